Background: an optimization exercise with open tools, aiming at small area, a short achievable clock period and few clock cycles. Do not read the settings as production practice. The RTL was checked by simulation tests, not by an equivalence proof against the original design. The runs stand in the order in which they began. Some may have run side by side, so a run need not build on the results above it, and the first need not be the original design. The series may have gaps, and a smaller design here may also do less where the tests do not look. Power and IR drop assume default switching activity.

===== design/flow/design.v =====
module adder (out,in1,in2);
  output [31:0] out;
  input [31:0] in1,in2;
  assign  out=in1+in2;
endmodule
module alu (out,A,B,opr);
  output reg [31:0] out;
  input [31:0] A,B;
  input [3:0] opr;
  always @ ( * ) begin
    case (opr)
      4'd0: out=A+B;  
      4'd1: out=A-B;  
      4'd2: out=A&B;  
      4'd3: out=A|B;  
      4'd4: out=A^B;  
      4'd5: out={31'b0,(A<B)};  
      4'd8: out=A<<B[4:0];  
      4'd9: out=A>>B[4:0];  
      4'd10: out=$signed(A)>>>B[4:0];  
      4'd11: out={31'b0,($signed(A)<$signed(B))};  
      default: out=A+B;
    endcase
  end
endmodule
module regr_file (readout1,readout2,rs1,rs2,rd,in,clk,enW);
  output reg [31:0] readout1,readout2;
  input [4:0] rs1,rs2;
  input [4:0] rd;
  input clk,enW;
  input [31:0] in;
  reg [31:0] rx09,rx18,rx19,rx20,rx21,rx22,rx23,rx24,rx25,rx26,rx27;
  always @ ( posedge clk ) begin
    if (enW) begin
      case (rd)
        5'd09: rx09<=in;
        5'd18: rx18<=in;
        5'd19: rx19<=in;
        5'd20: rx20<=in;
        5'd21: rx21<=in;
        5'd22: rx22<=in;
        5'd23: rx23<=in;
        5'd24: rx24<=in;
        5'd25: rx25<=in;
        5'd26: rx26<=in;
        5'd27: rx27<=in;
        default: ;
      endcase
    end
  end
  always @ ( * ) begin
    case (rs1)
      5'd09: readout1=rx09;
      5'd18: readout1=rx18;
      5'd19: readout1=rx19;
      5'd20: readout1=rx20;
      5'd21: readout1=rx21;
      5'd22: readout1=rx22;
      5'd23: readout1=rx23;
      5'd24: readout1=rx24;
      5'd25: readout1=rx25;
      5'd26: readout1=rx26;
      5'd27: readout1=rx27;
      default: readout1=32'd0;
    endcase
    case (rs2)
      5'd09: readout2=rx09;
      5'd18: readout2=rx18;
      5'd19: readout2=rx19;
      5'd20: readout2=rx20;
      5'd21: readout2=rx21;
      5'd22: readout2=rx22;
      5'd23: readout2=rx23;
      5'd24: readout2=rx24;
      5'd25: readout2=rx25;
      5'd26: readout2=rx26;
      5'd27: readout2=rx27;
      default: readout2=32'd0;
    endcase
  end
endmodule
module immediate_gen_unit (out,format,immsrc);
  output reg [31:0] out;
  input [31:0] format;
  input [2:0] immsrc;
  always @ ( * ) begin
    case (immsrc)
      3'd0: out={format[31:12],12'b0};  
      3'd1: out={{12{format[31]}},format[19:12],format[20],format[30:21],1'b0};  
      3'd5: out={{20{format[31]}},format[31:25],format[11:7]};   
      3'd6: out={{20{format[31]}},format[7],format[30:25],format[11:8],1'b0};  
      default: out={{20{format[31]}},format[31:20]};  
    endcase
  end
endmodule
module controller (state_init,ir_en,exec,wb,opr,immsrc,ALUsrcA,ALUsrcB,enW,wbsel,read_mem,write_mem,jump,jalr,branch,opcode,funct3,funct7b5,start,clk,rst);
  input clk,rst,start;
  input [6:0] opcode;
  input [2:0] funct3;
  input funct7b5;
  output state_init,ir_en,exec,wb;
  output reg [3:0] opr;
  output reg [2:0] immsrc;
  output reg [1:0] ALUsrcA;  
  output reg ALUsrcB;        
  output reg enW;
  output reg [1:0] wbsel;    
  output reg read_mem,write_mem,jump,jalr,branch;
  reg [2:0] state;
  parameter rtype=7'b0110011, ijalrtype=7'b1100111, itype=7'b0010011, imemtype=7'b0000011, stype=7'b0100011, ultype=7'b0110111, uatype=7'b0010111, jtype=7'b1101111, btype=7'b1100011;
  parameter S0=3'd0, S1=3'd1, S2=3'd2, S3=3'd3, S4=3'd4;
  always @ ( posedge clk ) begin
    if (rst) state<=S0;
    else begin
      case (state)
        S0: if (start) state<=S1;
        S1: state<=S2;
        S2: state<=S3;
        S3: state<=S4;
        S4: state<=S1;
        default: state<=S0;
      endcase
    end
  end
  assign state_init=(state==S0);
  assign ir_en=(state==S2);
  assign exec=(state==S3);
  assign wb=(state==S4);
  always @ ( * ) begin
    opr=4'd0; immsrc=3'd2; ALUsrcA=2'd0; ALUsrcB=1'b1; enW=1'b0; wbsel=2'd0;
    read_mem=1'b0; write_mem=1'b0; jump=1'b0; jalr=1'b0; branch=1'b0;
    case (opcode)
      rtype: begin
        ALUsrcB=1'b0; enW=1'b1;
        case (funct3)
          3'd0: opr=funct7b5?4'd1:4'd0;
          3'd1: opr=4'd8;
          3'd2: opr=4'd11;
          3'd3: opr=4'd5;
          3'd4: opr=4'd4;
          3'd5: opr=funct7b5?4'd10:4'd9;
          3'd6: opr=4'd3;
          3'd7: opr=4'd2;
        endcase
      end
      itype: begin
        enW=1'b1;
        case (funct3)
          3'd0: opr=4'd0;
          3'd1: opr=4'd8;
          3'd2: opr=4'd11;
          3'd3: opr=4'd5;
          3'd4: opr=4'd4;
          3'd5: opr=funct7b5?4'd10:4'd9;
          3'd6: opr=4'd3;
          3'd7: opr=4'd2;
        endcase
      end
      imemtype: begin enW=1'b1; read_mem=1'b1; wbsel=2'd1; end
      stype: begin immsrc=3'd5; write_mem=1'b1; end
      btype: begin immsrc=3'd6; ALUsrcB=1'b0; branch=1'b1; end
      jtype: begin immsrc=3'd1; enW=1'b1; wbsel=2'd2; jump=1'b1; end
      ijalrtype: begin enW=1'b1; wbsel=2'd2; jalr=1'b1; end
      ultype: begin immsrc=3'd0; ALUsrcA=2'd2; enW=1'b1; end
      uatype: begin immsrc=3'd0; ALUsrcA=2'd1; enW=1'b1; end
      default: ;
    endcase
  end
endmodule
module datapath (imem_addr,imem_rdata,dmem_addr,dmem_wdata,dmem_wstrb,dmem_rdata,initialize,start,clk,rst);
  output [31:0] imem_addr;
  input [31:0] imem_rdata;
  output [31:0] dmem_addr;
  output reg [31:0] dmem_wdata;
  output reg [3:0] dmem_wstrb;
  input [31:0] dmem_rdata;
  input [31:0] initialize;
  input start,clk,rst;
  wire state_init,ir_en,exec,wb;
  wire [3:0] opr;
  wire [2:0] immsrc;
  wire [1:0] ALUsrcA,wbsel;
  wire ALUsrcB,enW,read_mem,write_mem,jump,jalr,branch;
  reg [31:0] pc,format,aluout;
  reg take;
  wire [31:0] readout1,readout2,immdout,ALUresult,plus4,pcjumpout;
  reg [31:0] aluin1,toregfile,loadval;
  wire [2:0] funct3=format[14:12];
  controller CTRL (state_init,ir_en,exec,wb,opr,immsrc,ALUsrcA,ALUsrcB,enW,wbsel,read_mem,write_mem,jump,jalr,branch,format[6:0],funct3,format[30],start,clk,rst);
  assign imem_addr=pc;
  adder pcincrement (plus4,pc,32'd4);
  adder pcjump (pcjumpout,pc,immdout);
  immediate_gen_unit IGU (immdout,format,immsrc);
  regr_file RGF (readout1,readout2,format[19:15],format[24:20],format[11:7],toregfile,clk,enW&wb);
  always @ ( * ) begin
    case (ALUsrcA)
      2'd1: aluin1=pc;
      2'd2: aluin1=32'd0;
      default: aluin1=readout1;
    endcase
  end
  alu ALU (ALUresult,aluin1,ALUsrcB?immdout:readout2,opr);
  assign dmem_addr=ALUresult;
  always @ ( * ) begin
    dmem_wstrb=4'b0000;
    case (funct3[1:0])
      2'd0: begin dmem_wdata={4{readout2[7:0]}}; dmem_wstrb=4'b0001<<ALUresult[1:0]; end
      2'd1: begin dmem_wdata={2{readout2[15:0]}}; dmem_wstrb=ALUresult[1]?4'b1100:4'b0011; end
      default: begin dmem_wdata=readout2; dmem_wstrb=4'b1111; end
    endcase
    if (!(write_mem&exec)) dmem_wstrb=4'b0000;
  end
  always @ ( * ) begin
    case ({funct3[1:0],aluout[1:0]})
      4'b0000: loadval={{24{dmem_rdata[7]&~funct3[2]}},dmem_rdata[7:0]};
      4'b0001: loadval={{24{dmem_rdata[15]&~funct3[2]}},dmem_rdata[15:8]};
      4'b0010: loadval={{24{dmem_rdata[23]&~funct3[2]}},dmem_rdata[23:16]};
      4'b0011: loadval={{24{dmem_rdata[31]&~funct3[2]}},dmem_rdata[31:24]};
      4'b0100,4'b0101: loadval={{16{dmem_rdata[15]&~funct3[2]}},dmem_rdata[15:0]};
      4'b0110,4'b0111: loadval={{16{dmem_rdata[31]&~funct3[2]}},dmem_rdata[31:16]};
      default: loadval=dmem_rdata;
    endcase
    case (wbsel)
      2'd1: toregfile=loadval;
      2'd2: toregfile=plus4;
      default: toregfile=aluout;
    endcase
  end
  always @ ( posedge clk ) begin
    if (rst) format<=32'd0;
    else if (ir_en) format<=imem_rdata;
    if (exec) begin
      aluout<=ALUresult;
      case (funct3)
        3'd0: take<=(readout1==readout2);
        3'd1: take<=(readout1!=readout2);
        3'd4: take<=($signed(readout1)<$signed(readout2));
        3'd5: take<=!($signed(readout1)<$signed(readout2));
        3'd6: take<=(readout1<readout2);
        3'd7: take<=!(readout1<readout2);
        default: take<=1'b0;
      endcase
    end
  end
  always @ ( posedge clk ) begin
    if (rst|state_init) pc<=initialize;
    else if (wb) begin
      if (jalr) pc<={aluout[31:1],1'b0};
      else if (jump|(branch&take)) pc<=pcjumpout;
      else pc<=plus4;
    end
  end
endmodule
module riscv_core (clk,rst,start,initialize,imem_addr,imem_rdata,dmem_addr,dmem_wdata,dmem_wstrb,dmem_rdata);
  input clk,rst,start;
  input [31:0] initialize;
  output [31:0] imem_addr;
  input [31:0] imem_rdata;
  output [31:0] dmem_addr;
  output [31:0] dmem_wdata;
  output [3:0] dmem_wstrb;
  input [31:0] dmem_rdata;
  datapath DP (imem_addr,imem_rdata,dmem_addr,dmem_wdata,dmem_wstrb,dmem_rdata,initialize,start,clk,rst);
endmodule

===== design/flow/run.sh =====
#!/bin/bash
# synth_recipe.tcl (not shown) runs the flow's synth.tcl, then flattens the netlist and writes it again
# the make line also repeats each setting of config.mk as NAME=value (left out here)
make -C /OpenROAD-flow-scripts/flow DESIGN_CONFIG=/design/flow/config.mk WORK_HOME=/design/flow/orfs CLKGATE_MAP_FILE= SYNTH_SCRIPT=/design/flow/synth_recipe.tcl finish

===== design/flow/config.mk =====
export PLATFORM = sky130hd
export DESIGN_NAME = riscv_core
export DESIGN_NICKNAME = riscv_core
export VERILOG_FILES = /design/flow/design.v
export SDC_FILE = /design/flow/constraint.sdc
export NUM_CORES = 4
export LEC_CHECK = 0
export CAP_MARGIN = 40
export CORE_MARGIN = 2
export CORE_UTILIZATION = 40
export SLEW_MARGIN = 20

===== design/flow/constraint.sdc =====
create_clock -name core_clock -period 20.0 [get_ports {clk}]
set_input_delay 4.0000 -clock core_clock [delete_from_list [all_inputs] [get_ports {clk}]]
set_output_delay 4.0000 -clock core_clock [all_outputs]
set_load 0.01 [all_outputs]

==> qor.csv, run 1 <==
metric;value;unit
most common cell after layout, fill and taps aside;edfxtp_1;
worst slack at placement;8780;ps
Final ANT Viol Nets;0;
Reg2Reg Depth;19;
WS Path Type;register to output pin;
Critical Path Fanout Max;14;
Initial Util;40.2;%
met3 usage;12.0;%
peak supply drop;0.0657;mV
flops & latches, synth;452;
WHS Path Cells;2;
Req. time, crit path;16000;ps
Syn-to-layout area delta;16.4;%
synthesized instance count;3756;
Syn Std Cell Area;34700;um2
nets;4182;
CTS Root Cell;clkbuf_16;
share of the synthesized area in the top cell type;36.1;%
# setup viols final;0;
Core ar.;86300;um2
r2r setup slk;12920;ps
die width;299;um
busiest grt layer;met2;
critical path launch point type;register;
worst hold margin;514;ps
deepest clock path buffer count;3;
Rows;108;
filler instances;8201;
drt total wl;178;mm
later-pin clock latency in the skew report;680;ps
fin worst setup slack;7890;ps
Clock Sinks;452;
Reg clk slew, reported paths;60;ps
RSZ-0062 raised after global routing;no;
GRT Total Usage;38.5;%
total area of sequential cells;13200;um2
grt met1 use;51.9;%
worst slew margin relative to its limit;31.1;%
Post-CTS Hold Fix Bufs;0;
die height;299;um
sequential-to-total area share from yosys stat;38.1;%
Post-CTS Resized;0;
synth warn;5;
drt pass-1 iters;8;
Iteration-0 DRC Markers;6581;
gr ovfl total;0;
ys async rst share;0;%
met2 Use GR;54.7;%
Hold Path End;DP.format[26];
HPWL after DPL;129;mm
r2r startpoint;DP.format[17];
Fin. Hold Viols;0;
critical path endpoint category;output pin;
Hold Path Origin;DP.format[26];
vias in the first global route;32200;
CTS Buf Count;53;
I/O pin cnt;199;
Die Area;89200;um2
Via-to-Cell Ratio;6.92;
Area contributors post-synth;edfxtp_1 (36%), ha_1 (5.9%), mux2i_1 (4.3%);
most frequent cells in the layout;edfxtp_1 (417), nand2_1 (297), a21oi_1 (285);
GPL Wtd Cong;1.08;
skew final;80.1;ps
Wirelength per Cell;34.9;um
Arr. time, crit path;8110;ps
Yosys top cell by area;edfxtp_1;
PD cells;67.3;nW/um2
fmax;82.6;MHz
Main synth FF type;edfxtp_1;
initial antenna violation count;7;
first-pass GRT wire length;248;mm
Final Max Slew Viols;0;
CTS tree;yes;
pin count of the biggest net entering global routing;65;
number of max-cap violations;0;
worst-margin pin slew;1030;ps
P_leak;15.9;nW
Min Clock Period, post-route;12110;ps
Period Utilization, post-route;60.6;%
setup repair bufs after CTS;0;
Worst R2R End;DP.aluout[0];
H-tree levels;2;
Hold/Removal Path Class;register to register;
drt drc;0;
total negative slack;0;ps
status;finished clean;
Post-synth EDFFs;417;
layout cell share with drive strength beyond 1;10.9;%
Mean Syn Cell Area;9.25;um2
area of the multi-input gates;19900;um2
PortBufs;198;
Vias;35400;
synth unique cells;112;
## through the flow
step	utilization [%]	power, W	area (um2)	cells
after detailed placement	44.6	0.00167	38500	5011
after CTS	46.8	0.00270	40400	5109
after global routing	46.8	0.00278	40400	5113
final	46.8	0.00272	40400	5117
after global placement	44.4	0.00167	38300	4988
after floorplan	-	0.00142	34700	3756
## power breakdown
part           internal, W  total, W  leakage, nW  switching (W)
Clock             0.000603   0.00104        0.891       0.000440
Combinational     0.000213  0.000570         10.9       0.000357
Sequential         0.00105   0.00111         4.09      0.0000575
## worst max-delay path, stage by stage, from the launching register on
cell and delay [ps]:
dfxtp_1 590, nand3b_1 720, nor2_2 820, buf_4 460, a2111oi_1 190, a31oi_1 400
buf_4 260, ha_1 270, nor2b_1 220, o31a_1 170, nor2_1 90, o311ai_1 260
buf_4 220, nand3_1 140, a2111oi_0 760, o21ai_0 340, o41ai_1 510, o21bai_1 160
nand2_1 120, a31o_1 150, clkdlybuf4s50_1 530
## worst max-delay path by stage
stage | startpoint | to | cells after the start
2_1_floorplan | DP.format[6] | dmem_wstrb[0] | 25
3_3_place_gp | DP.format[4] | dmem_wstrb[2] | 24
3_5_place_dp | DP.format[4] | dmem_wstrb[2] | 24
4_1_cts | DP.format[4] | dmem_wstrb[2] | 24
5_1_grt | DP.format[4] | dmem_wstrb[0] | 24
6_report | DP.format[17] | dmem_wstrb[2] | 20
## layer usage
layer  share of wire, %  vias to the layer above  wire [um]
met2                 40                     2935      72200
met5              0.023                        -         41
li1                   -                    14900          -
met1                 39                    17100      69000
met3                 14                      524      25400
met4                6.6                        6      11800
## area by class of cell
class / count / area share [%]
clock buffer: 69 / 3.72
clock inverter: 29 / 0.913
timing repair buffer: 378 / 8.34
inverter: 173 / 1.61
sequential: 452 / 32.7
tap: 1155 / 3.57
antenna: 4 / 0.0248
multi-input combinational: 2857 / 49.1
## logic make-up (layout without fill, tap and decap cells)
group / after synthesis / in the layout / share of synthesized area (%)
AOI/OAI and AO/OA: 1245 / 1245 / 25.7
and+or+nand+nor: 1199 / 1199 / 17.7
DFF: 452 / 452 / 38.1
buffers and inverters: 447 / 649 / 5.47
muxes: 184 / 184 / 5.44
adders and majority gates: 168 / 168 / 6.12
xor gates and xnor gates: 61 / 61 / 1.54
other: 0 / 4 / 0
## cell usage after synthesis (18+ instances only)
cell / number
a211oi_1: 36
a22o_1: 47
nor2b_1: 24
o221ai_1: 25
o31ai_1: 18
a21o_1: 50
a2111oi_0: 20
a2111oi_1: 22
edfxtp_1: 417
a222oi_1: 22
nand3b_1: 28
nor3_1: 60
nand2_1: 297
nand3_1: 130
o22ai_1: 28
a31oi_1: 44
o211ai_1: 37
xor2_1: 21
clkbuf_1: 178
o21a_1: 34
nand2b_1: 55
a41oi_1: 20
nand4_1: 31
nor2_1: 231
o21ai_0: 169
mux2i_1: 148
and2_1: 21
buf_2: 51
inv_1: 166
a221oi_1: 111
a221o_1: 29
buf_1: 19
and3_1: 217
ha_1: 165
a21oi_1: 288
xnor2_1: 40
o21ai_1: 18
mux2_2: 33
dfxtp_1: 35
a22oi_1: 78
Testbench counts, summed over its fixed seeds: cycles 48,244.
==> run 2: changes to the inputs <==
==> design/flow/design.v (replaced) <==
module adder #(parameter W=32) (out,in1,in2);
  output [W-1:0] out;
  input [W-1:0] in1,in2;
  assign  out=in1+in2;
endmodule
module alu (out,sum,lt,eq,A,B,f3,sub,uns,arith);
  output reg [31:0] out;
  output [31:0] sum;
  output lt,eq;
  input [31:0] A,B;
  input [2:0] f3;
  input sub,uns,arith;
  wire [31:0] bx=sub?~B:B;
  wire c;
  assign {c,sum}={1'b0,A}+{1'b0,bx}+{32'd0,sub};
  assign lt=uns?~c:((A[31]^B[31])?A[31]:sum[31]);
  assign eq=(A==B);
  wire left=~f3[2];
  reg [31:0] ar,sh;
  integer i;
  always @ ( * ) begin
    for (i=0;i<32;i=i+1) ar[i]=left?A[31-i]:A[i];
  end
  wire [63:0] srx={{32{arith&A[31]}},ar}>>B[4:0];
  always @ ( * ) begin
    for (i=0;i<32;i=i+1) sh[i]=left?srx[31-i]:srx[i];
  end
  always @ ( * ) begin
    case (f3)
      3'd1,3'd5: out=sh;
      3'd2,3'd3: out={31'd0,lt};
      3'd4: out=A^B;
      3'd6: out=A|B;
      3'd7: out=A&B;
      default: out=sum;
    endcase
  end
endmodule
module regr_file (readout1,readout2,rs1,rs2,rd,in,clk,enW);
  output reg [31:0] readout1,readout2;
  input [4:0] rs1,rs2;
  input [4:0] rd;
  input clk,enW;
  input [31:0] in;
  reg [31:0] rx09,rx18,rx19,rx20,rx21,rx22,rx23,rx24,rx25,rx26,rx27;
  always @ ( posedge clk ) begin
    if (enW) begin
      case (rd)
        5'd09: rx09<=in;
        5'd18: rx18<=in;
        5'd19: rx19<=in;
        5'd20: rx20<=in;
        5'd21: rx21<=in;
        5'd22: rx22<=in;
        5'd23: rx23<=in;
        5'd24: rx24<=in;
        5'd25: rx25<=in;
        5'd26: rx26<=in;
        5'd27: rx27<=in;
        default: ;
      endcase
    end
  end
  always @ ( * ) begin
    case (rs1)
      5'd09: readout1=rx09;
      5'd18: readout1=rx18;
      5'd19: readout1=rx19;
      5'd20: readout1=rx20;
      5'd21: readout1=rx21;
      5'd22: readout1=rx22;
      5'd23: readout1=rx23;
      5'd24: readout1=rx24;
      5'd25: readout1=rx25;
      5'd26: readout1=rx26;
      5'd27: readout1=rx27;
      default: readout1=32'd0;
    endcase
    case (rs2)
      5'd09: readout2=rx09;
      5'd18: readout2=rx18;
      5'd19: readout2=rx19;
      5'd20: readout2=rx20;
      5'd21: readout2=rx21;
      5'd22: readout2=rx22;
      5'd23: readout2=rx23;
      5'd24: readout2=rx24;
      5'd25: readout2=rx25;
      5'd26: readout2=rx26;
      5'd27: readout2=rx27;
      default: readout2=32'd0;
    endcase
  end
endmodule
module immediate_gen_unit (out,format,is_store);
  output [31:0] out;
  input [31:0] format;
  input is_store;
  assign out={{20{format[31]}},format[31:25],is_store?format[11:7]:format[24:20]};
endmodule
module controller (op,f3,f7b5,sub,use_imm,uns,arith,is_load,is_store,is_branch,is_jal,is_jalr,is_lui,is_auipc,we);
  input [6:0] op;
  input [2:0] f3;
  input f7b5;
  output sub,use_imm,uns,arith,is_load,is_store,is_branch,is_jal,is_jalr,is_lui,is_auipc,we;
  wire ctl=op[6];                  
  assign is_branch=ctl&~op[2];
  assign is_jal=ctl&op[3];
  assign is_jalr=ctl&op[2]&~op[3];
  wire mem=~ctl&~op[4];            
  assign is_load=mem&~op[5];
  assign is_store=mem&op[5];
  wire upper=~ctl&op[4]&op[2];     
  assign is_lui=upper&op[5];
  assign is_auipc=upper&~op[5];
  wire is_alu=~ctl&op[4]&~op[2];   
  wire rtype=op[5];
  assign use_imm=~(is_alu&rtype)&~is_branch;
  assign sub=is_branch|(is_alu&((f3==3'd0)&rtype&f7b5|(f3[2:1]==2'b01)));
  assign uns=is_branch?f3[1]:f3[0];
  assign arith=f7b5;
  assign we=is_alu|upper|is_jal|is_jalr;
endmodule
module datapath (imem_addr,imem_rdata,dmem_addr,dmem_wdata,dmem_wstrb,dmem_rdata,initialize,start,clk,rst);
  output [31:0] imem_addr;
  input [31:0] imem_rdata;
  output [31:0] dmem_addr;
  output reg [31:0] dmem_wdata;
  output reg [3:0] dmem_wstrb;
  input [31:0] dmem_rdata;
  input [31:0] initialize;
  input start,clk,rst;
  reg [11:2] fpc;           
  reg d_valid;              
  reg [31:0] ir;            
  reg x_valid;
  wire [11:2] xpc=fpc-10'd2;  
  assign imem_addr={20'd0,fpc,2'b00};
  wire [6:0] op=ir[6:0];
  wire [2:0] f3=ir[14:12];
  wire [4:0] rd=ir[11:7];
  wire sub,use_imm,uns,arith,is_load,is_store,is_branch,is_jal,is_jalr,is_lui,is_auipc,we;
  controller CTRL (op,f3,ir[30],sub,use_imm,uns,arith,is_load,is_store,is_branch,is_jal,is_jalr,is_lui,is_auipc,we);
  wire [31:0] rs1v,rs2v,immdout;
  reg ld_p1,ld_p2;
  reg [4:0] ld_rd;
  reg [2:0] ld_f3;
  reg [1:0] ld_a;
  reg [31:0] loadval;
  wire [31:0] exres,wdata_rf;
  wire rf_we=ld_p2|(x_valid&we);
  wire [4:0] rf_wa=ld_p2?ld_rd:rd;
  immediate_gen_unit IGU (immdout,ir,is_store);
  regr_file RGF (rs1v,rs2v,ir[19:15],ir[24:20],rf_wa,wdata_rf,clk,rf_we);
  wire [31:0] aluout,sum;
  wire lt,eq;
  alu ALU (aluout,sum,lt,eq,rs1v,use_imm?immdout:rs2v,f3,sub,uns,arith);
  wire [12:2] link=xpc+10'd1;
  reg [31:0] res;
  always @ ( * ) begin
    if (is_lui) res={ir[31:12],12'd0};
    else if (is_auipc) res={ir[31:12],xpc,2'b00};
    else if (is_jal|is_jalr) res={19'd0,link,2'b00};
    else res=aluout;
  end
  assign exres=res;
  assign wdata_rf=ld_p2?loadval:exres;
  wire taken=f3[2]?(lt^f3[0]):(eq^f3[0]);
  wire [11:2] btarget;
  adder #(10) pcjump (btarget,xpc,is_jal?{ir[20],ir[30:22]}:{ir[7],ir[30:25],ir[11:9]});
  wire redirect=x_valid&(is_jal|is_jalr|is_load|(is_branch&taken));
  reg [11:2] target;
  always @ ( * ) begin
    if (is_jalr) target=sum[11:2];
    else if (is_load) target=link[11:2];
    else target=btarget;
  end
  always @ ( posedge clk ) begin
    if (rst) begin
      fpc<=initialize[11:2];
      d_valid<=1'b0;
      x_valid<=1'b0;
    end else begin
      if (redirect) fpc<=target;
      else if (start) fpc<=fpc+10'd1;
      d_valid<=start&~redirect;
      x_valid<=d_valid&~redirect;
    end
    ir<=imem_rdata;
  end
  reg [11:0] maddr;
  assign dmem_addr={20'd0,maddr};
  always @ ( posedge clk ) begin
    maddr<=sum[11:0];
    case (f3[1:0])
      2'd0: dmem_wdata<={4{rs2v[7:0]}};
      2'd1: dmem_wdata<={2{rs2v[15:0]}};
      default: dmem_wdata<=rs2v;
    endcase
    if (rst|~(x_valid&is_store)) dmem_wstrb<=4'b0000;
    else case (f3[1:0])
      2'd0: dmem_wstrb<=4'b0001<<sum[1:0];
      2'd1: dmem_wstrb<=sum[1]?4'b1100:4'b0011;
      default: dmem_wstrb<=4'b1111;
    endcase
    if (rst) begin
      ld_p1<=1'b0;
      ld_p2<=1'b0;
    end else begin
      ld_p1<=x_valid&is_load;
      ld_p2<=ld_p1;
    end
    if (x_valid) begin
      ld_rd<=rd;
      ld_f3<=f3;
      ld_a<=sum[1:0];
    end
  end
  always @ ( * ) begin
    case ({ld_f3[1:0],ld_a})
      4'b0000: loadval={{24{dmem_rdata[7]&~ld_f3[2]}},dmem_rdata[7:0]};
      4'b0001: loadval={{24{dmem_rdata[15]&~ld_f3[2]}},dmem_rdata[15:8]};
      4'b0010: loadval={{24{dmem_rdata[23]&~ld_f3[2]}},dmem_rdata[23:16]};
      4'b0011: loadval={{24{dmem_rdata[31]&~ld_f3[2]}},dmem_rdata[31:24]};
      4'b0100,4'b0101: loadval={{16{dmem_rdata[15]&~ld_f3[2]}},dmem_rdata[15:0]};
      4'b0110,4'b0111: loadval={{16{dmem_rdata[31]&~ld_f3[2]}},dmem_rdata[31:16]};
      default: loadval=dmem_rdata;
    endcase
  end
endmodule
module riscv_core (clk,rst,start,initialize,imem_addr,imem_rdata,dmem_addr,dmem_wdata,dmem_wstrb,dmem_rdata);
  input clk,rst,start;
  input [31:0] initialize;
  output [31:0] imem_addr;
  input [31:0] imem_rdata;
  output [31:0] dmem_addr;
  output [31:0] dmem_wdata;
  output [3:0] dmem_wstrb;
  input [31:0] dmem_rdata;
  datapath DP (imem_addr,imem_rdata,dmem_addr,dmem_wdata,dmem_wstrb,dmem_rdata,initialize,start,clk,rst);
endmodule
==> qor.csv, run 2 <==
metric;value;unit;change
PortBufs;132;;-33%
Min Clock Period, post-route;8810;ps;-3300 ps
crit path cell chain;buf_4 -> or3b_1 -> nor3b_4 -> buf_4 -> a22o_1 -> o41ai_2 -> nand2_2 -> inv_2 -> xnor2_1 -> inv_1 -> fa_1 -> nor2b_1 -> o21ai_0 -> a21oi_1 -> o21ai_0 -> a31oi_1 -> a221oi_1 -> o31a_1 -> nand3_1 -> o21ai_1 -> xor2_1 -> a31oi_1 -> buf_4 -> nand2b_1;;
fmax;114;MHz;+38%
vias in the first global route;24200;;-25%
skew final;38.1;ps;-42.0 ps
r2r setup slk;11190;ps;-1730 ps
setup repair bufs after CTS;0;;unchanged
Syn Std Cell Area;28200;um2;-19%
initial antenna violation count;4;;-3
Initial Util;40.3;%;+0.070 points
Hold/Removal Path Class;register to register;;
Int Pwr;0.00184;W;-1.4%
switching part of the total;32.3;%;+0.84 points
gr ovfl total;0;;unchanged
CTS Root Cell;clkbuf_16;;
synth unique cells;104;;-7.1%
synthesized instance count;2737;;-27%
Vias;25200;;-29%
worst slack at placement;11470;ps;+2690 ps
flops & latches, synth;454;;+0.44%
Reg2Reg Depth;24;;+5
Wirelength per Cell;32.9;um;-5.7%
H-tree levels;2;;unchanged
NetSw;0.000877;W;+2.5%
Clock Sinks;454;;+0.44%
Flop pwr share;40.3;%;-0.4 points
critical path endpoint category;register;;
deepest clock path buffer count;3;;unchanged
Fin. Hold Viols;0;;unchanged
HPWL after DPL;86.4;mm;-33%
Logic pwr share;25.3;%;+4.3 points
peak supply drop;0.0867;mV;+32%
Arr. time, crit path;9060;ps;+950 ps
Die Area;72600;um2;-19%
share of the synthesized area in the top cell type;39.7;%;+3.6 points
Iteration-0 DRC Markers;3721;;-43%
I/O pin cnt;199;;unchanged
die height;269;um;-9.8%
pin count of the biggest net entering global routing;64;;-1.5%
# setup viols final;0;;unchanged
Yosys top cell by area;edfxtp_1;;
Post-CTS Hold Fix Bufs;0;;unchanged
Req. time, crit path;20250;ps;+4250 ps
GPL Wtd Cong;1.02;;-5.7%
Period Utilization, post-route;44.0;%;-17 points
Hold Path End;DP.ld_p2;;
Tot Pwr;0.00272;W;-0.16%
later-pin clock latency in the skew report;640;ps;-40 ps
ys async rst share;0;%;unchanged
Final ANT Viol Nets;0;;unchanged
most used cell, CP;buf_4;;
r2r startpoint;DP.ir[21];;
Post-CTS Resized;0;;unchanged
drt total wl;125;mm;-30%
critical path's largest stage delay;750;ps;-70 ps
CTS Buf Count;50;;-5.7%
drt pass-1 iters;7;;-1
RSZ-0062 raised after global routing;no;;
Post-synth EDFFs;372;;-11%
CP max-delay cell;o21ai_0;;
GRT Total Usage;33.4;%;-5.2 points
Mean Syn Cell Area;10.3;um2;+11%
nets;3043;;-27%
Placed Area;30600;um2;-21%
first-pass GRT wire length;176;mm;-29%
synth cell count leaders;edfxtp_1 (372), nand2_1 (202), a22oi_1 (195);;
synth warn;3;;-2
sequential-to-total area share from yosys stat;45.5;%;+7.4 points
P_leak;11.8;nW;-26%
layout cell share with drive strength beyond 1;10.1;%;-0.74 points
Area contributors post-synth;edfxtp_1 (40%), dfxtp_1 (5.8%), a22oi_1 (5.2%);;
number of max-cap violations;0;;unchanged
fin worst setup slack;11190;ps;+3300 ps
Critical Path Fanout Max;39;;+25
Core ar.;69900;um2;-19%
Via-to-Cell Ratio;6.59;;-4.7%
Reg clk slew, reported paths;60;ps;about the same
clock network fraction of design power;34.5;%;-3.8 points
most frequent cells in the layout;edfxtp_1 (372), nand2_1 (202), a22oi_1 (195);;
critical path launch point type;register;;
most common cell after layout, fill and taps aside;edfxtp_1;;
Syn-to-layout area delta;14.6;%;
Rows;97;;-10%
total negative slack;0;ps;unchanged
status;finished clean;;
post-route cell area;32300;um2;-20%
die width;269;um;-9.8%
drt drc;0;;unchanged
most common cell in the netlist;edfxtp_1;;
WS Path Type;register to register;;
worst-margin pin slew;1060;ps;+22.5 ps
Main synth FF type;edfxtp_1;;
WHS Path Cells;1;;-1
Hold Path Origin;DP.ld_p1;;
Worst R2R End;DP.fpc[5];;
Final Max Slew Viols;0;;unchanged
CTS tree;yes;;
worst slew margin relative to its limit;29.6;%;-1.5 points
PD cells;84.2;nW/um2;+25%
-- run 2: cell count changes after synthesis, moves of 66 or more --
cell	delta
a21oi_1	-126
nand3_1	-68
a22oi_1	+117
nor2_1	-77
nand2_1	-95
clkbuf_1	-66
and3_1	-120
-- run 2: final cells by class --
class | count | area, um2
tap | 940 | 1180
antenna | 2 | 5.00
timing repair buffer | 238 | 2100
multi-input combinational | 1964 | 14000
clock inverter | 28 | 363
fill | 6554 | 37600
sequential | 454 | 12800
inverter | 125 | 469
clock buffer | 64 | 1300
-- run 2: how the worst max path moves through the flow --
stage	startpoint	end	slack (ps)
after floorplan	dmem_rdata[15]	DP.RGF.rx09[17]	13700
after global placement	DP.ir[21]	DP.fpc[10]	11440
after detailed placement	DP.ir[21]	DP.fpc[7]	11470
after CTS	DP.ir[21]	DP.fpc[5]	11440
after global routing	DP.ir[21]	DP.fpc[9]	10960
final	DP.ir[21]	DP.fpc[5]	11190
-- run 2: worst max-delay path, delay by kind of cell, from the launching register on --
family	cells	cell delay, ps
AO/OA/AOI/OAI	10	3610
XOR/XNOR	2	340
adder cells (fa/ha/maj)	1	210
buffers and inverters	5	1980
flip-flops	1	310
AND/OR/NAND/NOR	6	1960
-- run 2: kinds of logic (layout without fill, tap and decap cells) --
| family | count (synthesis) | in the layout | synth area share, % |
|---|---|---|---|
| adder cells (fa/ha/maj) | 111 | 111 | 4.98 |
| AO/OA/AOI/OAI | 867 | 867 | 21.4 |
| XOR/XNOR | 89 | 89 | 2.79 |
| buffers and inverters | 360 | 455 | 5.82 |
| other | 1 | 44 | 0.0133 |
| flip-flops | 454 | 454 | 45.5 |
| AND/OR/NAND/NOR | 719 | 719 | 13.1 |
| multiplexers | 136 | 136 | 6.47 |
-- run 2: layer usage --
layer / GRT usage, % / vias to the layer above / wire length, um
met5: 0 / - / 18
met4: 19.3 / 4 / 8180
met3: 9.24 / 394 / 14700
met2: 50.4 / 1775 / 54600
met1: 42.9 / 12300 / 48000
li1: - / 10700 / -
-- run 2: power groups by stage --
stage	Combinational, W	Clock (W)	Sequential (W)
finish	0.000686	0.000936	0.00109
global route	0.000715	0.000992	0.00110
CTS	0.000663	0.000949	0.00109
detailed placement	0.000660	0	0.00111
global placement	0.000653	0	0.00111
floorplan	0.000383	0	0.00111
-- run 2: metrics by stage --
stage | std cells | hold slack (ps) | utilization, %
detailed placement | 3719 | 419 | 43.8
finish | 3815 | 434 | 46.2
global placement | 3704 | 419 | 43.6
floorplan | 2778 | 406 | -
CTS | 3811 | 440 | 46.1
global route | 3813 | 461 | 46.2
Testbench counts for the RTL of run 2, summed over its fixed seeds: cycles 17,537.
==> run 3: changes to the inputs <==
--- a/design/flow/design.v
+++ b/design/flow/design.v
@@ -134,7 +134,8 @@
   reg d_valid;              
   reg [31:0] ir;            
   reg x_valid;
-  wire [11:2] xpc=fpc-10'd2;  
+  reg ld_p1,ld_p2;          
+  wire [11:2] xpc=fpc-{8'd0,~ld_p1,ld_p1};
   assign imem_addr={20'd0,fpc,2'b00};
   wire [6:0] op=ir[6:0];
   wire [2:0] f3=ir[14:12];
@@ -142,13 +143,17 @@
   wire sub,use_imm,uns,arith,is_load,is_store,is_branch,is_jal,is_jalr,is_lui,is_auipc,we;
   controller CTRL (op,f3,ir[30],sub,use_imm,uns,arith,is_load,is_store,is_branch,is_jal,is_jalr,is_lui,is_auipc,we);
   wire [31:0] rs1v,rs2v,immdout;
-  reg ld_p1,ld_p2;
-  reg [4:0] ld_rd;
+  reg [4:0] ld1_rd,ld_rd;
+  reg [2:0] ld1_f3;
+  reg [1:0] ld1_a;
   reg [2:0] ld_f3;
   reg [1:0] ld_a;
   reg [31:0] loadval;
   wire [31:0] exres,wdata_rf;
-  wire rf_we=ld_p2|(x_valid&we);
+  wire replay=x_valid&ld_p1&((ir[19:15]==ld1_rd)|(ir[24:20]==ld1_rd)|(ir[11:7]==ld1_rd));
+  wire ex_ok=x_valid&~replay;
+  wire ex_load=ex_ok&is_load;
+  wire rf_we=ld_p2|(ex_ok&we);
   wire [4:0] rf_wa=ld_p2?ld_rd:rd;
   immediate_gen_unit IGU (immdout,ir,is_store);
   regr_file RGF (rs1v,rs2v,ir[19:15],ir[24:20],rf_wa,wdata_rf,clk,rf_we);
@@ -168,11 +173,11 @@
   wire taken=f3[2]?(lt^f3[0]):(eq^f3[0]);
   wire [11:2] btarget;
   adder #(10) pcjump (btarget,xpc,is_jal?{ir[20],ir[30:22]}:{ir[7],ir[30:25],ir[11:9]});
-  wire redirect=x_valid&(is_jal|is_jalr|is_load|(is_branch&taken));
+  wire redirect=replay|(ex_ok&(is_jal|is_jalr|(is_branch&taken)));
   reg [11:2] target;
   always @ ( * ) begin
-    if (is_jalr) target=sum[11:2];
-    else if (is_load) target=link[11:2];
+    if (replay) target=xpc;
+    else if (is_jalr) target=sum[11:2];
     else target=btarget;
   end
   always @ ( posedge clk ) begin
@@ -182,9 +187,9 @@
       x_valid<=1'b0;
     end else begin
       if (redirect) fpc<=target;
-      else if (start) fpc<=fpc+10'd1;
+      else if (start&~ex_load) fpc<=fpc+10'd1;
       d_valid<=start&~redirect;
-      x_valid<=d_valid&~redirect;
+      x_valid<=d_valid&~redirect&~ld_p1;
     end
     ir<=imem_rdata;
   end
@@ -197,7 +202,7 @@
       2'd1: dmem_wdata<={2{rs2v[15:0]}};
       default: dmem_wdata<=rs2v;
     endcase
-    if (rst|~(x_valid&is_store)) dmem_wstrb<=4'b0000;
+    if (rst|~(ex_ok&is_store)) dmem_wstrb<=4'b0000;
     else case (f3[1:0])
       2'd0: dmem_wstrb<=4'b0001<<sum[1:0];
       2'd1: dmem_wstrb<=sum[1]?4'b1100:4'b0011;
@@ -207,14 +212,15 @@
       ld_p1<=1'b0;
       ld_p2<=1'b0;
     end else begin
-      ld_p1<=x_valid&is_load;
+      ld_p1<=ex_load;
       ld_p2<=ld_p1;
     end
-    if (x_valid) begin
-      ld_rd<=rd;
-      ld_f3<=f3;
-      ld_a<=sum[1:0];
-    end
+    ld1_rd<=rd;
+    ld1_f3<=f3;
+    ld1_a<=sum[1:0];
+    ld_rd<=ld1_rd;
+    ld_f3<=ld1_f3;
+    ld_a<=ld1_a;
   end
   always @ ( * ) begin
     case ({ld_f3[1:0],ld_a})
==> qor.csv, run 3 <==
metric;value;unit;change
initial antenna violation count;4;;unchanged
number of max-cap violations;0;;unchanged
Placed Area;31800;um2;+3.8%
setup repair bufs after CTS;0;;unchanged
Main synth FF type;edfxtp_1;;
switching part of the total;33.0;%;+0.79 points
fmax;124;MHz;+9.2%
CTS Root Cell;clkbuf_16;;
Core ar.;71900;um2;+2.8%
Hold/Removal Path Class;register to register;;
Tot Pwr;0.00280;W;+3.0%
worst slew margin relative to its limit;35.2;%;+5.5 points
Final Max Slew Viols;0;;unchanged
P_leak;12.9;nW;+9.8%
GPL Wtd Cong;1.03;;+1.3%
Compound-Gate Fraction of Synth Area;22.2;%;+0.80 points
Int Pwr;0.00187;W;+1.8%
Initial Util;40.5;%;+0.25 points
Rows;98;;+1.0%
first-pass GRT wire length;191;mm;+8.6%
clock network fraction of design power;33.5;%;-1.0 points
nets;3294;;+8.2%
Iteration-0 DRC Markers;3859;;+3.7%
share of the synthesized area in the top cell type;37.3;%;-2.3 points
drt pass-1 iters;9;;+2
Fin. Hold Viols;0;;unchanged
Reg clk slew, reported paths;60;ps;about the same
Synth Area in Simple Gates;16.2;%;+3.2 points
Syn Std Cell Area;29100;um2;+3.4%
drt drc;0;;unchanged
CTS Buf Count;49;;-2.0%
Req. time, crit path;20300;ps;+50 ps
mux cell area share after synthesis;3.79;%;-2.7 points
die height;274;um;+1.7%
Vias;27700;;+10%
GRT Total Usage;35.5;%;+2.1 points
layout cell share with drive strength beyond 1;10.9;%;+0.72 points
pin count of the biggest net entering global routing;58;;-9.4%
Mean Syn Cell Area;9.79;um2;-4.9%
deepest clock path buffer count;3;;unchanged
largest family of logic cells by synthesized area;compound AO/OA/AOI/OAI gates;;
PD cells;83.4;nW/um2;-0.97%
flops & latches, synth;462;;+1.8%
critical path endpoint category;register;;
Via-to-Cell Ratio;6.79;;+3.0%
synth unique cells;109;;+4.8%
Min Clock Period, post-route;8060;ps;-745 ps
post-route cell area;33600;um2;+4.0%
RSZ-0062 raised after global routing;no;;
worst-margin pin slew;967;ps;-89.1 ps
H-tree levels;2;;unchanged
synth cell count leaders;edfxtp_1 (362), nand2_1 (215), nor2_1 (188);;
XOR/XNOR Fraction of Synth Area;2.95;%;+0.15 points
Wirelength per Cell;33.5;um;+1.8%
Period Utilization, post-route;40.3;%;-3.7 points
PortBufs;132;;unchanged
Logic pwr share;26.7;%;+1.4 points
Arr. time, crit path;8370;ps;-690 ps
Final ANT Viol Nets;0;;unchanged
Post-synth EDFFs;362;;-2.7%
drt total wl;137;mm;+8.9%
Post-CTS Resized;0;;unchanged
I/O pin cnt;199;;unchanged
most common cell in the netlist;edfxtp_1;;
worst hold margin;328;ps;-106 ps
total negative slack;0;ps;unchanged
Syn-to-layout area delta;15.2;%;
skew final;42.6;ps;+4.52 ps
sequential-to-total area share from yosys stat;44.2;%;-1.3 points
later-pin clock latency in the skew report;620;ps;-20 ps
Adder-Cell Fraction of Synth Area;4.84;%;-0.14 points
synthesized instance count;2976;;+8.7%
NetSw;0.000925;W;+5.5%
most common cell after layout, fill and taps aside;edfxtp_1;;
gr ovfl total;0;;unchanged
peak supply drop;0.0762;mV;-12%
# setup viols final;0;;unchanged
status;finished clean;;
Die Area;75000;um2;+3.4%
critical path launch point type;register;;
WS Path Type;register to register;;
die width;274;um;+1.7%
Post-CTS Hold Fix Bufs;0;;unchanged
HPWL after DPL;94.0;mm;+8.8%
most frequent cells in the layout;edfxtp_1 (362), nand2_1 (215), a21oi_1 (178);;
Yosys top cell by area;edfxtp_1;;
Critical Path Fanout Max;30;;-23%
Clock Sinks;462;;+1.8%
CTS tree;yes;;
Area contributors post-synth;edfxtp_1 (37%), dfxtp_1 (6.9%), ha_1 (4.6%);;
vias in the first global route;26100;;+7.6%
ys async rst share;0;%;unchanged
Flop pwr share;39.8;%;-0.5 points
synth warn;3;;unchanged
run 3: cell count changes in the layout (fill, tap and decap cells not counted), moves of 18 or more:
cell,previous run,this run
and3_1,97,150
xor2_1,23,42
a31oi_1,17,53
a21oi_1,158,178
a22oi_1,195,143
nor2_1,139,167
nor3_1,28,50
nand3_1,62,106
dfxtp_1,77,95
a222oi_1,5,30
a221oi_1,51,28
run 3: layout make-up:
type	instances	area, um2
Fill cell	6754	38300
Clock buffer	64	1440
Tap cell	950	1190
Clock inverter	27	233
Antenna cell	5	12.5
Multi-Input combinational cell	2173	14900
Inverter	127	477
Sequential cell	462	12900
Timing Repair Buffer	271	2440
run 3: power groups by stage:
stage / clock network, W / registers (W) / logic, W
2_1_floorplan: 0 / 0.00113 / 0.000412
3_3_place_gp: 0 / 0.00114 / 0.000703
3_5_place_dp: 0 / 0.00114 / 0.000712
4_1_cts: 0.000947 / 0.00112 / 0.000715
5_1_grt: 0.000981 / 0.00112 / 0.000779
6_report: 0.000937 / 0.00111 / 0.000746
run 3: worst paths after layout:
check | start | end | slack, ps | cells after the start
setup / recovery | DP.ir[23] | DP.fpc[10] | 11940 | 23
hold / removal | DP.ld1_f3[0] | DP.ld_f3[0] | 330 | 0
setup reg to reg | DP.ir[23] | DP.fpc[10] | 11940 | 23
hold reg to reg | DP.ld1_f3[0] | DP.ld_f3[0] | 330 | 0
run 3: metal layers:
metal	track usage, %	share of wire [%]
met1	46.0	38
met2	53.5	43
met3	9.55	12
met4	19.6	6.8
met5	0.770	0.081
run 3: critical path: stages (launching register included):
cell and delay (ps):
dfxtp_1 740, or3b_1 540, nor3b_4 220, buf_4 520, a222oi_1 200, nand3_1 130
buf_4 200, a21o_1 140, buf_4 290, inv_1 140, buf_4 220, xnor2_1 400
ha_1 360, and3_1 200, o21ai_0 160, a21oi_1 210, o31a_1 350, or3_1 450
a41oi_1 500, mux2i_1 370, nand4_2 260, and2_4 310, or2_2 300, a211o_1 460
run 3: kinds of logic (layout without fill, tap and decap cells):
group	after synthesis	in the layout
adders and majority gates	111	111
and+or+nand+nor	912	912
AOI/OAI and AO/OA	915	915
DFF	462	462
other	1	47
buffers and inverters	382	489
muxes	95	95
xor gates and xnor gates	98	98
run 3: through the flow:
stage | cells | utilization, % | setup WS [ps]
finish | 4079 | 46.7 | 11940
global placement | 3952 | 43.9 | 11550
global route | 4075 | 46.7 | 11760
CTS | 4065 | 46.5 | 11800
floorplan | 3017 | - | 13870
detailed placement | 3974 | 44.2 | 11820
Testbench counts for the RTL of run 3, summed over its fixed seeds: cycles 16,523.
==> run 4: changes to the inputs <==
--- a/design/flow/design.v
+++ b/design/flow/design.v
@@ -10,10 +10,8 @@
   input [31:0] A,B;
   input [2:0] f3;
   input sub,uns,arith;
-  wire [31:0] bx=sub?~B:B;
-  wire c;
-  assign {c,sum}={1'b0,A}+{1'b0,bx}+{32'd0,sub};
-  assign lt=uns?~c:((A[31]^B[31])?A[31]:sum[31]);
+  assign sum=sub?A-B:A+B;
+  assign lt=uns?(A<B):($signed(A)<$signed(B));
   assign eq=(A==B);
   wire left=~f3[2];
   reg [31:0] ar,sh;
@@ -36,61 +34,49 @@
     endcase
   end
 endmodule
-module regr_file (readout1,readout2,rs1,rs2,rd,in,clk,enW);
+module regr_file (readout1,readout2,sel1,sel2,rd,in,clk,enW);
   output reg [31:0] readout1,readout2;
-  input [4:0] rs1,rs2;
+  input [10:0] sel1,sel2;
   input [4:0] rd;
   input clk,enW;
   input [31:0] in;
-  reg [31:0] rx09,rx18,rx19,rx20,rx21,rx22,rx23,rx24,rx25,rx26,rx27;
+  reg [31:0] rx [0:10];
+  integer k;
   always @ ( posedge clk ) begin
     if (enW) begin
       case (rd)
-        5'd09: rx09<=in;
-        5'd18: rx18<=in;
-        5'd19: rx19<=in;
-        5'd20: rx20<=in;
-        5'd21: rx21<=in;
-        5'd22: rx22<=in;
-        5'd23: rx23<=in;
-        5'd24: rx24<=in;
-        5'd25: rx25<=in;
-        5'd26: rx26<=in;
-        5'd27: rx27<=in;
+        5'd09: rx[0]<=in;
+        5'd18: rx[1]<=in;
+        5'd19: rx[2]<=in;
+        5'd20: rx[3]<=in;
+        5'd21: rx[4]<=in;
+        5'd22: rx[5]<=in;
+        5'd23: rx[6]<=in;
+        5'd24: rx[7]<=in;
+        5'd25: rx[8]<=in;
+        5'd26: rx[9]<=in;
+        5'd27: rx[10]<=in;
         default: ;
       endcase
     end
   end
   always @ ( * ) begin
-    case (rs1)
-      5'd09: readout1=rx09;
-      5'd18: readout1=rx18;
-      5'd19: readout1=rx19;
-      5'd20: readout1=rx20;
-      5'd21: readout1=rx21;
-      5'd22: readout1=rx22;
-      5'd23: readout1=rx23;
-      5'd24: readout1=rx24;
-      5'd25: readout1=rx25;
-      5'd26: readout1=rx26;
-      5'd27: readout1=rx27;
-      default: readout1=32'd0;
-    endcase
-    case (rs2)
-      5'd09: readout2=rx09;
-      5'd18: readout2=rx18;
-      5'd19: readout2=rx19;
-      5'd20: readout2=rx20;
-      5'd21: readout2=rx21;
-      5'd22: readout2=rx22;
-      5'd23: readout2=rx23;
-      5'd24: readout2=rx24;
-      5'd25: readout2=rx25;
-      5'd26: readout2=rx26;
-      5'd27: readout2=rx27;
-      default: readout2=32'd0;
-    endcase
-  end
+    readout1=32'd0;
+    readout2=32'd0;
+    for (k=0;k<11;k=k+1) begin
+      readout1=readout1|({32{sel1[k]}}&rx[k]);
+      readout2=readout2|({32{sel2[k]}}&rx[k]);
+    end
+  end
+endmodule
+module regr_sel (sel,r);
+  output [10:0] sel;
+  input [4:0] r;
+  assign sel[0]=(r==5'd9);
+  genvar i;
+  generate for (i=1;i<11;i=i+1) begin : g
+    assign sel[i]=(r==5'd17+i);
+  end endgenerate
 endmodule
 module immediate_gen_unit (out,format,is_store);
   output [31:0] out;
@@ -116,7 +102,7 @@
   wire is_alu=~ctl&op[4]&~op[2];   
   wire rtype=op[5];
   assign use_imm=~(is_alu&rtype)&~is_branch;
-  assign sub=is_branch|(is_alu&((f3==3'd0)&rtype&f7b5|(f3[2:1]==2'b01)));
+  assign sub=is_alu&rtype&f7b5;
   assign uns=is_branch?f3[1]:f3[0];
   assign arith=f7b5;
   assign we=is_alu|upper|is_jal|is_jalr;
@@ -156,7 +142,11 @@
   wire rf_we=ld_p2|(ex_ok&we);
   wire [4:0] rf_wa=ld_p2?ld_rd:rd;
   immediate_gen_unit IGU (immdout,ir,is_store);
-  regr_file RGF (rs1v,rs2v,ir[19:15],ir[24:20],rf_wa,wdata_rf,clk,rf_we);
+  wire [10:0] nsel1,nsel2;
+  reg [10:0] sel1,sel2;
+  regr_sel RS1 (nsel1,imem_rdata[19:15]);
+  regr_sel RS2 (nsel2,imem_rdata[24:20]);
+  regr_file RGF (rs1v,rs2v,sel1,sel2,rf_wa,wdata_rf,clk,rf_we);
   wire [31:0] aluout,sum;
   wire lt,eq;
   alu ALU (aluout,sum,lt,eq,rs1v,use_imm?immdout:rs2v,f3,sub,uns,arith);
@@ -187,11 +177,13 @@
       x_valid<=1'b0;
     end else begin
       if (redirect) fpc<=target;
-      else if (start&~ex_load) fpc<=fpc+10'd1;
+      else fpc<=fpc+{9'd0,start&~ex_load};
       d_valid<=start&~redirect;
       x_valid<=d_valid&~redirect&~ld_p1;
     end
     ir<=imem_rdata;
+    sel1<=nsel1;
+    sel2<=nsel2;
   end
   reg [11:0] maddr;
   assign dmem_addr={20'd0,maddr};
==> design/flow/flow/run.sh (new file) <==
#!/bin/bash
# The standard layout, with the resizer's setup repair asked to leave
# 13 ns of slack at the design's 20 ns clock (it stops when it can do no
# better), so that the achieved period is shorter. The SDC is unchanged.
set -euo pipefail
bash standard.sh SETUP_SLACK_MARGIN=13 finish > standard_flow.log 2>&1
==> design/flow/standard.sh (new file) <==
#!/bin/bash
# synth_recipe.tcl (not shown) runs the flow's synth.tcl, then flattens the netlist and writes it again
# the make line also repeats each setting of config.mk as NAME=value (left out here)
make -C /OpenROAD-flow-scripts/flow DESIGN_CONFIG=/design/flow/config.mk WORK_HOME=/design/flow/orfs CLKGATE_MAP_FILE= SYNTH_SCRIPT=/design/flow/synth_recipe.tcl "${@:-finish}"
removed: design/flow/run.sh
==> qor.csv, run 4 <==
metric;value;unit;change
Final ANT Viol Nets;0;;unchanged
Hold Path Origin;DP.ld1_f3[0];;
PortBufs;132;;unchanged
Fin. Hold Viols;0;;unchanged
Syn-to-layout area delta;14.6;%;
Final Non-Filler Cells;4028;;-1.3%
crit path launch;DP.ir[5];;
Ant. Diodes;0;;-5
Die Area;74200;um2;-1.0%
RSZ-0062 raised after global routing;no;;
nets;3249;;-1.4%
Flop pwr share;40.6;%;+0.8 points
share of the synthesized area in the top cell type;36.7;%;-0.66 points
synth unique cells;97;;-11%
XOR/XNOR Fraction of Synth Area;2.19;%;-0.76 points
synth cell count leaders;edfxtp_1 (352), nor2_1 (231), a21oi_1 (228);;
most common cell after layout, fill and taps aside;edfxtp_1;;
NetSw;0.000898;W;-2.8%
peak supply drop;0.0845;mV;+11%
Rows;98;;unchanged
# setup viols final;0;;unchanged
gr ovfl total;0;;unchanged
skew final;46.4;ps;+3.83 ps
die width;272;um;-0.51%
H-tree levels;2;;unchanged
worst-margin pin slew;940;ps;-26.6 ps
sequential-to-total area share from yosys stat;45.8;%;+1.6 points
flops & latches, synth;484;;+4.8%
Hold/Removal Path Class;register to register;;
r2r setup slk;13320;ps;+1380 ps
Initial Util;40.3;%;-0.21 points
Reg2Reg Depth;17;;-26%
GRT Total Usage;34.0;%;-1.5 points
drt drc;0;;unchanged
layout cell share with drive strength beyond 1;8.87;%;-2.0 points
Area contributors post-synth;edfxtp_1 (37%), dfxtp_1 (9.2%), ha_1 (4.8%);;
Period Utilization, post-route;33.4;%;-6.9 points
drt total wl;130;mm;-4.6%
Final Max Slew Viols;0;;unchanged
most frequent cells in the layout;edfxtp_1 (352), a21oi_1 (227), nor2_1 (226);;
drt pass-1 iters;8;;-1
Synth Area in Simple Gates;12.1;%;-4.1 points
Arr. time, crit path;7050;ps;-1320 ps
Mean Syn Cell Area;9.77;um2;-0.18%
synth warn;4;;+1
synthesized instance count;2951;;-0.84%
Critical Path Fanout Max;43;;+43%
Worst R2R End;DP.RGF.rx[1][16];;
WS Path Type;register to register;;
Main synth FF type;edfxtp_1;;
HPWL after DPL;90.0;mm;-4.3%
first-pass GRT wire length;182;mm;-4.8%
vias in the first global route;25400;;-2.5%
critical path endpoint category;register;;
switching part of the total;31.8;%;-1.3 points
die height;272;um;-0.51%
critical path capture point;DP.RGF.rx[1][16];;
fmax;150;MHz;+21%
Adder-Cell Fraction of Synth Area;5.05;%;+0.21 points
Post-synth EDFFs;352;;-2.8%
largest family of logic cells by synthesized area;compound AO/OA/AOI/OAI gates;;
Req. time, crit path;20370;ps;+70 ps
Syn Std Cell Area;28800;um2;-1.0%
number of max-cap violations;0;;unchanged
later-pin clock latency in the skew report;640;ps;+20 ps
most common cell in the netlist;edfxtp_1;;
CTS tree;yes;;
Logic pwr share;24.8;%;-1.9 points
Min Clock Period, post-route;6680;ps;-1380 ps
pin count of the biggest net entering global routing;58;;unchanged
Largest Register;DP.RGF.rx;;
GPL Wtd Cong;1.01;;-1.4%
PD cells;85.6;nW/um2;+2.6%
status;finished clean;;
total negative slack;0;ps;unchanged
Wirelength per Cell;32.3;um;-3.4%
critical path launch point type;register;;
max FFs per register;352;;
Compound-Gate Fraction of Synth Area;25.3;%;+3.1 points
clock network fraction of design power;34.6;%;+1.1 points
Yosys top cell by area;edfxtp_1;;
Iteration-0 DRC Markers;3830;;-0.75%
Placed Cells;3930;;-1.1%
mux cell area share after synthesis;3.38;%;-0.41 points
CTS Buf Count;51;;+4.1%
Core ar.;71500;um2;-0.51%
initial antenna violation count;1;;-3
setup repair bufs after CTS;0;;unchanged
Clock Sinks;484;;+4.8%
P_leak;12.3;nW;-4.9%
worst hold margin;327;ps;-1.03 ps
deepest clock path buffer count;3;;unchanged
I/O pin cnt;199;;unchanged
Via-to-Cell Ratio;6.67;;-1.7%
r2r startpoint;DP.ir[5];;
Reg clk slew, reported paths;60;ps;about the same
CTS Root Cell;clkbuf_16;;
Int Pwr;0.00193;W;+2.9%
worst slew margin relative to its limit;36.9;%;+1.7 points
biggest regs;DP.RGF.rx x352, DP.dmem_wdata x32, DP.ir x30;;
ys async rst share;0;%;unchanged
Vias;26900;;-3.0%
run 4: changes by cell type after synthesis, sizes merged, moves of 34 or more:
cell    delta
buf       -47
nor2      +40
nand3     -61
inv       +44
a22o      +40
and3     -116
a21oi     +47
clkbuf    +34
a221oi    +47
run 4: final cells by class:
cell class,instances,area (um2)
Timing Repair Buffer,233,2090
Sequential cell,484,13200
Clock inverter,17,253
Tap cell,950,1190
Clock buffer,78,1490
Inverter,173,658
Fill cell,6700,38500
Multi-Input combinational cell,2093,14100
run 4: critical path: stages (launching register included):
cell and delay, ps:
dfxtp_1 660, or3b_1 530, a221o_1 390, o41ai_4 60, buf_4 520, inv_2 320, ha_1 410, o311a_1 410
o41ai_1 540, a2111oi_0 330, nor3_1 310, a21oi_1 150, o41ai_2 440, o21ai_0 180, xnor2_1 170, o211ai_1 510
a21oi_1 170, buf_4 250
run 4: power groups by stage:
stage / Sequential (W) / Combinational (W) / Clock (W)
4_1_cts: 0.00115 / 0.000677 / 0.000989
6_report: 0.00115 / 0.000702 / 0.000977
2_1_floorplan: 0.00117 / 0.000394 / 0
5_1_grt: 0.00115 / 0.000738 / 0.00103
3_3_place_gp: 0.00117 / 0.000664 / 0
3_5_place_dp: 0.00117 / 0.000674 / 0
run 4: metrics by stage:
| stage | cell area [um2] | total power, W | util (%) | worst slack, ps |
|---|---|---|---|---|
| floorplan | 29000 | 0.00156 | - | 13990 |
| global route | 33000 | 0.00291 | 46.2 | 13050 |
| detailed placement | 31200 | 0.00184 | 43.7 | 13030 |
| finish | 33000 | 0.00283 | 46.2 | 13320 |
| CTS | 33000 | 0.00281 | 46.1 | 13230 |
| global placement | 31100 | 0.00183 | 43.6 | 12750 |
run 4: timing repair:
action                     4_1_cts  5_1_grt
hold buffers                     0        0
resized for setup                0        3
setup endpoints to repair        0       44
run 4: how the worst min path moves through the flow:
| stage | endpoint | slack [ps] | cells after the start |
|---|---|---|---|
| after floorplan | DP.ld_f3[0] | 310 | 0 |
| after global placement | DP.ld_f3[1] | 310 | 0 |
| after detailed placement | DP.ld_f3[1] | 310 | 0 |
| after CTS | DP.ld_f3[2] | 330 | 0 |
| after global routing | DP.ld_f3[2] | 340 | 0 |
| final | DP.ld_f3[0] | 330 | 0 |
run 4: per-layer routing:
metal | up-vias | track usage (%) | share of wire (%)
li1 | 11400 | - | -
met1 | 13100 | 43.4 | 38
met2 | 1932 | 51.9 | 44
met3 | 431 | 8.80 | 12
met4 | 0 | 19.9 | 6.7
met5 | - | 0 | 0
run 4: kinds of logic after synthesis:
group | after synthesis
adder cells (fa/ha/maj) | 114
other | 1
flip-flops | 484
AO/OA/AOI/OAI | 1030
multiplexers | 92
AND/OR/NAND/NOR | 743
buffers and inverters | 415
XOR/XNOR | 72
Testbench counts for the RTL of run 4, summed over its fixed seeds: cycles 16,523.
==> run 5: changes to the inputs <==
--- a/design/flow/design.v
+++ b/design/flow/design.v
@@ -3,17 +3,16 @@
   input [W-1:0] in1,in2;
   assign  out=in1+in2;
 endmodule
-module alu (out,sum,lt,eq,A,B,f3,sub,uns,arith);
-  output reg [31:0] out;
+module alu (out,sum,lt,eq,A,B,rsel,sub,uns,arith,left);
+  output [31:0] out;
   output [31:0] sum;
   output lt,eq;
   input [31:0] A,B;
-  input [2:0] f3;
-  input sub,uns,arith;
+  input [5:0] rsel;
+  input sub,uns,arith,left;
   assign sum=sub?A-B:A+B;
   assign lt=uns?(A<B):($signed(A)<$signed(B));
   assign eq=(A==B);
-  wire left=~f3[2];
   reg [31:0] ar,sh;
   integer i;
   always @ ( * ) begin
@@ -23,16 +22,8 @@
   always @ ( * ) begin
     for (i=0;i<32;i=i+1) sh[i]=left?srx[31-i]:srx[i];
   end
-  always @ ( * ) begin
-    case (f3)
-      3'd1,3'd5: out=sh;
-      3'd2,3'd3: out={31'd0,lt};
-      3'd4: out=A^B;
-      3'd6: out=A|B;
-      3'd7: out=A&B;
-      default: out=sum;
-    endcase
-  end
+  assign out=({32{rsel[0]}}&sum)|({32{rsel[1]}}&sh)|{31'd0,rsel[2]&lt}|
+    ({32{rsel[3]}}&(A^B))|({32{rsel[4]}}&(A|B))|({32{rsel[5]}}&(A&B));
 endmodule
 module regr_file (readout1,readout2,sel1,sel2,rd,in,clk,enW);
   output reg [31:0] readout1,readout2;
@@ -84,11 +75,12 @@
   input is_store;
   assign out={{20{format[31]}},format[31:25],is_store?format[11:7]:format[24:20]};
 endmodule
-module controller (op,f3,f7b5,sub,use_imm,uns,arith,is_load,is_store,is_branch,is_jal,is_jalr,is_lui,is_auipc,we);
+module controller (op,f3,f7b5,sub,use_imm,uns,is_load,is_store,is_branch,is_jal,is_jalr,we,rsel);
   input [6:0] op;
   input [2:0] f3;
   input f7b5;
-  output sub,use_imm,uns,arith,is_load,is_store,is_branch,is_jal,is_jalr,is_lui,is_auipc,we;
+  output sub,use_imm,uns,is_load,is_store,is_branch,is_jal,is_jalr,we;
+  output [8:0] rsel;
   wire ctl=op[6];                  
   assign is_branch=ctl&~op[2];
   assign is_jal=ctl&op[3];
@@ -97,15 +89,21 @@
   assign is_load=mem&~op[5];
   assign is_store=mem&op[5];
   wire upper=~ctl&op[4]&op[2];     
-  assign is_lui=upper&op[5];
-  assign is_auipc=upper&~op[5];
   wire is_alu=~ctl&op[4]&~op[2];   
   wire rtype=op[5];
   assign use_imm=~(is_alu&rtype)&~is_branch;
   assign sub=is_alu&rtype&f7b5;
   assign uns=is_branch?f3[1]:f3[0];
-  assign arith=f7b5;
   assign we=is_alu|upper|is_jal|is_jalr;
+  assign rsel[0]=is_alu&(f3==3'd0);
+  assign rsel[1]=is_alu&(f3[1:0]==2'b01);
+  assign rsel[2]=is_alu&(f3[2:1]==2'b01);
+  assign rsel[3]=is_alu&(f3==3'd4);
+  assign rsel[4]=is_alu&(f3==3'd6);
+  assign rsel[5]=is_alu&(f3==3'd7);
+  assign rsel[6]=upper&op[5];
+  assign rsel[7]=upper&~op[5];
+  assign rsel[8]=is_jal|is_jalr;
 endmodule
 module datapath (imem_addr,imem_rdata,dmem_addr,dmem_wdata,dmem_wstrb,dmem_rdata,initialize,start,clk,rst);
   output [31:0] imem_addr;
@@ -126,8 +124,11 @@
   wire [6:0] op=ir[6:0];
   wire [2:0] f3=ir[14:12];
   wire [4:0] rd=ir[11:7];
-  wire sub,use_imm,uns,arith,is_load,is_store,is_branch,is_jal,is_jalr,is_lui,is_auipc,we;
-  controller CTRL (op,f3,ir[30],sub,use_imm,uns,arith,is_load,is_store,is_branch,is_jal,is_jalr,is_lui,is_auipc,we);
+  wire n_sub,n_use_imm,n_uns,n_is_load,n_is_store,n_is_branch,n_is_jal,n_is_jalr,n_we;
+  wire [8:0] n_rsel;
+  controller CTRL (imem_rdata[6:0],imem_rdata[14:12],imem_rdata[30],n_sub,n_use_imm,n_uns,n_is_load,n_is_store,n_is_branch,n_is_jal,n_is_jalr,n_we,n_rsel);
+  reg sub,use_imm,uns,is_load,is_store,is_branch,is_jal,is_jalr,we;
+  reg [8:0] rsel;
   wire [31:0] rs1v,rs2v,immdout;
   reg [4:0] ld1_rd,ld_rd;
   reg [2:0] ld1_f3;
@@ -149,16 +150,10 @@
   regr_file RGF (rs1v,rs2v,sel1,sel2,rf_wa,wdata_rf,clk,rf_we);
   wire [31:0] aluout,sum;
   wire lt,eq;
-  alu ALU (aluout,sum,lt,eq,rs1v,use_imm?immdout:rs2v,f3,sub,uns,arith);
+  alu ALU (aluout,sum,lt,eq,rs1v,use_imm?immdout:rs2v,rsel[5:0],sub,uns,ir[30],~f3[2]);
   wire [12:2] link=xpc+10'd1;
-  reg [31:0] res;
-  always @ ( * ) begin
-    if (is_lui) res={ir[31:12],12'd0};
-    else if (is_auipc) res={ir[31:12],xpc,2'b00};
-    else if (is_jal|is_jalr) res={19'd0,link,2'b00};
-    else res=aluout;
-  end
-  assign exres=res;
+  assign exres=aluout|({32{rsel[6]}}&{ir[31:12],12'd0})|({32{rsel[7]}}&{ir[31:12],xpc,2'b00})|
+    ({32{rsel[8]}}&{19'd0,link,2'b00});
   assign wdata_rf=ld_p2?loadval:exres;
   wire taken=f3[2]?(lt^f3[0]):(eq^f3[0]);
   wire [11:2] btarget;
@@ -182,6 +177,8 @@
       x_valid<=d_valid&~redirect&~ld_p1;
     end
     ir<=imem_rdata;
+    {sub,use_imm,uns,is_load,is_store,is_branch,is_jal,is_jalr,we,rsel}<=
+      {n_sub,n_use_imm,n_uns,n_is_load,n_is_store,n_is_branch,n_is_jal,n_is_jalr,n_we,n_rsel};
     sel1<=nsel1;
     sel2<=nsel2;
   end
==> design/flow/flow/run.sh (replaced) <==
#!/bin/bash
# The standard layout, with the resizer's setup repair asked to leave
# 14 ns of slack at the design's 20 ns clock (it stops when it can do no
# better), so that the achieved period is shorter. The SDC is unchanged.
set -euo pipefail
bash standard.sh SETUP_SLACK_MARGIN=14 finish > standard_flow.log 2>&1
==> qor.csv, run 5 <==
metric;value;unit;change
Final Max Slew Viols;0;;unchanged
H-tree levels;2;;unchanged
ys async rst share;0;%;unchanged
Hold Path Origin;DP.ld1_f3[2];;
peak supply drop;0.0864;mV;+2.2%
PD cells;82.9;nW/um2;-3.1%
clock network fraction of design power;34.1;%;-0.5 points
deepest clock path buffer count;3;;unchanged
Wirelength per Cell;32.8;um;+1.5%
fin worst setup slack;13970;ps;+651 ps
r2r setup slk;13970;ps;+650 ps
first-pass GRT wire length;179;mm;-1.4%
later-pin clock latency in the skew report;620;ps;-20 ps
synthesized instance count;2826;;-4.2%
met3 usage;8.03;%;-0.77 points
critical path launch point type;input port;;
Main synth FF type;edfxtp_1;;
synth warn;4;;unchanged
fmax;166;MHz;+11%
HPWL after DPL;89.8;mm;-0.25%
crit path cell chain;clkdlybuf4s50_1 -> mux2i_1 -> nor2_1 -> a31oi_1 -> a211o_1 -> a211o_4 -> nand2_4 -> buf_4 -> a21oi_1 -> a31oi_4;;
Flop pwr share;42.0;%;+1.4 points
sequential-to-total area share from yosys stat;46.9;%;+1.0 points
CTS Buf Count;51;;unchanged
Logic pwr share;23.9;%;-0.9 points
most frequent cells in the layout;edfxtp_1 (352), nand2_1 (202), a22oi_1 (170);;
switching part of the total;31.4;%;-0.38 points
gr ovfl total;0;;unchanged
P_leak;12.4;nW;+0.35%
drt pass-1 iters;12;;+4
Via-to-Cell Ratio;6.65;;-0.37%
most common cell in the netlist;edfxtp_1;;
Placed Cells;3831;;-2.5%
critical path endpoint category;register;;
crit path launch;dmem_rdata[7];;
die width;272;um;-0.14%
layout cell share with drive strength beyond 1;11.5;%;+2.6 points
worst slack at placement;12950;ps;-81.2 ps
Critical Path Fanout Max;12;;-72%
Largest Register;DP.RGF.rx;;
critical path capture point;DP.RGF.rx[9][18];;
I/O pin cnt;199;;unchanged
max FFs per register;352;;unchanged
Fin. Hold Viols;0;;unchanged
grt met1 use;42.2;%;-1.2 points
Iteration-0 DRC Markers;3888;;+1.5%
Min Clock Period, post-route;6030;ps;-651 ps
synth unique cells;89;;-8.2%
nets;3167;;-2.5%
Die Area;74000;um2;-0.28%
Clock Sinks;497;;+2.7%
Period Utilization, post-route;30.2;%;-3.3 points
CTS Root Cell;clkbuf_16;;
NetSw;0.000866;W;-3.6%
Arr. time, crit path;6360;ps;-690 ps
GPL Wtd Cong;1.06;;+4.2%
PortBufs;132;;unchanged
worst slew margin relative to its limit;25.7;%;-11 points
Yosys top cell by area;edfxtp_1;;
die height;272;um;-0.14%
GRT Total Usage;33.5;%;-0.41 points
drt drc;0;;unchanged
drt total wl;129;mm;-0.56%
biggest regs;DP.RGF.rx x352, DP.dmem_wdata x32, DP.ir x25;;
WS Path Type;input port to register;;
Vias;26200;;-2.4%
Reg clk slew, reported paths;60;ps;about the same
skew final;24.4;ps;-22.1 ps
Mean Syn Cell Area;10.2;um2;+4.1%
Hold/Removal Path Class;register to register;;
# setup viols final;0;;unchanged
vias in the first global route;24700;;-3.0%
total negative slack;0;ps;unchanged
Area contributors post-synth;edfxtp_1 (37%), dfxtp_1 (10%), ha_1 (4.8%);;
Rows;98;;unchanged
initial antenna violation count;9;;+8
Final Non-Filler Cells;3946;;-2.0%
Post-CTS Hold Fix Bufs;0;;unchanged
most common cell after layout, fill and taps aside;edfxtp_1;;
CP max-delay cell;clkdlybuf4s50_1;;
r2r startpoint;DP.sel2[0];;
Req. time, crit path;20330;ps;-40 ps
synth cell count leaders;edfxtp_1 (352), nand2_1 (203), a22oi_1 (171);;
RSZ-0062 raised after global routing;yes;;
Reg2Reg Depth;18;;+1
status;finished clean;;
critical path's largest stage delay;540;ps;-120 ps
Int Pwr;0.00189;W;-1.9%
Syn Std Cell Area;28800;um2;-0.29%
flops & latches, synth;497;;+2.7%
Syn-to-layout area delta;15.7;%;
Core ar.;71400;um2;-0.17%
share of the synthesized area in the top cell type;36.8;%;+0.11 points
Post-synth EDFFs;352;;unchanged
pin count of the biggest net entering global routing;74;;+28%
Worst R2R End;DP.RGF.rx[10][30];;
busiest grt layer;met2;;
Initial Util;40.3;%;-0.046 points
number of max-cap violations;0;;unchanged
Final ANT Viol Nets;0;;unchanged
met2 Use GR;51.8;%;about the same
CTS tree;yes;;
worst-margin pin slew;1110;ps;+174 ps
-- run 5: cell count changes in the layout (fill, tap and decap cells not counted), sizes merged, moves of 13 or more --
cell	change
a21oi	-88
nor2	-70
o21ai	-41
o21a	+28
buf	+25
o211ai	+23
and3	-21
nand3	+17
a22oi	+16
nor3	-15
mux2	+14
a211oi	-13
dfxtp	+13
-- run 5: worst max-delay path: cells and delay by family --
family / cells / cell delay (ps)
AO/OA/AOI/OAI: 5 / 1310
buffers and inverters: 2 / 670
multiplexers: 1 / 90
AND/OR/NAND/NOR: 2 / 270
-- run 5: area by class of cell --
class | count | area [um2]
Timing Repair inverter | 2 | 10.0
Clock inverter | 26 | 211
Multi-Input combinational cell | 1984 | 14000
Inverter | 161 | 616
Fill cell | 6669 | 38100
Timing Repair Buffer | 257 | 2290
Clock buffer | 68 | 1430
Antenna cell | 1 | 2.50
Sequential cell | 497 | 13500
Tap cell | 950 | 1190
-- run 5: cells by family after synthesis --
group           count (synthesis)  share of synthesized area [%]
xor+xnor                       74                           2.25
fa+ha+maj                     114                           5.07
buf+inv                       387                           5.79
other cells                     1                         0.0130
compound gates                958                           24.5
simple gates                  685                           11.6
flops                         497                           46.9
mux                           110                           3.95
-- run 5: metal layers --
layer	vias to the layer above	part of all wire, %
li1	11100	-
met1	12800	38
met2	1865	44
met3	442	11
met4	2	7.3
met5	-	0.010
-- run 5: worst min path at each step --
stage | endpoint | cells past startpoint
floorplan | DP.ld_f3[0] | 0
global placement | DP.ld_f3[0] | 0
detailed placement | DP.ld_f3[2] | 0
CTS | DP.ld_f3[2] | 0
global route | DP.ld_f3[2] | 0
finish | DP.ld_f3[2] | 0
-- run 5: repair_timing --
action                                  4_1_cts  5_1_grt
buffers inserted                              1        9
pin swaps                                     2        4
gates resized for setup                      18       23
gates cloned                                  0        5
endpoints found under the setup margin      211      164
-- run 5: stage by stage --
stage	utilization [%]	total power (W)	cell area [um2]	hold slack [ps]
after global routing	46.6	0.00284	33300	337
after global placement	43.5	0.00179	31000	311
after CTS	46.2	0.00274	33000	325
final	46.6	0.00276	33300	325
after detailed placement	43.8	0.00180	31300	312
after floorplan	-	0.00154	28900	310
-- run 5: power groups by stage --
stage               Sequential (W)  Combinational, W  Clock (W)
floorplan                  0.00118          0.000366          0
global placement           0.00118          0.000614          0
detailed placement         0.00118          0.000624          0
CTS                        0.00116          0.000630   0.000951
global route               0.00116          0.000689   0.000993
finish                     0.00116          0.000660   0.000941
Testbench counts for the RTL of run 5, summed over its fixed seeds: cycles 16,523.
==> run 6: changes to the inputs <==
==> design/flow/flow/run.sh (replaced) <==
#!/bin/bash
# The standard layout (standard.sh) with two changes to how it is made; the
# SDC and the design's clock period are unchanged:
# - the resizer's setup repair is asked to leave 14 ns of slack at the
#   20 ns clock (it stops when it gets there), so the achieved period is
#   shorter;
# - every input and output port still gets a buffer, but a buf_1 instead
#   of the default delay-buffer cell (the resizer resizes it if needed).
set -euo pipefail
bash standard.sh SETUP_SLACK_MARGIN=14 "BUFFER_PORTS_ARGS=-buffer_cell sky130_fd_sc_hd__buf_1" finish > standard_flow.log 2>&1
--- a/design/flow/config.mk
+++ b/design/flow/config.mk
@@ -7,5 +7,7 @@
 export LEC_CHECK = 0
 export CAP_MARGIN = 40
 export CORE_MARGIN = 2
-export CORE_UTILIZATION = 40
+export CORE_UTILIZATION = 60
+export CTS_BUF_LIST = sky130_fd_sc_hd__clkbuf_8
+export CTS_CLUSTER_SIZE = 20
 export SLEW_MARGIN = 20
==> qor.csv, run 6 <==
metric;value;unit;change
Core ar.;47500;um2;-33%
biggest regs;DP.RGF.rx x352, DP.dmem_wdata x32, DP.ir x25;;
met2 Use GR;67.5;%;+16 points
peak supply drop;0.109;mV;+27%
Placed Cells;3474;;-9.3%
worst-margin pin slew;1100;ps;-14.1 ps
die width;223;um;-18%
most frequent cells in the layout;edfxtp_1 (352), nand2_1 (202), inv_1 (182);;
Worst Path Buf+Inv;2;;unchanged
flops & latches, synth;497;;unchanged
Yosys top cell by area;edfxtp_1;;
worst hold margin;332;ps;+6.99 ps
critical path endpoint category;register;;
synth cell count leaders;edfxtp_1 (352), nand2_1 (203), a22oi_1 (171);;
Period Utilization, post-route;29.7;%;-0.52 points
Int Pwr;0.00175;W;-7.6%
GRT Total Usage;47.1;%;+14 points
Critical Path Fanout Max;32;;+20
critical path launch point type;register;;
HPWL after DPL;80.9;mm;-9.9%
Min Clock Period, post-route;5930;ps;-103 ps
synthesized instance count;2826;;unchanged
Hold/Removal Path Class;register to register;;
Mean Syn Cell Area;10.2;um2;unchanged
pin count of the biggest net entering global routing;56;;-24%
clock network fraction of design power;32.0;%;-2.1 points
Reg clk slew, reported paths;70;ps;about the same
Arr. time, crit path;6460;ps;+100 ps
Final Non-Filler Cells;3629;;-8.0%
Final Max Slew Viols;0;;unchanged
drt drc;0;;unchanged
Placed Area;29800;um2;-4.6%
Syn Std Cell Area;28800;um2;unchanged
synth unique cells;89;;unchanged
cell family with most CP delay;compound AO/OA/AOI/OAI gates;;
share of the synthesized area in the top cell type;36.8;%;unchanged
Req. time, crit path;20530;ps;+200 ps
GPL Wtd Cong;1.05;;-0.53%
drt pass-1 iters;10;;-2
Vias;27000;;+2.8%
max FFs per register;352;;unchanged
ys async rst share;0;%;unchanged
Post-synth EDFFs;352;;unchanged
CTS Root Cell;clkbuf_8;;
most common cell after layout, fill and taps aside;edfxtp_1;;
sequential-to-total area share from yosys stat;46.9;%;unchanged
Via-to-Cell Ratio;7.43;;+12%
CTS tree;yes;;
Largest Register;DP.RGF.rx;;
initial antenna violation count;6;;-3
Main synth FF type;edfxtp_1;;
WS Path Type;register to register;;
grt met1 use;60.7;%;+18 points
I/O pin cnt;199;;unchanged
drt total wl;120;mm;-7.5%
# setup viols final;0;;unchanged
Final ANT Viol Nets;0;;unchanged
WHS Path Cells;0;;unchanged
Area contributors post-synth;edfxtp_1 (37%), dfxtp_1 (10%), ha_1 (4.8%);;
Clock Sinks;497;;unchanged
Tot Pwr;0.00260;W;-5.8%
Initial Util;60.5;%;+20 points
gr ovfl total;0;;unchanged
RSZ-0062 raised after global routing;no;;
NetSw;0.000852;W;-1.7%
met3 usage;14.9;%;+6.9 points
filler instances;3766;;-44%
Hold Path End;DP.ld_a[0];;
Flop pwr share;44.6;%;+2.6 points
die height;223;um;-18%
critical path's largest stage delay;520;ps;-20 ps
P_leak;11.9;nW;-3.8%
deepest clock path buffer count;3;;unchanged
Logic pwr share;23.4;%;-0.5 points
Fin. Hold Viols;0;;unchanged
most common cell in the netlist;edfxtp_1;;
H-tree levels;3;;+1
Syn-to-layout area delta;9.63;%;
synth warn;4;;unchanged
fmax;169;MHz;+1.7%
skew final;68.2;ps;+43.9 ps
nets;3169;;+0.063%
Wirelength per Cell;33.0;um;+0.56%
crit path cell chain;buf_4 -> a22o_1 -> a221oi_1 -> nand3_1 -> mux2_2 -> ha_1 -> or3b_2 -> nor3b_1 -> a21oi_1 -> a31oi_2 -> a41oi_2 -> o2111ai_2 -> nand2_1 -> a211oi_1 -> mux2_2 -> a21oi_1 -> buf_4;;
r2r setup slk;14070;ps;+100 ps
worst slew margin relative to its limit;26.6;%;+0.94 points
r2r startpoint;DP.sel2[4];;
Hold Path Origin;DP.ld1_a[0];;
first-pass GRT wire length;169;mm;-5.8%
CP max-delay cell;or3b_2;;
vias in the first global route;24900;;+0.93%
layout cell share with drive strength beyond 1;10.7;%;-0.80 points
number of max-cap violations;0;;unchanged
PD cells;82.5;nW/um2;-0.51%
Worst R2R End;DP.RGF.rx[2][27];;
Die Area;49700;um2;-33%
later-pin clock latency in the skew report;730;ps;+110 ps
Rows;80;;-18%
total negative slack;0;ps;unchanged
Iteration-0 DRC Markers;4783;;+23%
status;finished clean;;
Reg2Reg Depth;17;;-1
CTS Buf Count;77;;+51%
switching part of the total;32.8;%;+1.4 points
PortBufs;132;;unchanged
busiest grt layer;met2;;
post-route cell area;31500;um2;-5.3%
==> run 6: power by group through the flow <==
stage	logic [W]	registers, W	clock network (W)
floorplan	0.000366	0.00118	0
global placement	0.000552	0.00118	0
detailed placement	0.000563	0.00118	0
CTS	0.000567	0.00116	0.000830
global route	0.000632	0.00116	0.000872
finish	0.000609	0.00116	0.000831
==> run 6: cell families after synthesis <==
logic type	count (synthesis)	synth area share, %
and+or+nand+nor	685	11.6
muxes	110	3.95
xor gates and xnor gates	74	2.25
DFF	497	46.9
adders and majority gates	114	5.07
buffers and inverters	387	5.79
AOI/OAI and AO/OA	958	24.5
other	1	0.0130
==> run 6: repair_timing <==
action | 4_1_cts | 5_1_grt
hold buffers | 0 | 0
buffers inserted | 2 | 9
resized for setup | 9 | 6
pin swaps | 1 | 5
endpoints found under the hold margin | 0 | 0
setup endpoints to repair | 88 | 81
==> run 6: how the worst max path moves through the flow <==
| stage | from | endpoint | slack [ps] | cells past startpoint |
|---|---|---|---|---|
| 6_report | DP.sel2[4] | DP.RGF.rx[2][27] | 14070 | 17 |
| 3_5_place_dp | dmem_rdata[15] | DP.RGF.rx[3][16] | 13130 | 9 |
| 5_1_grt | DP.sel2[2] | DP.RGF.rx[1][27] | 14030 | 17 |
| 2_1_floorplan | dmem_rdata[15] | DP.RGF.rx[0][18] | 14100 | 9 |
| 3_3_place_gp | dmem_rdata[15] | DP.RGF.rx[10][29] | 13040 | 10 |
| 4_1_cts | DP.sel2[1] | DP.RGF.rx[2][0] | 14010 | 14 |
==> run 6: stage by stage <==
stage                     utilization (%)  worst slack, ps
final                                66.3            14070
after global routing                 66.3            14030
after CTS                            65.9            14010
after detailed placement             62.7            13130
after global placement               62.3            13040
after floorplan                         -            14100
==> run 6: per-layer routing <==
metal / part of all wire [%] / vias to the layer above / wire [um]
li1: - / 11100 / -
met1: 34 / 12700 / 41100
met2: 41 / 2447 / 48900
met3: 16 / 616 / 18900
met4: 9.0 / 8 / 10800
met5: 0.063 / - / 75
==> run 6: area by class of cell <==
type | count | area (um2) | share of cell area (%)
antenna | 2 | 5.00 | 0.0159
clock buffer | 85 | 1170 | 3.71
clock inverter | 50 | 307 | 0.973
inverter | 161 | 608 | 1.93
multi-input combinational | 1983 | 13900 | 44.1
sequential | 497 | 13500 | 42.8
tap | 615 | 769 | 2.44
timing repair buffer | 236 | 1280 | 4.07
==> run 6: worst reg2reg max path, delay by kind of cell (launching register included) <==
family	cells	cell delay, ps
multiplexers	2	820
adder cells (fa/ha/maj)	1	470
AO/OA/AOI/OAI	8	2370
buffers and inverters	2	580
AND/OR/NAND/NOR	4	1250
flip-flops	1	300
==> run 7: changes to the inputs <==
==> design/flow/flow/run.sh (replaced) <==
#!/bin/bash
# The standard layout (standard.sh) with two changes to how it is made; the
# SDC and the design's clock period are unchanged:
# - the resizer's setup repair is asked to leave 14.5 ns of slack at the
#   20 ns clock (it stops when it gets there), so the achieved period is
#   shorter;
# - every input and output port still gets a buffer, but a buf_1 instead
#   of the default delay-buffer cell (the resizer resizes it if needed).
set -euo pipefail
bash standard.sh SETUP_SLACK_MARGIN=14.5 "BUFFER_PORTS_ARGS=-buffer_cell sky130_fd_sc_hd__buf_1" finish > standard_flow.log 2>&1
==> qor.csv, run 7 <==
metric;value;unit;change
Final Max Slew Viols;0;;unchanged
gr ovfl total;0;;unchanged
Arr. time, crit path;5840;ps;-620 ps
GRT Total Usage;47.1;%;about the same
synthesized instance count;2826;;unchanged
PD cells;81.9;nW/um2;-0.67%
Main synth FF type;edfxtp_1;;
most common cell in the netlist;edfxtp_1;;
PortBufs;132;;unchanged
Vias;26900;;-0.36%
nets;3170;;+0.032%
number of max-cap violations;0;;unchanged
most used cell, CP;a211o_1;;
Rows;80;;unchanged
Die Area;49700;um2;unchanged
synth unique cells;89;;unchanged
Syn-to-layout area delta;11.2;%;
synth cell count leaders;edfxtp_1 (352), nand2_1 (203), a22oi_1 (171);;
Yosys top cell by area;edfxtp_1;;
critical path's largest stage delay;660;ps;+140 ps
CP max-delay cell;a21oi_1;;
critical path launch point type;input port;;
Fin. Hold Viols;0;;unchanged
CTS tree;yes;;
later-pin clock latency in the skew report;720;ps;about the same
critical path endpoint category;register;;
die height;223;um;unchanged
flops & latches, synth;497;;unchanged
layout cell share with drive strength beyond 1;12.1;%;+1.4 points
CTS Root Cell;clkbuf_8;;
sequential-to-total area share from yosys stat;46.9;%;unchanged
Req. time, crit path;20370;ps;-160 ps
worst hold margin;327;ps;-5.10 ps
drt pass-1 iters;12;;+2
fmax;183;MHz;+8.4%
deepest clock path buffer count;3;;unchanged
Syn Std Cell Area;28800;um2;unchanged
P_leak;11.9;nW;+0.36%
H-tree levels;3;;unchanged
share of the synthesized area in the top cell type;36.8;%;unchanged
biggest regs;DP.RGF.rx x352, DP.dmem_wdata x32, DP.ir x25;;
worst slew margin relative to its limit;34.0;%;+7.4 points
Placed Cells;3462;;-0.35%
die width;223;um;unchanged
Largest Register;DP.RGF.rx;;
worst-margin pin slew;987;ps;-114 ps
Tot Pwr;0.00262;W;+0.78%
vias in the first global route;25300;;+1.7%
Min Clock Period, post-route;5470;ps;-462 ps
crit path cell chain;buf_1 -> mux2i_1 -> nor2_1 -> a31oi_1 -> a211o_1 -> a211o_1 -> nand2_4 -> a21oi_1 -> a31oi_4;;
Hold/Removal Path Class;register to register;;
Wirelength per Cell;32.9;um;-0.20%
Area contributors post-synth;edfxtp_1 (37%), dfxtp_1 (10%), ha_1 (4.8%);;
initial antenna violation count;4;;-2
peak supply drop;0.0933;mV;-15%
RSZ-0062 raised after global routing;no;;
drt drc;0;;unchanged
skew final;74.7;ps;+6.49 ps
status;finished clean;;
Iteration-0 DRC Markers;4647;;-2.8%
HPWL after DPL;81.6;mm;+0.81%
Initial Util;60.5;%;unchanged
max FFs per register;352;;unchanged
Post-synth EDFFs;352;;unchanged
drt total wl;120;mm;-0.14%
# setup viols final;0;;unchanged
Via-to-Cell Ratio;7.40;;-0.42%
first-pass GRT wire length;170;mm;+0.78%
total negative slack;0;ps;unchanged
CTS Buf Count;75;;-2.6%
Clock Sinks;497;;unchanged
most frequent cells in the layout;edfxtp_1 (352), nand2_1 (202), inv_1 (173);;
Core ar.;47500;um2;unchanged
ys async rst share;0;%;unchanged
Final ANT Viol Nets;0;;unchanged
GPL Wtd Cong;1.04;;-1.3%
Critical Path Fanout Max;16;;-50%
Reg clk slew, reported paths;60;ps;about the same
pin count of the biggest net entering global routing;52;;-7.1%
Post-CTS Hold Fix Bufs;0;;unchanged
most common cell after layout, fill and taps aside;edfxtp_1;;
Final Non-Filler Cells;3631;;+0.055%
Mean Syn Cell Area;10.2;um2;unchanged
WS Path Type;input port to register;;
Period Utilization, post-route;27.3;%;-2.3 points
I/O pin cnt;199;;unchanged
synth warn;4;;unchanged
## run 7: area by class of cell
class	instances	area, um2
Clock buffer	84	1160
Antenna cell	4	10.0
Timing Repair inverter	2	10.0
Sequential cell	497	13500
Tap cell	615	769
Clock inverter	48	324
Fill cell	3583	15600
Timing Repair Buffer	237	1390
Multi-Input combinational cell	1983	14200
Inverter	161	616
## run 7: worst max-delay path, delay by kind of cell
kind	cells	cell delay, ps
AOI/OAI and AO/OA	5	1410
and+or+nand+nor	2	180
muxes	1	140
buffers and inverters	1	110
## run 7: repair_timing
item                       CTS  global route
cloned                       2             0
buffers inserted             8            16
pin swaps                    6            14
setup endpoints to repair  286           253
resized for setup           27            30
## run 7: cell families (layout without fill, tap and decap cells)
logic type | after synthesis | after routing | synth area share, %
compound gates | 958 | 958 | 24.5
xor+xnor | 74 | 74 | 2.25
fa+ha+maj | 114 | 114 | 5.07
buf+inv | 387 | 532 | 5.79
flops | 497 | 497 | 46.9
mux | 110 | 110 | 3.95
other cells | 1 | 46 | 0.0130
simple gates | 685 | 685 | 11.6
## run 7: per-stage QoR
stage	worst slack, ps	utilization [%]	area (um2)
after floorplan	14300	-	29000
after global placement	13540	62.5	29700
after detailed placement	13590	62.8	29800
after CTS	14450	66.4	31600
after global routing	14510	67.2	32000
final	14530	67.3	32000
## run 7: worst paths after layout
check                                    start                 to  slack (ps)  depth (start not counted)
worst min register to register    DP.ld1_f3[0]        DP.ld_f3[0]         330                          0
worst max-delay path            dmem_rdata[15]  DP.RGF.rx[10][17]       14530                          9
worst max register to register      DP.sel2[2]  DP.RGF.rx[10][30]       14540                         18
worst min-delay path              DP.ld1_f3[0]        DP.ld_f3[0]         330                          0
## run 7: routing by layer
layer	global-route usage [%]	vias to the layer above	wire length, um
li1	-	11100	-
met5	0	-	39
met4	33.1	6	10000
met3	16.0	600	19400
met2	66.5	2506	48900
met1	60.7	12600	41300
## run 7: report_power, final
| group | leakage, nW | internal (W) | total (W) | switching (W) |
|---|---|---|---|---|
| clock network | 0.820 | 0.000428 | 0.000836 | 0.000408 |
| logic | 6.67 | 0.000197 | 0.000626 | 0.000429 |
| registers | 4.44 | 0.00114 | 0.00116 | 0.0000212 |
==> run 8: changes to the inputs <==
==> design/flow/flow/run.sh (replaced) <==
#!/bin/bash
# The standard layout (standard.sh) with two changes to how it is made; the
# SDC and the design's clock period are unchanged:
# - the resizer's setup repair is asked to leave 15 ns of slack at the
#   20 ns clock (it stops when it gets there), so the achieved period is
#   shorter;
# - every input and output port still gets a buffer, but a buf_1 instead
#   of the default delay-buffer cell (the resizer resizes it if needed).
set -euo pipefail
bash standard.sh SETUP_SLACK_MARGIN=15 "BUFFER_PORTS_ARGS=-buffer_cell sky130_fd_sc_hd__buf_1" finish > standard_flow.log 2>&1
==> qor.csv, run 8 <==
metric;value;unit;change
status;finished clean;;
Final ANT Viol Nets;0;;unchanged
r2r setup slk;14680;ps;+140 ps
I/O pin cnt;199;;unchanged
post-route cell area;34100;um2;+6.8%
synth cell count leaders;edfxtp_1 (352), nand2_1 (203), a22oi_1 (171);;
worst hold margin;328;ps;+1.06 ps
Reg clk slew, reported paths;60;ps;about the same
pin count of the biggest net entering global routing;63;;+21%
die width;223;um;unchanged
Post-synth EDFFs;352;;unchanged
Area contributors post-synth;edfxtp_1 (37%), dfxtp_1 (10%), ha_1 (4.8%);;
total negative slack;0;ps;unchanged
Min Clock Period, post-route;5490;ps;+25.7 ps
synthesized instance count;2826;;unchanged
initial antenna violation count;6;;+2
Mean Syn Cell Area;10.2;um2;unchanged
gr ovfl total;0;;unchanged
later-pin clock latency in the skew report;710;ps;about the same
drt total wl;129;mm;+8.0%
most common cell after layout, fill and taps aside;edfxtp_1;;
# setup viols final;0;;unchanged
Core ar.;47500;um2;unchanged
max FFs per register;352;;unchanged
WS Path Type;input port to register;;
flops & latches, synth;497;;unchanged
Arr. time, crit path;6040;ps;+200 ps
filler instances;3210;;-10%
Syn-to-layout area delta;18.8;%;
Fin. Hold Viols;0;;unchanged
most frequent cells in the layout;edfxtp_1 (352), nand2_1 (201), inv_1 (182);;
skew final;52.6;ps;-22.1 ps
CTS tree;yes;;
P_leak;12.9;nW;+8.3%
Vias;28200;;+5.1%
fmax;182;MHz;-0.47%
deepest clock path buffer count;3;;unchanged
Via-to-Cell Ratio;7.58;;+2.5%
layout cell share with drive strength beyond 1;20.0;%;+7.9 points
peak supply drop;0.0893;mV;-4.4%
PortBufs;132;;unchanged
GPL Wtd Cong;0.997;;-4.0%
biggest regs;DP.RGF.rx x352, DP.dmem_wdata x32, DP.ir x25;;
CTS Root Cell;clkbuf_8;;
share of the synthesized area in the top cell type;36.8;%;unchanged
Rows;80;;unchanged
number of max-cap violations;0;;unchanged
Clock Sinks;497;;unchanged
GRT Total Usage;49.7;%;+2.7 points
HPWL after DPL;82.8;mm;+1.6%
Yosys top cell by area;edfxtp_1;;
most common cell in the netlist;edfxtp_1;;
nets;3251;;+2.6%
Placed Area;29900;um2;+0.13%
WHS Path Cells;0;;unchanged
Largest Register;DP.RGF.rx;;
critical path endpoint category;register;;
Iteration-0 DRC Markers;5236;;+13%
ys async rst share;0;%;unchanged
Die Area;49700;um2;unchanged
CTS Buf Count;78;;+4.0%
worst slew margin relative to its limit;33.0;%;-1.1 points
Reg2Reg Depth;17;;-1
Period Utilization, post-route;27.5;%;+0.13 points
Post-CTS Hold Fix Bufs;0;;unchanged
Final Max Slew Viols;0;;unchanged
sequential-to-total area share from yosys stat;46.9;%;unchanged
drt drc;0;;unchanged
drt pass-1 iters;10;;-2
die height;223;um;unchanged
Hold/Removal Path Class;register to register;;
Main synth FF type;edfxtp_1;;
final core occ;71.8;%;+4.6 points
synth unique cells;89;;unchanged
worst slack at placement;13540;ps;-41.1 ps
H-tree levels;3;;unchanged
Syn Std Cell Area;28800;um2;unchanged
Wirelength per Cell;34.7;um;+5.3%
worst-margin pin slew;1000;ps;+15.8 ps
PD cells;81.3;nW/um2;-0.75%
critical path launch point type;input port;;
first-pass GRT wire length;179;mm;+5.1%
Req. time, crit path;20540;ps;+170 ps
vias in the first global route;26300;;+3.7%
RSZ-0062 raised after global routing;yes;;
synth warn;4;;unchanged
Critical Path Fanout Max;11;;-5
fin worst setup slack;14510;ps;-25.7 ps
Initial Util;60.5;%;unchanged
run 8: area by class of cell:
type / instances / area, um2 / area share, %
Timing Repair Buffer: 315 / 2770 / 8.10
Sequential cell: 497 / 13500 / 39.7
Tap cell: 615 / 769 / 2.25
Antenna cell: 7 / 17.5 / 0.0513
Clock inverter: 59 / 463 / 1.36
Clock buffer: 84 / 1160 / 3.39
Timing Repair inverter: 1 / 5.00 / 0.0147
Multi-Input combinational cell: 1984 / 14800 / 43.4
Inverter: 161 / 612 / 1.79
run 8: worst paths after layout:
check	start	end
worst max register to register	DP.sel2[1]	DP.RGF.rx[0][16]
worst min-delay path	DP.ld1_f3[2]	DP.ld_f3[2]
worst min register to register	DP.ld1_f3[2]	DP.ld_f3[2]
worst max-delay path	dmem_rdata[15]	DP.RGF.rx[4][25]
run 8: logic make-up (layout without fill, tap and decap cells):
logic type | Yosys count | count (layout) | share of synthesized area [%]
AOI/OAI and AO/OA | 958 | 958 | 24.5
and+or+nand+nor | 685 | 686 | 11.6
DFF | 497 | 497 | 46.9
buffers and inverters | 387 | 620 | 5.79
adders and majority gates | 114 | 114 | 5.07
muxes | 110 | 110 | 3.95
xor gates and xnor gates | 74 | 74 | 2.25
other | 1 | 49 | 0.0130
run 8: power by group:
| part | switching, W | total (W) | internal [W] | leakage (nW) |
|---|---|---|---|---|
| sequential | 0.0000223 | 0.00116 | 0.00114 | 4.45 |
| clock | 0.000441 | 0.000915 | 0.000475 | 0.920 |
| combinational | 0.000457 | 0.000700 | 0.000242 | 7.54 |
| total | 0.000920 | 0.00278 | 0.00186 | 12.9 |
run 8: stage by stage:
stage | power (W) | instances
after floorplan | 0.00155 | 2867
after detailed placement | 0.00175 | 3457
after global placement | 0.00175 | 3445
after global routing | 0.00283 | 3721
final | 0.00278 | 3723
after CTS | 0.00270 | 3672
run 8: worst max-delay path: stages:
cell and delay [ps]:
buf_6 70, mux2i_1 70, nor2_1 160, a31oi_2 70, a211o_1 360, a211o_4 410, nand2_8 120, a21o_1 160
buf_4 130, nand2_1 90, o21ai_4 210, buf_12 180
run 8: metal layers:
layer  track usage (%)  share of wire [%]
met5                 0              0.029
met4              34.6                9.2
met3              17.9                 17
met2              71.9                 41
met1              62.2                 33
run 8: repair_timing:
action,CTS,global route
gates resized for setup,269,68
gates cloned,4,3
endpoints found under the setup margin,400,377
pin swaps,28,27
setup buffers,68,35
==> run 9: changes to the inputs <==
==> design/flow/flow/run.sh (replaced) <==
#!/bin/bash
# The standard layout (standard.sh) with two changes to how it is made; the
# SDC and the design's clock period are unchanged:
# - the resizer's setup repair is asked to leave 14.75 ns of slack at the
#   20 ns clock (it stops when it gets there), so the achieved period is
#   shorter;
# - every input and output port still gets a buffer, but a buf_1 instead
#   of the default delay-buffer cell (the resizer resizes it if needed).
set -euo pipefail
bash standard.sh SETUP_SLACK_MARGIN=14.75 "BUFFER_PORTS_ARGS=-buffer_cell sky130_fd_sc_hd__buf_1" finish > standard_flow.log 2>&1
==> qor.csv, run 9 <==
metric;value;unit;change
Syn-to-layout area delta;14.1;%;
filler instances;3570;;+11%
worst slack at placement;13590;ps;+43.5 ps
area of the multi-input gates;14500;um2;-2.1%
share of the synthesized area in the top cell type;36.8;%;unchanged
Wirelength per Cell;33.6;um;-3.1%
later-pin clock latency in the skew report;700;ps;about the same
GRT Total Usage;48.0;%;-1.7 points
first-pass GRT wire length;173;mm;-3.5%
r2r setup slk;14540;ps;-140 ps
Hold/Removal Path Class;register to register;;
total negative slack;0;ps;unchanged
die height;223;um;unchanged
RSZ-0062 raised after global routing;yes;;
Post-synth EDFFs;352;;unchanged
max FFs per register;352;;unchanged
deepest clock path buffer count;3;;unchanged
CTS Buf Count;77;;-1.3%
Clock Sinks;497;;unchanged
synth unique cells;89;;unchanged
most common cell in the netlist;edfxtp_1;;
H-tree levels;3;;unchanged
Critical Path Fanout Max;32;;+21
Iteration-0 DRC Markers;4467;;-15%
Main synth FF type;edfxtp_1;;
drt drc;0;;unchanged
Reg clk slew, reported paths;70;ps;about the same
vias in the first global route;25500;;-2.7%
peak supply drop;0.0911;mV;+2.0%
Largest Register;DP.RGF.rx;;
# setup viols final;0;;unchanged
fin worst setup slack;14540;ps;+38.0 ps
drt total wl;123;mm;-4.9%
most common cell after layout, fill and taps aside;edfxtp_1;;
CTS tree;yes;;
worst slew margin relative to its limit;34.9;%;+2.0 points
Fin. Hold Viols;0;;unchanged
Yosys top cell by area;edfxtp_1;;
Core ar.;47500;um2;unchanged
HPWL after DPL;81.9;mm;-1.1%
r2r startpoint;DP.sel1[2];;
CTS Root Cell;clkbuf_8;;
Area contributors post-synth;edfxtp_1 (37%), dfxtp_1 (10%), ha_1 (4.8%);;
Initial Util;60.5;%;unchanged
sequential-to-total area share from yosys stat;46.9;%;unchanged
die width;223;um;unchanged
status;finished clean;;
PD cells;82.0;nW/um2;+0.90%
total area of sequential cells;13500;um2;-0.37%
gr ovfl total;0;;unchanged
layout cell share with drive strength beyond 1;14.6;%;-5.4 points
Hold Path Origin;DP.ld1_f3[1];;
WS Path Type;register to register;;
nets;3195;;-1.7%
critical path launch point type;register;;
P_leak;12.2;nW;-5.4%
Req. time, crit path;20430;ps;-110 ps
Via-to-Cell Ratio;7.47;;-1.4%
PortBufs;132;;unchanged
fmax;183;MHz;+0.70%
Rows;80;;unchanged
worst-margin pin slew;966;ps;-36.9 ps
Die Area;49700;um2;unchanged
synth cell count leaders;edfxtp_1 (352), nand2_1 (203), a22oi_1 (171);;
Vias;27300;;-3.3%
Arr. time, crit path;5890;ps;-150 ps
skew final;66.4;ps;+13.8 ps
I/O pin cnt;199;;unchanged
Final ANT Viol Nets;0;;unchanged
initial antenna violation count;9;;+3
Mean Syn Cell Area;10.2;um2;unchanged
Min Clock Period, post-route;5460;ps;-38.0 ps
synthesized instance count;2826;;unchanged
most frequent cells in the layout;edfxtp_1 (352), nand2_1 (202), inv_1 (172);;
crit path launch;DP.sel1[2];;
synth warn;4;;unchanged
pin count of the biggest net entering global routing;52;;-17%
biggest regs;DP.RGF.rx x352, DP.dmem_wdata x32, DP.ir x25;;
Final Max Slew Viols;0;;unchanged
GPL Wtd Cong;1.04;;+4.5%
ys async rst share;0;%;unchanged
drt pass-1 iters;10;;unchanged
flops & latches, synth;497;;unchanged
critical path endpoint category;register;;
Period Utilization, post-route;27.3;%;-0.19 points
number of max-cap violations;0;;unchanged
Syn Std Cell Area;28800;um2;unchanged
==> run 9: changes by cell type in the layout (fill, tap and decap cells not counted), moves of 8 or more <==
cell     change
dfxtp_2     -31
buf_2        -8
buf_6       -51
nand3_1      +9
buf_4       -32
dfxtp_1     +34
inv_1       -10
buf_1       +51
nand3_2      -9
==> run 9: what timing repair did <==
item                                    in CTS  in global routing
pin swaps                                   17                 19
gates cloned                                 2                  1
endpoints found under the setup margin     340                297
gates resized for setup                     98                 37
setup buffers                               33                 17
hold buffers                                 0                  0
==> run 9: worst max-delay path: stages (launching register included) <==
cell      delay (ps)
dfxtp_1          300
buf_4            300
a222oi_1         680
and2_1           550
inv_1            140
ha_1             610
nand2_1          220
nor2_1           170
and3_1           260
nand4_1          130
o21ai_2          330
nand3_1          130
a21oi_1          220
o31ai_1          100
xnor2_1          470
o211ai_1         170
buf_4            210
buf_8            160
==> run 9: power breakdown <==
group | internal (W) | switching, W | leakage (nW) | total (W)
Combinational | 0.000211 | 0.000441 | 6.93 | 0.000652
Sequential | 0.00114 | 0.0000217 | 4.44 | 0.00116
Clock | 0.000462 | 0.000418 | 0.847 | 0.000880
Total | 0.00181 | 0.000880 | 12.2 | 0.00269
==> run 9: logic make-up after synthesis <==
group                    count (synthesis)  share of synthesized area (%)
AO/OA/AOI/OAI                          958                           24.5
XOR/XNOR                                74                           2.25
adder cells (fa/ha/maj)                114                           5.07
buffers and inverters                  387                           5.79
flip-flops                             497                           46.9
multiplexers                           110                           3.95
other                                    1                         0.0130
AND/OR/NAND/NOR                        685                           11.6
==> run 9: area by class of cell <==
cell class | instances | area share [%]
Multi-Input combinational cell | 1984 | 44.2
Tap cell | 615 | 2.35
Antenna cell | 5 | 0.0381
Sequential cell | 497 | 41.2
Timing Repair Buffer | 261 | 5.65
Clock buffer | 85 | 3.57
Inverter | 161 | 1.85
Clock inverter | 46 | 1.19
==> run 9: per-layer routing <==
metal  global-route usage [%]  up-vias  part of all wire (%)
met1                     60.1    12700                    34
met3                     17.5      708                    16
met4                     35.1       10                   9.2
li1                         -    11200                     -
met5                        0        -                 0.060
met2                     68.5     2660                    41
==> run 9: per-stage QoR <==
step | power (W) | hold slack [ps] | instances | area (um2) | utilization (%)
2_1_floorplan | 0.00155 | 310 | 2867 | 29100 | -
3_3_place_gp | 0.00174 | 312 | 3447 | 29800 | 62.6
3_5_place_dp | 0.00175 | 314 | 3460 | 29900 | 62.8
4_1_cts | 0.00263 | 330 | 3626 | 32300 | 68.0
5_1_grt | 0.00275 | 348 | 3652 | 32800 | 69.0
6_report | 0.00269 | 332 | 3654 | 32800 | 69.0
==> run 9: worst paths after layout <==
check	to	depth (start not counted)
hold reg to reg	DP.ld_f3[1]	0
setup / recovery	DP.RGF.rx[7][24]	17
hold / removal	DP.ld_f3[1]	0
setup reg to reg	DP.RGF.rx[7][24]	17

afterwards: timing with drivers on the ports:
No port has a modelled driver above. Below, the same layouts with a new extraction and two added sets of constraints. Step 1 assumes that a clkbuf_16 drives the clock port and a buf_2 every other input. Step 2 adds t to the input delays and takes it off the output delays; t is the mean of the earliest and latest rising clock arrival at the registers after step 1. Input paths then give back, and output paths get back, about the clock's delay inside the block. Slacks: ideal ports / drivers / drivers and shift; pairs: ideal ports / drivers.
| run | t (ns) | setup slack, ns | clock arrival spread, ns |
|---|---|---|---|
| run 1 | 0.698 | 7.888 / 7.828 / 8.526 | 0.080 / 0.080 |
| run 2 | 0.682 | 11.192 / 11.192 / 11.192 | 0.038 / 0.038 |
| run 3 | 0.667 | 11.937 / 11.937 / 11.937 | 0.043 / 0.043 |
| run 4 | 0.692 | 13.315 / 13.315 / 12.873 | 0.046 / 0.046 |
| run 5 | 0.666 | 13.966 / 13.970 / 13.335 | 0.024 / 0.024 |
| run 6 | 0.761 | 14.070 / 14.070 / 13.416 | 0.068 / 0.068 |
| run 7 | 0.746 | 14.531 / 14.539 / 13.822 | 0.077 / 0.077 |
| run 8 | 0.744 | 14.506 / 14.511 / 13.767 | 0.052 / 0.053 |
| run 9 | 0.728 | 14.543 / 14.543 / 13.878 | 0.067 / 0.066 |
After both steps every run listed still meets setup and hold. For run 8, which loses most, drivers alone change the setup slack by +0.005 ns; drivers and shift together by -0.739 ns.
